Background: an optimization exercise with open tools, aiming at small area and a short achievable clock period. Do not read the settings as production practice. Only simulation tests tie the RTL to the original design; equivalence was not proved. The runs stand in the order in which they began. Some may have run side by side, so a run need not build on the results above it, and the first need not be the original design. Not every run is shown, and edits may drop behaviour that the tests do not exercise. No activity file was given, so power comes from the tool's default toggle rates.

==> flow/design.v <==
module Adder #(parameter WIDTH=32)
    (
	  input	[WIDTH-1:0] DATA_A,
	  input	[WIDTH-1:0] DATA_B,
	  output [WIDTH-1:0] OUT
    );
assign OUT = DATA_A + DATA_B;
endmodule	 
module ALU #(parameter WIDTH=8)
    (
	  input [3:0] control,
	  input CI,
	  input [WIDTH-1:0] DATA_A,
	  input [WIDTH-1:0] DATA_B,
      output reg [WIDTH-1:0] OUT,
	  output reg CO,
	  output reg OVF,
	  output N, Z
    );
localparam AND=4'b0000,
		  EXOR=4'b0001,
		  SubtractionAB=4'b0010,
		  SubtractionBA=4'b0011,
		  Addition=4'b0100,
		  Addition_Carry=4'b0101,
		  SubtractionAB_Carry=4'b0110,
		  SubtractionBA_Carry=4'b0111,
		  ORR=4'b1100,
		  Move=4'b1101,
		  Bit_Clear=4'b1110,
		  Move_Not=4'b1111;
assign N = OUT[WIDTH-1];
assign Z = ~(|OUT);
always@(*) begin
	case(control)
		AND:begin
			OUT = DATA_A & DATA_B;
			CO = 1'b0;
			OVF = 1'b0;
		end
		EXOR:begin
			OUT = DATA_A ^ DATA_B;
			CO = 1'b0;
			OVF = 1'b0;
		end
		SubtractionAB:begin
			{CO,OUT} =  DATA_A +  $unsigned(~DATA_B) +  1'b1;
			OVF = (DATA_A[WIDTH-1] & ~DATA_B[WIDTH-1] & ~OUT[WIDTH-1]) | (~DATA_A[WIDTH-1] & DATA_B[WIDTH-1] & OUT[WIDTH-1]);
		end
		SubtractionBA:begin
			{CO,OUT} =  DATA_B +  $unsigned(~DATA_A) +  1'b1;
			OVF = (DATA_B[WIDTH-1] & ~DATA_A[WIDTH-1] & ~OUT[WIDTH-1]) | (~DATA_B[WIDTH-1] & DATA_A[WIDTH-1] & OUT[WIDTH-1]);
		end
		Addition:begin
			{CO,OUT} = DATA_A + DATA_B;
			OVF = (DATA_A[WIDTH-1] & DATA_B[WIDTH-1] & ~OUT[WIDTH-1]) | (~DATA_A[WIDTH-1] & ~DATA_B[WIDTH-1] & OUT[WIDTH-1]);
		end
		Addition_Carry:begin
			{CO,OUT} = DATA_A + DATA_B + CI;
			OVF = (DATA_A[WIDTH-1] & DATA_B[WIDTH-1] & ~OUT[WIDTH-1]) | (~DATA_A[WIDTH-1] & ~DATA_B[WIDTH-1] & OUT[WIDTH-1]);
		end
		SubtractionAB_Carry:begin
			{CO,OUT} =  DATA_A +  $unsigned(~DATA_B) + CI;
			OVF = (DATA_A[WIDTH-1] & ~DATA_B[WIDTH-1] & ~OUT[WIDTH-1]) | (~DATA_A[WIDTH-1] & DATA_B[WIDTH-1] & OUT[WIDTH-1]);
		end
		SubtractionBA_Carry:begin
			{CO,OUT} =  DATA_B +  $unsigned(~DATA_A) + CI;
			OVF = (DATA_B[WIDTH-1] & ~DATA_A[WIDTH-1] & ~OUT[WIDTH-1]) | (~DATA_B[WIDTH-1] & DATA_A[WIDTH-1] & OUT[WIDTH-1]);
		end
		ORR:begin
			OUT = DATA_A | DATA_B;
			CO = 1'b0;
			OVF = 1'b0;
		end
		Move:begin
			OUT = DATA_B;
			CO = 1'b0;
			OVF = 1'b0;
		end
		Bit_Clear:begin
			OUT = DATA_A ^ ~DATA_B;
			CO = 1'b0;
			OVF = 1'b0;
		end
		Move_Not:begin
			OUT = ~DATA_B;
			CO = 1'b0;
			OVF = 1'b0;
		end
		default:begin
		OUT = {WIDTH{1'b0}};
		CO = 1'b0;
		OVF = 1'b0;
		end
	endcase
end
endmodule	 
module Condition_Check(
	input clk, reset,
	input [3:0] CondE, FlagsE,
	input [1:0] FlagWriteE,
	output CarryIn,
	output CondEx
);
wire C,V,N,Z;
assign CarryIn = C;
Register_rsten #(2) CO_OVF_reg (.clk(clk),.reset(reset),.we(FlagWriteE[1]),.DATA(FlagsE[3:2]),.OUT({C,V}));
Register_rsten #(2) N_Z_reg (.clk(clk),.reset(reset),.we(FlagWriteE[0]),.DATA(FlagsE[1:0]),.OUT({N,Z}));
Mux_16to1 #(1) CondEx_mux(.select(CondE),.output_value(CondEx),
	.input_0(Z),.input_1(~Z),.input_2(C),.input_3(~C),
	.input_4(N),.input_5(~N),.input_6(V),.input_7(~V),
	.input_8(C & ~Z),.input_9(~C | Z),.input_10(N ~^ V),.input_11(N ^ V),
	.input_12(~Z & (N ~^ V)),.input_13(Z | (N ^ V)),.input_14(1'b1),.input_15(1'b0)
);
endmodule
module Controller(
	input clk,
	input [1:0] Op,
	input [5:0] Funct,	
	input Z_FLAG, 
	input [3:0] Rd,
	output reg PCSrcD,
	output reg BranchD,
	output reg RegWriteD,
	output reg MemWriteD,
	output reg MemtoRegD,
	output reg [3:0] ALUControlD,
	output reg ALUSrcD,
	output reg [1:0] FlagWriteD,
	output reg [1:0] ImmSrcD,
	output reg [1:0] RegSrcD
); 
always @(*) begin
	BranchD = 0;
	RegWriteD = 0;
	MemWriteD = 0;
	MemtoRegD = 0;
	ALUControlD = 0;
	ALUSrcD = 0;
	FlagWriteD = 0; 
	ImmSrcD = 0;
	RegSrcD = 0;
	case(Op)
		2'b00:begin
			MemtoRegD = 0; 
			MemWriteD = 0;
			ALUSrcD = 0;
			ImmSrcD = 0;
			RegSrcD = 0;
			case(Funct[4:1])				
				4'b0100: begin 
					ALUControlD = 4'b0100;
					RegWriteD = 1;
					FlagWriteD = 1;
				end			
				4'b0010: begin 
					ALUControlD = 4'b0010;
					RegWriteD = 1;
					FlagWriteD = 1;
				end				
				4'b0000: begin 
					ALUControlD = 4'b0000;
					RegWriteD = 1;
					FlagWriteD = 1;
				end			
				4'b1100: begin 
					ALUControlD = 4'b1100;
					RegWriteD = 1;
					FlagWriteD = 1;
				end	 
				4'b1101: begin 
					ALUControlD = 4'b1101;
					RegWriteD = 1;
					FlagWriteD = 0;
				end		
				4'b1010: begin 
					ALUControlD = 4'b0010;
					RegWriteD = 0;
					FlagWriteD = 1;
					end
				4'b1001: begin 
					ALUControlD = 4'b1101; 
					BranchD = 1;
					RegWriteD = 0;
					FlagWriteD = 0;
				end
				default: begin
					ALUControlD = 4'b0000; 
					RegWriteD = 0;
					FlagWriteD = 0;
				end
			endcase
		end	
		2'b01:begin
			case(Funct[0])
				1'b1: begin
					MemtoRegD = 1; 
					MemWriteD = 0;
					ALUControlD = 4'b0100;
					ALUSrcD = 1;
					ImmSrcD = 1;
					RegWriteD = 1;
					RegSrcD = 0;
				end			
				1'b0: begin
					RegSrcD = 2;
					MemtoRegD = 0;
					MemWriteD = 1;
					ALUControlD = 4'b0100;
					ALUSrcD = 1;
					ImmSrcD = 1;
					RegWriteD = 0;
				end	
				default:begin
					RegSrcD = 0;
					MemtoRegD = 0;
					MemWriteD = 0;
					ALUControlD = 0;
					ALUSrcD = 0;
					ImmSrcD = 0;
					RegWriteD = 0;
					end
			endcase		
		end	
		2'b10:begin
			MemtoRegD = 0;
			MemWriteD = 0;
			ImmSrcD = 2'b10;
			ALUSrcD = 1'b1;
			ALUControlD = 4'b0100;
			BranchD=1;
			case(Funct[5:4])
				2'b11: begin 
					RegSrcD = 2'b11;
					RegWriteD = 1;	
				end			
				2'b10: begin 
					RegSrcD = 2'b01;
					RegWriteD = 0;
				end
				default:begin
					RegSrcD = 0;
					RegWriteD = 0;
				end
			endcase
		end
		default:begin
			RegSrcD = 0;
			MemtoRegD = 0;
			MemWriteD = 0;
			ALUControlD = 0;
			ALUSrcD = 0;
			ImmSrcD = 0;
			RegWriteD = 0;
		end
	endcase
	PCSrcD = (Rd == 15) & (Funct != 4'b1001) & RegWriteD;
end
endmodule
module Controller_unit(
	input clk,reset,
	input [1:0] Op,
	input [5:0] Funct,
	input [3:0] Cond,
	input Z_FLAG,
	input [3:0] Rd,
	output [1:0] RegSrcD,
	output [1:0] ImmSrcD,
	output ALUSrcE,
	output [3:0] ALUControlE,
	output MemWriteM,
	output MemtoRegW,
	output Write_Z_ENABLE,
	output BranchTakenE,
	output MemtoRegE,
	output RegWriteW,
	output RegWriteM,
	output PCSrcD,
	output PCSrcE,
	output PCSrcM,
	output PCSrcW
);
assign BranchTakenE = BranchE & CondEx;
assign Write_Z_ENABLE = FlagWriteE[0];
wire [3:0] CondE;
wire CondEx;
wire BranchD;
wire RegWriteD;
wire MemWriteD;
wire MemtoRegD;
wire [3:0] ALUControlD;
wire ALUSrcD;
wire [1:0] FlagWriteD;
wire BranchE;
wire RegWriteE;
wire MemWriteE;
wire [1:0] FlagWriteE;
wire MemtoRegM;
wire BControl; 
wire FuncControl ; 
assign BControl = (Op == 2'b10); 
assign FuncControl = (Funct == 4'b0010); 
Controller my_controller(
	.clk(clk),
	.Op(Op),
	.Funct(Funct),	
	.Z_FLAG(Z_FLAG),
	.Rd(Rd),
	.PCSrcD(PCSrcD),
	.BranchD(BranchD),
	.RegWriteD(RegWriteD),
	.MemWriteD(MemWriteD),
	.MemtoRegD(MemtoRegD),
	.ALUControlD(ALUControlD),
	.ALUSrcD(ALUSrcD),
	.FlagWriteD(FlagWriteD),
	.ImmSrcD(ImmSrcD),
	.RegSrcD(RegSrcD)
);
Register_reset #(1) PCSrcD_Reg(
	.clk(clk),
	.reset(reset),
	.DATA(PCSrcD),
	.OUT(PCSrcE)
);
Register_reset #(1) BranchD_Reg(
	.clk(clk),
	.reset(reset),
	.DATA(BranchD),
	.OUT(BranchE)
);
Register_reset #(1) RegWriteE_Reg(
	.clk(clk),
	.reset(reset),
	.DATA(RegWriteD & (~(BControl | FuncControl))),
	.OUT(RegWriteE)
);
Register_reset #(1) MemWriteE_Reg(
	.clk(clk),
	.reset(reset),
	.DATA(MemWriteD),
	.OUT(MemWriteE)
);
Register_reset #(1) MemtoRegE_Reg(
	.clk(clk),
	.reset(reset),
	.DATA(MemtoRegD),
	.OUT(MemtoRegE)
);
Register_reset #(4) ALUControlE_Reg(
	.clk(clk),
	.reset(reset),
	.DATA(ALUControlD),
	.OUT(ALUControlE)
);
Register_reset #(1) ALUSrcE_Reg(
	.clk(clk),
	.reset(reset),
	.DATA(ALUSrcD),
	.OUT(ALUSrcE)
);
Register_reset #(2) FlagWriteE_Reg(
	.clk(clk),
	.reset(reset),
	.DATA(FlagWriteD),
	.OUT(FlagWriteE)
);
Register_reset #(4) Cond_Reg(
	.clk(clk),
	.reset(reset),
	.DATA(Cond),
	.OUT(CondE)
);
Condition_Check Condition_Check_unit (
	.clk(clk), 
	.reset(reset),
	.CondE(CondE), 
	.FlagsE({3'b000,Z_FLAG}),
	.FlagWriteE(FlagWriteE),
	.CondEx(CondEx)
);
Register_reset #(1) PCSrcM_Reg(
	.clk(clk),
	.reset(reset),
	.DATA((PCSrcE & CondEx)),
	.OUT(PCSrcM)
);
Register_reset #(1) RegWriteM_Reg(
	.clk(clk),
	.reset(reset),
	.DATA((RegWriteE & CondEx)),
	.OUT(RegWriteM)
);
Register_reset #(1) MemWriteM_Reg(
	.clk(clk),
	.reset(reset),
	.DATA((MemWriteE & CondEx)),
	.OUT(MemWriteM)
);
Register_reset #(1) MemtoRegM_Reg(
	.clk(clk),
	.reset(reset),
	.DATA(MemtoRegE),
	.OUT(MemtoRegM)
);
Register_reset #(1) PCSrcW_Reg(
	.clk(clk),
	.reset(reset),
	.DATA(PCSrcM),
	.OUT(PCSrcW)
);
Register_reset #(1) RegWriteW_Reg(
	.clk(clk),
	.reset(reset),
	.DATA(RegWriteM),
	.OUT(RegWriteW)
);
Register_reset #(1) MemtoRegW_Reg(
	.clk(clk),
	.reset(reset),
	.DATA(MemtoRegM),
	.OUT(MemtoRegW)
);
endmodule
module Decoder_4to16
    (
	  input [3:0] IN,
      output reg [15:0] OUT
    );
always @(*) begin
	case(IN)
		4'h0:OUT=16'h0001;
		4'h1:OUT=16'h0002;
		4'h2:OUT=16'h0004;
		4'h3:OUT=16'h0008;
		4'h4:OUT=16'h0010;
		4'h5:OUT=16'h0020;
		4'h6:OUT=16'h0040;
		4'h7:OUT=16'h0080;
		4'h8:OUT=16'h0100;
		4'h9:OUT=16'h0200;
		4'ha:OUT=16'h0400;
		4'hb:OUT=16'h0800;
		4'hc:OUT=16'h1000;
		4'hd:OUT=16'h2000;
		4'he:OUT=16'h4000;
		4'hf:OUT=16'h8000;
	endcase
end
endmodule
module Extender (
    output reg [31:0]Extended_data,
    input [23:0]DATA,
    input [1:0]select
);
always @(*) begin
    case (select)
        2'b00: Extended_data = {24'd0, DATA[7:0]};
        2'b01: Extended_data = {20'd0, DATA[11:0]};
        2'b10: Extended_data = {{6{DATA[23]}}, DATA[23:0], 2'b0};
        default: Extended_data = 32'd0;
    endcase
end
endmodule
module Hazard_unit(
	input MemtoRegE,
	input RegWriteW,
	input RegWriteM,
	input PCSrcD,
	input PCSrcE,
	input PCSrcM,
	input PCSrcW,
	input [3:0] RA1D,RA2D,RA1E,RA2E,WA3E,WA3M,WA3W,
	input BranchTakenE,
	output reg [1:0] ForwardBE,
	output reg [1:0] ForwardAE,
	output reg FlushE,
	output reg FlushD,
	output reg StallD,
	output reg StallF
);
wire Match_1E_M;
assign Match_1E_M = (RA1E == WA3M);
wire Match_1E_W;
assign Match_1E_W = (RA1E == WA3W);
wire Match_2E_M;
assign Match_2E_M = (RA2E == WA3M);
wire Match_2E_W;
assign Match_2E_W = (RA2E == WA3W);
wire Match_12D_E;
assign Match_12D_E = (RA1D == WA3E) | (RA2D == WA3E);
wire PCWrPendingF ;
assign PCWrPendingF= PCSrcD | PCSrcE | PCSrcM;
wire LDRstall ;
assign LDRstall= Match_12D_E & MemtoRegE;
always @(*) begin
	if(Match_1E_M & RegWriteM)begin
		ForwardAE = 2'b10;
	end
	else if(Match_1E_W & RegWriteW)begin
		ForwardAE = 2'b01;
	end
	else begin
		ForwardAE = 2'b00;
	end
	if(Match_2E_M & RegWriteM)begin
		ForwardBE = 2'b10;
	end
	else if(Match_2E_W & RegWriteW)begin
		ForwardBE = 2'b01;
	end
	else begin
		ForwardBE = 2'b00;
	end	
	StallF = LDRstall + PCWrPendingF;
	StallD = LDRstall;
	FlushD = PCWrPendingF + PCSrcW + BranchTakenE;
	FlushE = LDRstall + BranchTakenE;
end
endmodule
module Mux_16to1 #(parameter WIDTH=4)
    (
	  input [3:0] select,
	  input [WIDTH-1:0] input_0, input_1, input_2, input_3, input_4, input_5, input_6, input_7, input_8, input_9, input_10, input_11, input_12, input_13, input_14, input_15,
      output reg [WIDTH-1:0] output_value
    );
always@(*) begin
	case(select)
		4'b0000:output_value = input_0;
		4'b0001:output_value = input_1;
		4'b0010:output_value = input_2;
		4'b0011:output_value = input_3;
		4'b0100:output_value = input_4;
		4'b0101:output_value = input_5;
		4'b0110:output_value = input_6;
		4'b0111:output_value = input_7;
		4'b1000:output_value = input_8;
		4'b1001:output_value = input_9;
		4'b1010:output_value = input_10;
		4'b1011:output_value = input_11;
		4'b1100:output_value = input_12;
		4'b1101:output_value = input_13;
		4'b1110:output_value = input_14;
		4'b1111:output_value = input_15;
		default: output_value = {WIDTH{1'b0}};
	endcase
end
endmodule
module Mux_2to1 #(parameter WIDTH=4)
    (
	  input select,
	  input [WIDTH-1:0] input_0, input_1,
      output [WIDTH-1:0] output_value
    );
assign output_value = select ? input_1 : input_0;
endmodule
module Mux_4to1 #(parameter WIDTH=4)
    (
	  input [1:0] select,
	  input [WIDTH-1:0] input_0, input_1, input_2, input_3,
      output reg [WIDTH-1:0] output_value
    );
always@(*) begin
	case(select)
		2'b00:output_value = input_0;
		2'b01:output_value = input_1;
		2'b10:output_value = input_2;
		2'b11:output_value = input_3;
		default: output_value = {WIDTH{1'b0}};
	endcase
end
endmodule
module Register_en #(
     parameter WIDTH=8)
    (
	  input  clk, reset, en,
	  input	[WIDTH-1:0] DATA,
	  output reg [WIDTH-1:0] OUT
    );
always@(posedge clk) begin
	if (reset == 1'b1)
		OUT<={WIDTH{1'b0}};
	else if(en == 1'b1)
		OUT<=DATA;
end
endmodule	 
module Register_file #(parameter WIDTH=32)
    (
	  input clk, write_enable, reset,
	  input [3:0] Source_select_0, Source_select_1, Debug_Source_select, Destination_select,
	  input	[WIDTH-1:0] DATA, Reg_15,
	  output [WIDTH-1:0] out_0, out_1, Debug_out
    );
wire [WIDTH-1:0] Reg_Out [14:0];
wire [15:0] Reg_enable;
genvar i;
generate
    for (i = 0 ; i < 15 ; i = i + 1) begin : registers
        Register_rsten #(WIDTH) Reg (.clk(clk),.reset(reset),.we(Reg_enable[i]& write_enable),.DATA(DATA),.OUT(Reg_Out[i]));
    end
endgenerate
Decoder_4to16 dec (.IN(Destination_select),.OUT(Reg_enable));
Mux_16to1 #(WIDTH) mux_0 (.select(Source_select_0),
	.input_0 (Reg_Out[0]),
	.input_1 (Reg_Out[1]),
	.input_2 (Reg_Out[2]),
	.input_3 (Reg_Out[3]),
	.input_4 (Reg_Out[4]),
	.input_5 (Reg_Out[5]),
	.input_6 (Reg_Out[6]),
	.input_7 (Reg_Out[7]),
	.input_8 (Reg_Out[8]),
	.input_9 (Reg_Out[9]),
	.input_10(Reg_Out[10]),
	.input_11(Reg_Out[11]),
	.input_12(Reg_Out[12]),
	.input_13(Reg_Out[13]),
	.input_14(Reg_Out[14]),
	.input_15(Reg_15),
	.output_value(out_0)
    );
Mux_16to1 #(WIDTH) mux_1 (.select(Source_select_1),
	.input_0 (Reg_Out[0]),
	.input_1 (Reg_Out[1]),
	.input_2 (Reg_Out[2]),
	.input_3 (Reg_Out[3]),
	.input_4 (Reg_Out[4]),
	.input_5 (Reg_Out[5]),
	.input_6 (Reg_Out[6]),
	.input_7 (Reg_Out[7]),
	.input_8 (Reg_Out[8]),
	.input_9 (Reg_Out[9]),
	.input_10(Reg_Out[10]),
	.input_11(Reg_Out[11]),
	.input_12(Reg_Out[12]),
	.input_13(Reg_Out[13]),
	.input_14(Reg_Out[14]),
	.input_15(Reg_15),
	.output_value(out_1)
    );
Mux_16to1 #(WIDTH) mux_2 (.select(Debug_Source_select),
	.input_0 (Reg_Out[0]),
	.input_1 (Reg_Out[1]),
	.input_2 (Reg_Out[2]),
	.input_3 (Reg_Out[3]),
	.input_4 (Reg_Out[4]),
	.input_5 (Reg_Out[5]),
	.input_6 (Reg_Out[6]),
	.input_7 (Reg_Out[7]),
	.input_8 (Reg_Out[8]),
	.input_9 (Reg_Out[9]),
	.input_10(Reg_Out[10]),
	.input_11(Reg_Out[11]),
	.input_12(Reg_Out[12]),
	.input_13(Reg_Out[13]),
	.input_14(Reg_Out[14]),
	.input_15(Reg_15),
	.output_value(Debug_out)
    );	 
endmodule
module Register_reset#(
     parameter WIDTH=8)
    (
	  input  clk, reset,
	  input	[WIDTH-1:0] DATA,
	  output reg [WIDTH-1:0] OUT
    );
always@(posedge clk) begin
	if (reset == 1'b1)
		OUT<={WIDTH{1'b0}};		
	else	
		OUT<=DATA;
end
endmodule	 
module Register_rsten#(
     parameter WIDTH=8)
    (
	  input  clk, reset,we,
	  input	[WIDTH-1:0] DATA,
	  output reg [WIDTH-1:0] OUT
    );
always@(posedge clk) begin
	if (reset == 1'b1)
		OUT<={WIDTH{1'b0}};
	else if(we==1'b1)	
		OUT<=DATA;
end
endmodule	 
module shifter #(
     parameter WIDTH=8)
    (
	  input [1:0]  control,
	  input [4:0]  shamt,
	  input signed [WIDTH-1:0] DATA,
	  output reg signed [WIDTH-1:0] OUT
    );
localparam LSL=2'b00,
		  LSR=2'b01,
		  ASR=2'b10,
		  RR=2'b11;
always@(*) begin
	case(control)
	LSL: OUT = DATA << shamt;
	LSR: OUT = DATA >> shamt;
	ASR: OUT = DATA >>> shamt;
	RR: OUT = {DATA, DATA} >> shamt;
	endcase
end
endmodule	 
module datapath #(parameter WIDTH=32)
(
  input clk, reset,
  input PCSrcW,ALUSrcE,RegWriteW,MemtoRegW,MemWriteM,
  input [1:0] ImmSrcD,
  input [1:0] RegSrcD,
  input [3:0] ALUControlE,
  input [3:0] Debug_Source_select,
  input Write_Z_ENABLE,StallF,StallD,FlushD,FlushE,BranchTakenE,
  input [1:0] ForwardAE,ForwardBE,
  output [3:0] Cond,
  output [1:0] Op,
  output [5:0] Funct,
  output [WIDTH-1:0] PCFetch,
  output Z_FLAG,
  output [WIDTH-1:0] Debug_out,
  output [3:0] Rd,
  output [3:0] RA1D,RA2D,RA1E,RA2E,WA3E,WA3M,WA3W,
  input [WIDTH-1:0] InstrF,
  input [WIDTH-1:0] ReadDataM,
  output [WIDTH-1:0] DataAdrM,
  output [WIDTH-1:0] WriteDataOutM
);
wire [WIDTH-1:0] ALUResultE,PC_NEXT,PC_NEXT_NEXT,InstructionF,InstructionD,InstructionE,PCPlus4F,PCPlus8D,PCPlus4D, RD1, RD2,REG_FILE_DATA,SrcBEData;
wire [WIDTH-1:0] RD1E,RD2E,ExtImmD,ExtImmE,ALUOutM,ALUOutW,SrcAE,SrcB,SrcBE,WriteDataM,ReadDataW,ResultW; 
wire [WIDTH-1:0] SHIFT_DATA,SHIFTED_DATA;
wire Z_OUT;
wire [1:0] SHIFT_CONTROL;
wire [4:0] SHIFT_SHAMT;
wire [7:0] ROT_VALUE ;
wire I;
wire L;
wire BX;
wire [3:0] Rn,Rm,DestSelect;
wire [23:0] Inst;
assign ROT_VALUE = {InstructionE[11:8],InstructionE[11:8]}<< 1;
assign L = InstructionD[24] & InstructionD[27] &  (~InstructionD[26]) ;
assign BX = (InstructionE[24:21] == 4'b1001);
assign PCPlus8D = PCPlus4F;
assign Cond = InstructionD[31:28];
assign Op = InstructionD[27:26];
assign Funct = InstructionD[25:20];
assign Rd = InstructionD[15:12];
assign Rn = InstructionD[19:16];
assign Rm = InstructionD[3:0];
assign Inst = InstructionD[23:0];
Mux_2to1 #(32) PC_MUX_1 (
    .input_0(PCPlus4F),
    .input_1(ResultW),
    .select(PCSrcW),
    .output_value(PC_NEXT)
);
Mux_2to1 #(32) PC_MUX_2 (
    .input_0(PC_NEXT),
    .input_1(ALUResultE),
    .select(BranchTakenE),
    .output_value(PC_NEXT_NEXT)
);
Register_rsten #(32) Fetch_Register(
	.clk(clk),
	.reset(reset),
	.we(~StallF),
	.DATA(PC_NEXT_NEXT),
	.OUT(PCFetch)
);
Adder PC_PLUS_4(
	.DATA_A(PCFetch),
	.DATA_B(4),
	.OUT(PCPlus4F)
);
assign InstructionF = InstrF;
Register_rsten #(32) Decode_Register(
	.clk(clk),
	.reset(FlushD | reset),
	.we(~StallD),
	.DATA(InstructionF),
	.OUT(InstructionD)
);
Register_rsten #(32) Decode_PCPlus4D(
	.clk(clk),
	.reset(FlushD | reset),
	.we(~StallD),
	.DATA(PCPlus4F),
	.OUT(PCPlus4D)
);
Mux_2to1 RA1_MUX (
    .input_0(Rn),
    .input_1(4'b1111),
    .select(RegSrcD[0]),
    .output_value(RA1D)
);
Mux_2to1 RA2_MUX (
    .input_0(Rm),
    .input_1(Rd),
    .select(RegSrcD[1]),
    .output_value(RA2D)
);
Register_file #(WIDTH) reg_file_dp(
	.clk(clk),
	.write_enable(RegWriteW | L), 
	.reset(reset),
	.Source_select_0(RA1D), 
	.Source_select_1(RA2D), 
	.Destination_select(DestSelect), 
	.out_0(RD1),
	.out_1(RD2),
	.Debug_out(Debug_out), 
	.DATA(REG_FILE_DATA), 
	.Reg_15(PCPlus8D),
	.Debug_Source_select(Debug_Source_select) 
);
Mux_2to1 #(WIDTH) WD3_MUX (
    .input_0(ResultW ), 
    .input_1(PCPlus4D), 
    .select(L), 
    .output_value(REG_FILE_DATA)
);
Mux_2to1 #(4) WA3W_MUX (
    .input_0(WA3W ), 
    .input_1(4'b1110), 
    .select(L), 
    .output_value(DestSelect)
);
Extender EXTEND(
	.select(ImmSrcD),
	.Extended_data(ExtImmD),
	.DATA(Inst)
);
Register_reset #(32) Execute_Register_RD1(
	.clk(clk),
	.reset(FlushE | reset),
	.DATA(RD1),
	.OUT(RD1E)
);
Register_reset #(32) Execute_Instruction(
	.clk(clk),
	.reset(FlushE | reset),
	.DATA(InstructionD),
	.OUT(InstructionE)
);
Mux_2to1 #(2) SHIFT_MUX_CONTROL (
    .input_0(InstructionE[6:5]), 
    .input_1(2'b11), 
    .select(InstructionE[25]), 
    .output_value(SHIFT_CONTROL)
);
Mux_2to1 #(WIDTH) SHIFT_MUX_DATA (
    .input_0(SrcB ), 
    .input_1({24'b0,InstructionE[7:0]}), 
    .select(InstructionE[25]), 
    .output_value(SHIFT_DATA)
);
Mux_2to1 #(5) SHIFT_MUX_SHAMT(
    .input_0(InstructionE[11:7]), 
    .input_1(ROT_VALUE[4:0] ), 
    .select(InstructionE[25]), 
    .output_value(SHIFT_SHAMT)
);
shifter #(32) SHIFT(
	.control(SHIFT_CONTROL),
	.shamt(SHIFT_SHAMT),
	.DATA(SHIFT_DATA),
	.OUT(SHIFTED_DATA)
);
Mux_2to1 #(WIDTH) SRCBE_PRE_MUX (
    .input_0(SHIFTED_DATA ), 
    .input_1(RD2E), 
    .select(BX), 
    .output_value(SrcBEData)
);
Register_reset #(32) Execute_Register_RD2(
	.clk(clk),
	.reset(FlushE | reset),
	.DATA(RD2),
	.OUT(RD2E)
);
Register_reset #(4) Execute_Register_RA1E(
	.clk(clk),
	.reset(FlushE | reset),
	.DATA(RA1D),
	.OUT(RA1E)
);
Register_reset #(4) Execute_Register_RA2E(
	.clk(clk),
	.reset(FlushE | reset),
	.DATA(RA2D),
	.OUT(RA2E)
);
Register_reset #(4) Execute_Register_WA3D(
	.clk(clk),
	.reset(FlushE | reset),
	.DATA(Rd),
	.OUT(WA3E)
);
Register_reset #(32) Execute_Register_Extend(
	.clk(clk),
	.reset(reset | reset),
	.DATA(ExtImmD),
	.OUT(ExtImmE)
);
Mux_4to1 #(32) SRCAE_MUX(
    .input_0( RD1E),
    .input_1( ResultW),
	 .input_2( ALUOutM),
	 .input_3( 0),
    .select(ForwardAE),
    .output_value(SrcAE)
);
Mux_4to1 #(32) SRCBE_MUX(
    .input_0( RD2E ),
    .input_1( ResultW),
	 .input_2( ALUOutM),
	 .input_3( 0),
    .select(ForwardBE),
    .output_value(SrcB)
);
Mux_2to1 #(32) SRCBE_MUX_2(
    .input_0( SrcBEData),
    .input_1( ExtImmE),
    .select(ALUSrcE),
    .output_value(SrcBE)
);
ALU #(WIDTH) ALU(
	.control(ALUControlE),
	.DATA_A(SrcAE),
	.CI(1'b0),
	.DATA_B(SrcBE),
	.OUT(ALUResultE), 
	.Z(Z_OUT)
);
Register_en #(1) reg_z(
	.clk(clk),
	.reset(reset),
	.DATA(Z_OUT),
	.OUT(Z_FLAG),
   .en(Write_Z_ENABLE)
);
Register_reset #(32) Execute_Register_ALUResultE(
	.clk(clk),
	.reset(reset),
	.DATA(ALUResultE),
	.OUT(ALUOutM)
);
Register_reset #(32) Execute_Register_RD2E(
	.clk(clk),
	.reset(reset | reset),
	.DATA(RD2E), 
	.OUT(WriteDataM)
);
Register_reset #(4) Execute_Register_WA3E(
	.clk(clk),
	.reset(reset ),
	.DATA(WA3E),
	.OUT(WA3M)
);
assign DataAdrM = ALUOutM;
assign WriteDataOutM = WriteDataM;
Register_reset #(32) Execute_Register_ReadDataM(
	.clk(clk),
	.reset(reset ),
	.DATA(ReadDataM),
	.OUT(ReadDataW)
);
Register_reset #(32) Execute_Register_ALUOutM(
	.clk(clk),
	.reset(reset | reset),
	.DATA(ALUOutM), 
	.OUT(ALUOutW)
);
Register_reset #(4) Execute_Register_WA3M(
	.clk(clk),
	.reset(reset),
	.DATA(WA3M),
	.OUT(WA3W)
);
Mux_2to1 #(32) ResultMuxW(
    .input_0( ALUOutW),
    .input_1( ReadDataW),
    .select(MemtoRegW),
    .output_value(ResultW)
);
endmodule
module Pipeline_Computer#(parameter WIDTH=32)(
	input clk,
	input reset,
	input [3:0] debug_reg_select, 
	output [31:0] debug_reg_out,
	output [31:0] PCFetch,
	input [31:0] Instr,
	output [31:0] DataAdr,
	output [31:0] WriteData,
	output MemWrite,
	input [31:0] ReadData
);
assign MemWrite = MemWriteM;
wire [1:0] RegSrcD;
wire [1:0] ImmSrcD;
wire ALUSrcE;
wire [3:0] ALUControlE;
wire MemWriteM;
wire BranchTakenE;
wire MemtoRegW;
wire [3:0] RA1D,RA2D,RA1E,RA2E,WA3E,WA3M,WA3W;
wire [3:0] Cond;
wire [3:0] Rd;
wire [1:0] Op;
wire [5:0] Funct;
wire [1:0] ALUSrcB;
wire [3:0] RA1, RA2;
wire [3:0] State_reg;
wire [WIDTH-1:0] Rd1,Rd2,ALU_RESULT,Instruction,Result,SRC_A,SRC_B,Instr_read,Instr_write;
wire  Z_FLAG,Write_Z_ENABLE;
wire MemtoRegE;
wire RegWriteW;
wire RegWriteM;
wire PCSrcD;
wire PCSrcE;
wire PCSrcM;
wire PCSrcW;
wire StallF,StallD,FlushD,FlushE;
wire [1:0]ForwardAE,ForwardBE;
Controller_unit my_controller(
	.clk(clk),
	.reset(reset),
	.Op(Op),
	.Funct(Funct),
	.Cond(Cond),
	.Z_FLAG(Z_FLAG),
	.Rd(Rd),
	.RegSrcD(RegSrcD),
	.ImmSrcD(ImmSrcD),
	.ALUSrcE(ALUSrcE),
	.ALUControlE(ALUControlE),
	.MemWriteM(MemWriteM),
	.MemtoRegW(MemtoRegW),
	.Write_Z_ENABLE(Write_Z_ENABLE),
	.BranchTakenE(BranchTakenE),
	.MemtoRegE(MemtoRegE),
	.RegWriteW(RegWriteW),
	.RegWriteM(RegWriteM),
	.PCSrcD(PCSrcD),
	.PCSrcE(PCSrcE),
	.PCSrcM(PCSrcM),
	.PCSrcW(PCSrcW)
);
datapath #(32) my_datapath
(
  .clk(clk), .reset(reset),
  .PCSrcW(PCSrcW),.ALUSrcE(ALUSrcE),.RegWriteW(RegWriteW),.MemtoRegW(MemtoRegW),.MemWriteM(MemWriteM),
  .ImmSrcD(ImmSrcD),
  .RegSrcD(RegSrcD),
  .ALUControlE(ALUControlE),
  .Debug_Source_select(debug_reg_select),.BranchTakenE(BranchTakenE),
  .Write_Z_ENABLE(Write_Z_ENABLE),.StallF(StallF),.StallD(StallD),.FlushD(FlushD),.FlushE(FlushE),.ForwardAE(ForwardAE),.ForwardBE(ForwardBE),
  .Cond(Cond),.Rd(Rd),
  .Op(Op),
  .Funct(Funct),
  .PCFetch(PCFetch),
  .Z_FLAG(Z_FLAG),
  .Debug_out(debug_reg_out),
  .RA1D(RA1D),.RA2D(RA2D),.RA1E(RA1E),.RA2E(RA2E),.WA3E(WA3E),.WA3M(WA3M),.WA3W(WA3W),
  .InstrF(Instr),.ReadDataM(ReadData),.DataAdrM(DataAdr),.WriteDataOutM(WriteData)
);
Hazard_unit my_hazard_unit(
	.MemtoRegE(MemtoRegE),
	.RegWriteW(RegWriteW),
	.RegWriteM(RegWriteM),
	.PCSrcD(PCSrcD),
	.PCSrcE(PCSrcE),
	.PCSrcM(PCSrcM),
	.PCSrcW(PCSrcW),
	.RA1D(RA1D),.RA2D(RA2D),.RA1E(RA1E),.RA2E(RA2E),.WA3E(WA3E),.WA3M(WA3M),.WA3W(WA3W),
	.BranchTakenE(BranchTakenE),
	.ForwardBE(ForwardBE),
	.ForwardAE(ForwardAE),
	.FlushE(FlushE),
	.FlushD(FlushD),
	.StallD(StallD),
	.StallF(StallF)
);
endmodule
==> flow/run.sh <==
#!/bin/bash
# synth_recipe.tcl (not shown) runs the flow's synth.tcl, then flattens the netlist and writes it again
# the make line also repeats each setting of config.mk as NAME=value (left out here)
make -C /OpenROAD-flow-scripts/flow DESIGN_CONFIG=/design/flow/config.mk WORK_HOME=/design/flow/orfs CLKGATE_MAP_FILE= SYNTH_SCRIPT=/design/flow/synth_recipe.tcl finish
==> flow/config.mk <==
export PLATFORM = sky130hd
export DESIGN_NAME = Pipeline_Computer
export DESIGN_NICKNAME = Pipeline_Computer
export VERILOG_FILES = /design/flow/design.v
export SDC_FILE = /design/flow/constraint.sdc
export NUM_CORES = 4
export LEC_CHECK = 0
export CAP_MARGIN = 20
export CORE_MARGIN = 2
export CORE_UTILIZATION = 40
export PLACE_DENSITY = 0.6
export SLEW_MARGIN = 20
==> flow/constraint.sdc <==
create_clock -name core_clock -period 10.0 [get_ports {clk}]
set_input_delay 2.0000 -clock core_clock [delete_from_list [all_inputs] [get_ports {clk}]]
set_output_delay 2.0000 -clock core_clock [all_outputs]
set_load 0.01 [all_outputs]
==> summary.md, run 1 <==
| Metric | Value |
|---|---|
| I/O pin cnt | `199` |
| Combinational share of power | `31.4%` |
| Slowest library cell on the worst path | `a22oi_1` |
| Die width | `377.9 µm` |
| Fin crit share | `98.05%` |
| Syn_area_per_cell | `7.315 µm²` |
| First-pass GRT wire length | `508.4 mm` |
| Post-Synth Adder-Cell Area | `3.083%` |
| Max FO, Critical Path | `16` |
| Dpl hpwl | `263.5 mm` |
| Clk Latency, worst-skew pair | `0.75 ns` |
| Fillers | `13865` |
| Post-synth design cell area | `0.05593 mm²` |
| RSZ-0062 raised after global routing | `false` |
| Register area | `0.01713 mm²` |
| Worst endpoint required time | `10.63 ns` |
| FMAX | `102.0 MHz` |
| Mapped Cells | `7646` |
| Slew margin rel. | `11.14%` |
| Pwr dens | `163.4 mW/mm²` |
| DR vias | `69742` |
| Most used cell, CP | `buf_4` |
| XOR/XNOR Fraction of Synth Area | `2.490%` |
| Setup Skew | `0.07793 ns` |
| GPL Wtd Cong | `1.113` |
| Maximum root-to-sink buffer count | `3` |
| Crit-path max cell delay | `0.93 ns` |
| Initial antenna violation count | `42` |
| Total CTS buffers | `95` |
| Vias in the first global route | `62910` |
| Crit start category | `register` |
| Status | `no timing/DRC/antenna violations` |
| Mux cell area share after synthesis | `3.995%` |
| Initial Util | `40.18%` |
| Ys async rst share | `0%` |
| CTS Hold Buffers Added | `0` |
| EDFF count, synth | `0` |
| Sequential share of power | `33.5%` |
| DRT antenna net count | `0` |
| IO buf count | `198` |
| Post-CTS Resized | `0` |
| Placed cell area | `0.06323 mm²` |
| Yosys Warn Count | `17` |
| CTS Sinks | `855` |
| Maximum VDD drop | `140.1 µV` |
| Largest net degree at the start of global routing | `189` |
| Synth Area in Compound Gates | `31.32%` |
| Drt first-iter violations | `12494` |
| Max cap viols | `0` |
| CTS tree | `built` |
| Yosys cell types | `108` |
| Dominant cell type by area after synthesis | `dfxtp_1` |
| Fin nets | `8123` |
| LEAKAGE | `24.89 nW` |
| Pint | `6.882 mW` |
| Switching power total | `4.028 mW` |
| Largest family of logic cells by synthesized area | `compound AO/OA/AOI/OAI gates` |
| Worst Max-Slew Pin Slew | `1.330 ns` |
| Row count | `137` |
| Hold crit path type | `register to register` |
| CP Capture Type | `register` |
| Multi-input logic area | `0.03655 mm²` |
| Final Cell Area | `0.06676 mm²` |
| Final WL | `374.4 mm` |
| Core area | `0.1392 mm²` |
| GRT Residual Overflow | `0` |
| Most used flip-flop cell after synthesis | `dfxtp_1` |
| Worst EP arrival | `10.43 ns` |
| Layout cells sized above 1 | `12.46%` |
| Syn_nets | `7852` |
| Tmin final | `9.805 ns` |
| Die area | `0.1428 mm²` |
| Kind of critical path | `register to register` |
| H-tree depth | `3` |
| Share of the synthesized area in the top cell type | `30.60%` |
| Seq cells post-synth | `855` |
| Overall Global Routing Usage | `50.21%` |
| Buffer count from post-CTS setup fixing | `0` |
| Post-Route Setup TNS | `0 ns` |
| Root buffer cell | `clkbuf_16` |
| Largest cells by area after synthesis | `dfxtp_1 31%, nor2_1 11%, a21oi_1 7.3%, a22oi_1 6.2%, clkbuf_1 3.8%` |
| Register area share after synthesis | `30.60%` |
| DRT Pass-1 Iters | `14` |
| Clock power frac | `35.1%` |
| Sw Share | `36.92%` |
| Final Hold Fails | `0` |
| Clk pin slew, worst setup/hold paths | `0.06 ns` |
| Die height | `377.9 µm` |
| Final count of negative-setup-slack endpoints | `0` |
| Layout area overhead | `19.36%` |
| Slew Limit Fails | `0` |
| Synth Area in Simple Gates | `23.23%` |
| # DRC | `0` |
| Drt via density | `7.050` |
| Wire per inst | `37.84 µm` |
## path summary, 6_finish.rpt
check / startpoint / to / slack [ns] / cells after the start
worst max-delay path: my_controller.MemtoRegW_Reg.OUT / my_datapath.reg_z.OUT / 0.19 / 33
worst min-delay path: my_controller.MemWriteE_Reg.OUT / my_controller.MemWriteM_Reg.OUT / 0.43 / 1
worst min register to register: my_controller.MemWriteE_Reg.OUT / my_controller.MemWriteM_Reg.OUT / 0.43 / 1
worst max register to register: my_controller.MemtoRegW_Reg.OUT / my_datapath.reg_z.OUT / 0.19 / 33
## worst max-delay path: cells and delay by family, from the launching register on
kind	cells	cell delay (ns)
AO/OA/AOI/OAI	12	3.70
adder cells (fa/ha/maj)	1	0.40
buffers and inverters	8	1.62
flip-flops	1	0.56
multiplexers	3	1.20
AND/OR/NAND/NOR	9	2.15
## cells in the mapped netlist, types with 112 or more instances
| library cell | count |
|---|---|
| a21oi_1 | 821 |
| a22oi_1 | 464 |
| clkbuf_1 | 572 |
| dfxtp_1 | 855 |
| ha_1 | 133 |
| mux2i_1 | 176 |
| nand2_1 | 435 |
| nand3_1 | 213 |
| nand4_1 | 119 |
| nor2_1 | 1603 |
| nor2b_1 | 152 |
| nor3_1 | 112 |
| o21ai_0 | 250 |
| xnor2_1 | 118 |
## cells by family (layout without fill, tap and decap cells)
logic type,count (synthesis),in the layout
AND/OR/NAND/NOR,2923,2923
AO/OA/AOI/OAI,2603,2603
flip-flops,855,855
buffers and inverters,764,1117
multiplexers,206,206
XOR/XNOR,159,159
adder cells (fa/ha/maj),136,136
other,0,17
## flip-flops by register name (all words and copies together) (netlist names), 21 cells and up
name / cells
my_datapath.reg_file_dp.registers.Reg.OUT: 480
my_datapath.Decode_PCPlus4D.OUT: 32
my_datapath.Decode_Register.OUT: 32
my_datapath.Execute_Register_ALUOutM.OUT: 32
my_datapath.Execute_Register_ALUResultE.OUT: 32
my_datapath.Execute_Register_RD1.OUT: 32
my_datapath.Execute_Register_RD2.OUT: 32
my_datapath.Execute_Register_RD2E.OUT: 32
my_datapath.Execute_Register_ReadDataM.OUT: 32
my_datapath.Fetch_Register.OUT: 32
my_datapath.Execute_Register_Extend.OUT: 26
my_datapath.Execute_Instruction.OUT: 21
## routing by layer
metal	GRT usage, %	vias up	share of wire, %
li1	-	28622	-
met1	61.97	33249	37
met2	70.19	5995	39
met3	19.25	1852	14
met4	37.59	24	9.7
met5	0.3431	-	0.058
## cells in the final DEF, fill, tap and decap left out, drive strengths merged, types with 119 or more instances in the layout
| cell | netlist | routed |
|---|---|---|
| a21oi | 821 | 821 |
| a22oi | 465 | 465 |
| buf | 71 | 622 |
| clkbuf | 574 | 130 |
| clkdlybuf4s50 | 0 | 197 |
| dfxtp | 855 | 855 |
| ha | 133 | 133 |
| mux2i | 176 | 176 |
| nand2 | 435 | 435 |
| nand3 | 214 | 214 |
| nand4 | 119 | 119 |
| nor2 | 1603 | 1603 |
| nor2b | 153 | 153 |
| o21ai | 302 | 302 |
## power by group through the flow
stage	clock, mW	sequential (mW)	combinational, mW
floorplan	0	3.61	1.57
CTS	3.83	3.63	3.24
finish	3.83	3.65	3.43
detailed placement	0	3.71	3.22
global route	3.96	3.64	3.50
global placement	0	3.71	3.24
## cell type report
type	count	area share [%]
antenna	17	0.06372
clock buffer	130	4.044
clock inverter	49	1.038
inverter	119	0.6691
multi-input combinational	6027	54.75
sequential	855	25.66
tap	1876	3.516
timing repair buffer	819	10.26
## stage by stage
step	hold slack [ns]	power [mW]	setup WS, ns	cells	utilization [%]
floorplan	0.4057	5.183	2.101	7646	-
global placement	0.4139	6.946	0.05237	9694	45.40
detailed placement	0.4147	6.930	0.1452	9696	45.43
CTS	0.4288	10.70	0.03226	9875	47.87
global route	0.4519	11.10	0.02386	9879	47.94
finish	0.4267	10.91	0.1949	9892	47.96
==> run 2: changes to the inputs <==
==> flow/design.v (replaced) <==
module Pipeline_Computer#(parameter WIDTH=32)(
	input clk,
	input reset,
	input [3:0] debug_reg_select,
	output [31:0] debug_reg_out,
	output [31:0] PCFetch,
	input [31:0] Instr,
	output [31:0] DataAdr,
	output [31:0] WriteData,
	output MemWrite,
	input [31:0] ReadData
);
reg  [31:0] PC;
reg  [31:0] InstrD;
reg  [31:0] PCPlus4D;
reg  [31:0] RD1E;           
reg  [31:0] RD2E;           
reg  [31:0] ImmE;           
reg  [3:0]  WA3E;
reg  [1:0]  shtE;
reg  [4:0]  shamtE;
reg         useImmE, useRD2E;
reg         fA_M, fA_W, fA_R, fB_M, fB_W, fB_R;
reg         BranchE, RegWriteE, MemWriteE, MemtoRegE, PCSrcE, FlagWriteE;
reg  [3:0]  CondE;
reg         addE, subE, orrE, movE;
reg  [31:0] ALUOutM, WriteDataM;
reg  [3:0]  WA3M;
reg         PCSrcM, RegWriteM, MemWriteM, MemtoRegM;
reg  [31:0] ResultW;
reg  [3:0]  WA3W;
reg         PCSrcW, RegWriteW;
reg         Zf, Zc;
wire [31:0] PCPlus4F = PC + 32'd4;
assign PCFetch = PC;
wire [1:0] OpD    = InstrD[27:26];
wire [5:0] FunctD = InstrD[25:20];
wire [3:0] cmdD   = InstrD[24:21];
wire [3:0] RnD    = InstrD[19:16];
wire [3:0] RdD    = InstrD[15:12];
wire [3:0] RmD    = InstrD[3:0];
wire op00 = (OpD == 2'b00);
wire op01 = (OpD == 2'b01);
wire op10 = (OpD == 2'b10);
wire cADD = (cmdD == 4'b0100);
wire cSUB = (cmdD == 4'b0010);
wire cAND = (cmdD == 4'b0000);
wire cORR = (cmdD == 4'b1100);
wire cMOV = (cmdD == 4'b1101);
wire cCMP = (cmdD == 4'b1010);
wire cBX  = (cmdD == 4'b1001);
wire RegWriteD  = (op00 & (cADD | cSUB | cAND | cORR | cMOV)) | (op01 & FunctD[0]) | (op10 & FunctD[5] & FunctD[4]);
wire FlagWriteD = op00 & (cADD | cSUB | cAND | cORR | cCMP);
wire BranchD    = (op00 & cBX) | op10;
wire MemWriteD  = op01 & ~FunctD[0];
wire MemtoRegD  = op01 & FunctD[0];
wire ALUSrcD    = op01 | op10;
wire addD = op01 | op10 | (op00 & cADD);
wire subD = op00 & (cSUB | cCMP);
wire orrD = op00 & cORR;
wire movD = op00 & (cMOV | cBX);
wire RegSrc0 = op10 & FunctD[5];
wire RegSrc1 = (op01 & ~FunctD[0]) | (op10 & FunctD[5] & FunctD[4]);
wire PCSrcD = (RdD == 4'd15) & (FunctD != 6'b001001) & RegWriteD;
wire L = InstrD[24] & InstrD[27] & ~InstrD[26];
wire [3:0] RA1D = RegSrc0 ? 4'd15 : RnD;
wire [3:0] RA2D = RegSrc1 ? RdD : RmD;
wire [7:0]  imm8 = InstrD[7:0];
wire [4:0]  rot  = {InstrD[11:8], 1'b0};
wire [63:0] rotx = {24'd0, imm8, 24'd0, imm8} >> rot;
wire [31:0] rotimm = rotx[31:0];
wire [31:0] ImmD = op01 ? {20'd0, InstrD[11:0]} :
                   op10 ? {{6{InstrD[23]}}, InstrD[23:0], 2'b00} : rotimm;
wire        wen  = RegWriteW | L;
wire [3:0]  wdst = L ? 4'd14 : WA3W;
wire [31:0] wdat = (L ? PCPlus4D : ResultW) & {32{~reset}};
wire [31:0] rf [0:15];
genvar gi;
generate
	for (gi = 0; gi < 15; gi = gi + 1) begin : regs
		reg [31:0] q;
		always @(posedge clk)
			if (reset | (wen & (wdst == gi)))
				q <= wdat;
		assign rf[gi] = q;
	end
endgenerate
assign rf[15] = PCPlus4F;
wire [31:0] RD1 = rf[RA1D];
wire [31:0] RD2 = rf[RA2D];
assign debug_reg_out = rf[debug_reg_select];
wire CondEx;
wire BranchTakenE = BranchE & CondEx;
wire LDRstall   = MemtoRegE & ((RA1D == WA3E) | (RA2D == WA3E));
wire PCWrPending = PCSrcD | PCSrcE | PCSrcM;
wire StallF = LDRstall ^ PCWrPending;
wire StallD = LDRstall;
wire FlushD = PCWrPending ^ PCSrcW ^ BranchTakenE;
wire FlushE = LDRstall ^ BranchTakenE;
wire flE = reset | FlushE;
wire [3:0] nRA1E = flE ? 4'd0 : RA1D;
wire [3:0] nRA2E = flE ? 4'd0 : RA2D;
wire [3:0] nWA3M = reset ? 4'd0 : WA3E;
wire [3:0] nWA3W = reset ? 4'd0 : WA3M;
wire nRWM = ~reset & RegWriteE & CondEx;
wire nRWW = ~reset & RegWriteM;
wire nAM = nRWM & (nRA1E == nWA3M);
wire nAW = ~nAM & nRWW & (nRA1E == nWA3W);
wire nBM = nRWM & (nRA2E == nWA3M);
wire nBW = ~nBM & nRWW & (nRA2E == nWA3W);
assign CondEx = (CondE == 4'd0)  ? Zc  :
                (CondE == 4'd1)  ? ~Zc :
                (CondE == 4'd12) ? ~Zc :
                (CondE == 4'd13) ? Zc  :
                (CondE == 4'd3) | (CondE == 4'd5) | (CondE == 4'd7) | (CondE == 4'd9) |
                (CondE == 4'd10) | (CondE == 4'd14);
wire [31:0] SrcA = ({32{fA_M}} & ALUOutM) | ({32{fA_W}} & ResultW) | ({32{fA_R}} & RD1E);
wire [31:0] SrcB = ({32{fB_M}} & ALUOutM) | ({32{fB_W}} & ResultW) | ({32{fB_R}} & RD2E);
wire [63:0] shr = {(shtE[1] ? (shtE[0] ? SrcB : {32{SrcB[31]}}) : 32'd0), SrcB} >> shamtE;
wire [31:0] shifted = (shtE == 2'b00) ? SrcB << shamtE : shr[31:0];
wire [31:0] opB = useImmE ? ImmE : useRD2E ? RD2E : shifted;
wire [31:0] sum = SrcA + (opB ^ {32{subE}}) + {31'd0, subE};
wire [31:0] ALUResultE = (addE | subE) ? sum :
                         orrE ? (SrcA | opB) :
                         movE ? opB : (SrcA & opB);
wire Z_OUT = ~|ALUResultE;
wire [31:0] PCnext = BranchTakenE ? ALUResultE : (PCSrcW ? ResultW : PCPlus4F);
always @(posedge clk) begin
	if (reset) PC <= 32'd0;
	else if (~StallF) PC <= PCnext;
	if (reset | FlushD) InstrD <= 32'd0;
	else if (~StallD) InstrD <= Instr;
	if (~StallD) PCPlus4D <= PCPlus4F;
	RD1E <= RD1;
	ImmE <= ImmD;
	RD2E   <= flE ? 32'd0 : RD2;
	WA3E   <= flE ? 4'd0 : RdD;
	shtE   <= flE ? 2'd0 : InstrD[6:5];
	shamtE <= flE ? 5'd0 : InstrD[11:7];
	useImmE <= ~reset & (ALUSrcD | (~FlushE & InstrD[25] & ~cBX));
	useRD2E <= ~reset & ~ALUSrcD & ~FlushE & cBX;
	fA_M <= nAM;
	fA_W <= nAW;
	fA_R <= ~flE & ~nAM & ~nAW;
	fB_M <= nBM;
	fB_W <= nBW;
	fB_R <= ~nBM & ~nBW;
	BranchE    <= ~reset & BranchD;
	RegWriteE  <= ~reset & RegWriteD & ~op10 & (FunctD != 6'b000010);
	MemWriteE  <= ~reset & MemWriteD;
	MemtoRegE  <= ~reset & MemtoRegD;
	PCSrcE     <= ~reset & PCSrcD;
	FlagWriteE <= ~reset & FlagWriteD;
	CondE      <= reset ? 4'd0 : InstrD[31:28];
	addE <= ~reset & addD;
	subE <= ~reset & subD;
	orrE <= ~reset & orrD;
	movE <= ~reset & movD;
	if (reset) begin
		Zf <= 1'b0;
		Zc <= 1'b0;
	end else if (FlagWriteE) begin
		Zf <= Z_OUT;
		Zc <= Zf;
	end
	ALUOutM    <= reset ? 32'd0 : ALUResultE;
	WriteDataM <= reset ? 32'd0 : RD2E;
	WA3M       <= nWA3M;
	PCSrcM     <= ~reset & PCSrcE & CondEx;
	RegWriteM  <= nRWM;
	MemWriteM  <= ~reset & MemWriteE & CondEx;
	MemtoRegM  <= ~reset & MemtoRegE;
	ResultW   <= MemtoRegM ? ReadData : ALUOutM;
	WA3W      <= nWA3W;
	PCSrcW    <= ~reset & PCSrcM;
	RegWriteW <= nRWW;
end
assign DataAdr   = ALUOutM;
assign WriteData = WriteDataM;
assign MemWrite  = MemWriteM;
endmodule
==> run 2 against run 1 <==
Compared with the run above:
- clock power down 5.2%
- highest routed layer unchanged
- global-route usage down 8.6 points
- synthesized cell count down 38%
- hold slack better by 0.038 ns
- first-iteration DRC count down 19%
==> summary.md, run 2 <==
| Metric | Value |
|---|---|
| Clk pin slew, worst setup/hold paths | `0.06 ns` |
| WL met1 | `89.06 mm` |
| Most used flip-flop cell after synthesis | `edfxtp_1` |
| Yosys cell types | `106` |
| Core area | `0.1162 mm²` |
| Largest Register | `regs.q` |
| Met2 wire length | `107.9 mm` |
| Post-Route Setup TNS | `0 ns` |
| Worst endpoint required time | `8.00 ns` |
| Initial Util | `40.30%` |
| Maximum root-to-sink buffer count | `3` |
| Final WL | `258.3 mm` |
| Post-synth design cell area | `0.04683 mm²` |
| H-tree depth | `3` |
| Share of the synthesized area in the top cell type | `32.83%` |
| Setup Skew | `0.02141 ns` |
| GPL Wtd Cong | `1.088` |
| Drt via density | `7.406` |
| Largest cells by area after synthesis | `edfxtp_1 33%, dfxtp_1 13%, a22oi_1 7.6%, nor2_1 3.5%, a21oi_1 3.0%` |
| DR vias | `47581` |
| Yosys Warn Count | `1` |
| Vias in the first global route | `44776` |
| DRT Pass-1 Iters | `10` |
| Tmin final | `8.033 ns` |
| Max cap viols | `0` |
| Met3 WL | `36.91 mm` |
| Slew margin rel. | `13.30%` |
| CTS tree | `built` |
| Most frequent cells in the layout | `512 x edfxtp_1, 472 x a22oi_1, 398 x nor2_1` |
| FMAX | `124.5 MHz` |
| Fin crit share | `80.33%` |
| Finished Layout Cells | `6425` |
| # DRC | `0` |
| Row count | `125` |
| Worst R2R Setup Slack | `2.57 ns` |
| Reg2reg end | `Zf` |
| Top routing layer in use | `met5` |
| Clk Latency, worst-skew pair | `0.71 ns` |
| EDFF count, synth | `512` |
| Slew Limit Fails | `0` |
| Kind of critical path | `primary input to output port` |
| Multi-input logic area | `0.02401 mm²` |
| Drt first-iter violations | `10161` |
| Wire per inst | `40.20 µm` |
| Final Hold Fails | `0` |
| Ys async rst share | `0%` |
| Dominant cell type by area after synthesis | `edfxtp_1` |
| Hold path start | `InstrD[31]` |
| Syn_area_per_cell | `9.932 µm²` |
| Post-CTS Resized | `0` |
| Final count of negative-setup-slack endpoints | `0` |
| Power, Total | `10.00 mW` |
| Syn_nets | `4820` |
| Most common library cell in the layout ignoring fill and taps | `edfxtp_1` |
| Crit start category | `primary input` |
| Status | `no timing/DRC/antenna violations` |
| Worst Max-Slew Pin Slew | `1.291 ns` |
| Overall Global Routing Usage | `41.59%` |
| CTS Hold Buffers Added | `0` |
| Root buffer cell | `clkbuf_16` |
| LEAKAGE | `19.55 nW` |
| Largest net degree at the start of global routing | `77` |
| Max reg flops | `480` |
| Hold crit path type | `register to register` |
| Max FO, Critical Path | `20` |
| Maximum VDD drop | `129.6 µV` |
| First-pass GRT wire length | `355.4 mm` |
| IO buf count | `198` |
| Dpl hpwl | `168.9 mm` |
| Buffer count from post-CTS setup fixing | `0` |
| R2r startpoint | `shamtE[0]` |
| Most common library cells after synthesis | `512 x edfxtp_1, 473 x a22oi_1, 435 x nor2_1` |
| Mapped Cells | `4715` |
| GRT Residual Overflow | `0` |
| Die width | `346.2 µm` |
| Layout area overhead | `16.45%` |
| CTS Sinks | `817` |
| Register area | `0.02150 mm²` |
| CP Capture Type | `output port` |
| Initial antenna violation count | `18` |
| Worst Reg-to-Reg Cells | `21` |
| RSZ-0062 raised after global routing | `false` |
| Register area share after synthesis | `45.87%` |
| Hold Path Sink | `CondE[3]` |
| Dpl cells | `6245` |
| Total CTS buffers | `93` |
| Fin util | `46.93%` |
| Hold depth | `1` |
| Cell with the most instances after synthesis | `edfxtp_1` |
| DRT antenna net count | `0` |
| Layout cells sized above 1 | `13.09%` |
| Worst EP arrival | `6.03 ns` |
| Die area | `0.1198 mm²` |
| Pwr dens | `183.4 mW/mm²` |
| I/O pin cnt | `199` |
| Seq cells post-synth | `817` |
| Die height | `346.2 µm` |
| Fin nets | `4923` |
| Fillers | `10811` |
[run 2: cell types whose count changed after synthesis, sizes merged, moves of 66 or more]
| cell | delta |
|---|---|
| nor2 | -1168 |
| dfxtp | -550 |
| a21oi | -538 |
| edfxtp | +512 |
| clkbuf | -250 |
| o21ai | -131 |
| ha | -99 |
| nor2b | -94 |
| nand2 | -85 |
| nor3 | -66 |
[run 2: layout make-up]
type,count,share of cell area [%]
Inverter,57,0.3923
Multi-Input combinational cell,3428,44.03
Clock inverter,49,1.106
Tap cell,1524,3.496
Sequential cell,817,39.42
Clock buffer,126,4.795
Timing Repair Buffer,421,6.752
Antenna cell,3,0.01377
[run 2: report_power, final]
group          total (mW)  switching (mW)  internal (mW)
clock network        3.63            1.50           2.13
registers            4.19           0.341           3.85
logic                2.18            1.45          0.729
total                10.0            3.29           6.71
[run 2: worst max-delay path by stage]
stage                              from           endpoint  slack [ns]
global route        debug_reg_select[3]  debug_reg_out[13]        2.09
global placement    debug_reg_select[2]  debug_reg_out[20]        2.39
detailed placement  debug_reg_select[2]  debug_reg_out[26]        2.30
floorplan                     shamtE[0]                 Zf        4.15
finish              debug_reg_select[2]  debug_reg_out[20]        1.97
CTS                 debug_reg_select[2]  debug_reg_out[20]        2.28
[run 2: worst max-delay path, cell delays in order]
cell and delay [ns]:
clkdlybuf4s50_1 0.63, nand2b_1 0.41, nor3_2 0.98, buf_4 0.59, a222oi_1 0.20, nand3_1 0.15, a211oi_1 0.06, nor2_1 0.36
clkdlybuf4s50_1 0.62
[run 2: cells by family after synthesis]
family / count (synthesis) / share of synthesized area [%]
AOI/OAI and AO/OA: 1685 / 26.27
and+or+nand+nor: 1351 / 13.48
DFF: 817 / 45.87
buffers and inverters: 470 / 4.024
muxes: 270 / 7.777
xor gates and xnor gates: 87 / 1.627
adders and majority gates: 35 / 0.9511
[run 2: through the flow]
step / instance area, µm² / hold slack (ns) / setup WS [ns]
3_3_place_gp: 51230 / 0.4522 / 2.392
4_1_cts: 54460 / 0.4668 / 2.283
2_1_floorplan: 46830 / 0.4250 / 4.148
6_report: 54540 / 0.4649 / 1.967
5_1_grt: 54530 / 0.4762 / 2.091
3_5_place_dp: 51250 / 0.4579 / 2.304
[run 2: metal layers]
layer	global-route usage [%]	vias to the layer above
met5	0	-
met3	15.01	1379
met2	61.46	4601
li1	-	18880
met1	49.95	22711
met4	30.18	10
==> run 3: changes to the inputs <==
--- a/flow/design.v
+++ b/flow/design.v
@@ -20,5 +20,5 @@
 reg  [1:0]  shtE;
 reg  [4:0]  shamtE;
-reg         useImmE, useRD2E;
+reg         useImmE, useRD2E, ALUSrcE;
 reg         fA_M, fA_W, fA_R, fB_M, fB_W, fB_R;
 reg         BranchE, RegWriteE, MemWriteE, MemtoRegE, PCSrcE, FlagWriteE;
@@ -124,6 +124,14 @@
                          orrE ? (SrcA | opB) :
                          movE ? opB : (SrcA & opB);
-wire Z_OUT = ~|ALUResultE;
-wire [31:0] PCnext = BranchTakenE ? ALUResultE : (PCSrcW ? ResultW : PCPlus4F);
+wire [31:0] zX = SrcA;
+wire [31:0] zY = opB ^ {32{subE}};
+wire [31:0] zP = zX ^ zY;
+wire [31:0] zK = zX | zY;
+wire zArith = &(zP ~^ {zK[30:0], subE});
+wire zLogic = ~|(orrE ? (SrcA | opB) : movE ? opB : (SrcA & opB));
+wire Z_OUT = (addE | subE) ? zArith : zLogic;
+wire [31:0] BranchSum = SrcA + ImmE;
+wire [31:0] BranchTarget = ALUSrcE ? BranchSum : (useRD2E ? RD2E : SrcB);
+wire [31:0] PCnext = BranchTakenE ? BranchTarget : (PCSrcW ? ResultW : PCPlus4F);
 always @(posedge clk) begin
 	if (reset) PC <= 32'd0;
@@ -140,4 +148,5 @@
 	useImmE <= ~reset & (ALUSrcD | (~FlushE & InstrD[25] & ~cBX));
 	useRD2E <= ~reset & ~ALUSrcD & ~FlushE & cBX;
+	ALUSrcE <= ~reset & ALUSrcD;
 	fA_M <= nAM;
 	fA_W <= nAW;
==> flow/flow/run.sh (new file) <==
#!/bin/bash
# Own layout flow: the standard flow (standard.sh) with two changes:
#  - synthesis maps with flow/abc_speed.script instead of ORFS's abc_speed.script
#    (everything else in synthesis is the standard script, so registers keep
#    their standard names and cells);
#  - the port buffers that global placement inserts are buf_2 cells.
set -euo pipefail
W=$PWD
PORTBUF="BUFFER_PORTS_ARGS=-buffer_cell sky130_fd_sc_hd__buf_2"

# ORFS scripts with only the ABC mapping script replaced, used for synthesis only
rm -rf "$W/synth_scripts"
cp -r "$FLOW_HOME/scripts" "$W/synth_scripts"
cp "$W/flow/abc_speed.script" "$W/synth_scripts/abc_speed.script"

bash standard.sh "SCRIPTS_DIR=$W/synth_scripts" "$PORTBUF" synth > "$W/synth.log" 2>&1
bash standard.sh "$PORTBUF" > "$W/layout.log" 2>&1
test -f "$W/out/final.def"
==> flow/flow/abc_speed.script (new file) <==
&get -n
&st
&dch
&nf
&put
buffer -c
topo
stime -c
upsize -c
dnsize -c
==> flow/standard.sh (new file) <==
#!/bin/bash
# synth_recipe.tcl (not shown) runs the flow's synth.tcl, then flattens the netlist and writes it again
# the make line also repeats each setting of config.mk as NAME=value (left out here)
make -C /OpenROAD-flow-scripts/flow DESIGN_CONFIG=/design/flow/config.mk WORK_HOME=/design/flow/orfs CLKGATE_MAP_FILE= SYNTH_SCRIPT=/design/flow/synth_recipe.tcl "${@:-finish}"
--- a/flow/config.mk
+++ b/flow/config.mk
@@ -8,5 +8,6 @@
 export CAP_MARGIN = 20
 export CORE_MARGIN = 2
-export CORE_UTILIZATION = 40
-export PLACE_DENSITY = 0.6
+export CORE_UTILIZATION = 60
+export PLACE_DENSITY = 0.7
+export SETUP_SLACK_MARGIN = 4.5
 export SLEW_MARGIN = 20
removed: flow/run.sh
==> run 3 against run 2 <==
Compared with the run above:
- combinational power up 14%
- core utilization is 24 points higher
- still clean
- wire length decreased by 12%
- critical endpoint is now debug_reg_out[2]
- via count grew 1.1%
- sequential cell count grew 1
- register-to-register slack better by 1.6 ns
- setup slack improved by 2.1 ns
- cell count is 7.4% lower
- highest routed layer unchanged
- die area shrank 33%
- sequential power up 2%
- area after synthesis grew 0.26%
- count of clock-buffer cells in the layout shrank 14
==> summary.md, run 3 <==
| Metric | Value |
|---|---|
| Maximum VDD drop | `217.6 µV` |
| Final WL | `227.2 mm` |
| Clk Latency, worst-skew pair | `0.71 ns` |
| CP Capture Type | `output port` |
| LEAKAGE | `20.94 nW` |
| Tmin final | `5.899 ns` |
| H-tree depth | `3` |
| Layout cells sized above 1 | `22.34%` |
| Fin crit share | `58.99%` |
| DR vias | `48108` |
| Largest Register | `regs.q` |
| Hold slack | `0.4618 ns` |
| CTS tree | `built` |
| Initial antenna violation count | `15` |
| Final count of negative-setup-slack endpoints | `0` |
| Hold crit path type | `register to register` |
| Combinational share of power | `24.5%` |
| Initial Util | `60.61%` |
| Post-Route Setup TNS | `0 ns` |
| IO buf count | `198` |
| Kind of critical path | `primary input to output port` |
| Multi-input logic area | `0.02494 mm²` |
| Root buffer cell | `clkbuf_16` |
| Most common library cells after synthesis | `512 x edfxtp_1, 452 x nor2_1, 428 x nand2_1` |
| Switching power total | `3.477 mW` |
| Die height | `283.7 µm` |
| Met2 wire length | `89.49 mm` |
| Pint | `6.665 mW` |
| Die width | `283.7 µm` |
| Post-synth design cell area | `0.04695 mm²` |
| # DRC | `0` |
| Vias in the first global route | `44842` |
| Finished Layout Cells | `5949` |
| Maximum root-to-sink buffer count | `3` |
| Yosys cell types | `80` |
| Core area | `0.07747 mm²` |
| Register area share after synthesis | `45.79%` |
| Worst endpoint required time | `8.00 ns` |
| Dpl cells | `5670` |
| Max reg flops | `480` |
| Row count | `102` |
| DRT Pass-1 Iters | `22` |
| Wire per inst | `38.20 µm` |
| RSZ-0062 raised after global routing | `true` |
| Drt via density | `8.087` |
| Worst R2R Setup Slack | `4.18 ns` |
| Ys async rst share | `0%` |
| Max cap viols | `0` |
| Overall Global Routing Usage | `53.89%` |
| Total CTS buffers | `87` |
| Syn_nets | `4801` |
| Most frequent cells in the layout | `512 x edfxtp_1, 421 x nand2_1, 407 x nor2_1` |
| Pwr dens | `183.9 mW/mm²` |
| Sequential share of power | `42.2%` |
| Worst Max-Slew Pin Slew | `1.303 ns` |
| CTS Hold Buffers Added | `0` |
| Fin nets | `4996` |
| Top routing layer in use | `met5` |
| GRT Residual Overflow | `0` |
| WL met1 | `70.29 mm` |
| Status | `no timing/DRC/antenna violations` |
| Final Hold Fails | `0` |
| EDFF count, synth | `512` |
| Yosys Warn Count | `1` |
| Sw Share | `34.28%` |
| Fillers | `5488` |
| GPL Wtd Cong | `1.105` |
| Die area | `0.08051 mm²` |
| Met3 WL | `40.90 mm` |
| Register area | `0.02155 mm²` |
| Worst EP arrival | `3.90 ns` |
| Crit start category | `primary input` |
| Setup Skew | `0.05711 ns` |
| Cell with the most instances after synthesis | `edfxtp_1` |
| Slew margin rel. | `12.22%` |
| Max FO, Critical Path | `6` |
| Slew Limit Fails | `0` |
| Most common library cell in the layout ignoring fill and taps | `edfxtp_1` |
| Most used flip-flop cell after synthesis | `edfxtp_1` |
| Layout area overhead | `17.45%` |
| DRT antenna net count | `0` |
| Clk pin slew, worst setup/hold paths | `0.06 ns` |
| First-pass GRT wire length | `314.2 mm` |
| CTS Sinks | `818` |
| I/O pin cnt | `199` |
| Dpl hpwl | `142.6 mm` |
| Seq cells post-synth | `818` |
| Clock power frac | `33.3%` |
| FMAX | `169.5 MHz` |
| Share of the synthesized area in the top cell type | `32.75%` |
| Largest cells by area after synthesis | `edfxtp_1 33%, dfxtp_1 13%, a222oi_1 6.7%, mux4_2 5.8%, a21oi_1 3.8%` |
| Largest net degree at the start of global routing | `93` |
| Drt first-iter violations | `13688` |
| Mapped Cells | `4633` |
| Syn_area_per_cell | `10.13 µm²` |
| Dominant cell type by area after synthesis | `edfxtp_1` |
==> run 3: cell types whose count changed after synthesis, sizes merged, moves of 38 or more <==
cell    change
ha         +62
xor2       +45
nand2      +78
a222oi    +202
mux4       +58
a211oi     -38
inv        +46
a22oi     -268
nand3      -80
nor3       +60
a21oi      +77
==> run 3: metrics by stage <==
step           setup slack (ns)  utilization (%)  area (µm²)  power (mW)
2_1_floorplan             4.473                -       46980       5.448
3_3_place_gp              2.808            64.04       49610       6.420
3_5_place_dp              2.831            64.04       49610       6.421
4_1_cts                   4.307            69.90       54150       9.810
5_1_grt                   4.074            71.16       55130       10.29
6_report                  4.101            71.18       55140       10.14
==> run 3: cell type report <==
cell class                      count  share of cell area [%]
Multi-Input combinational cell   3313                   45.22
Sequential cell                   818                   39.09
Timing Repair Buffer              503                   7.159
Clock buffer                      112                   4.248
Tap cell                         1040                   2.360
Clock inverter                     50                   1.098
Inverter                          105                  0.7896
Antenna cell                        8                 0.03630
==> run 3: kinds of logic after synthesis <==
| logic type | after synthesis | synth area share, % |
|---|---|---|
| AOI/OAI and AO/OA | 1449 | 22.60 |
| and+or+nand+nor | 1344 | 12.88 |
| DFF | 818 | 45.79 |
| buffers and inverters | 504 | 4.136 |
| muxes | 270 | 9.151 |
| xor gates and xnor gates | 150 | 2.798 |
| adders and majority gates | 98 | 2.644 |
==> run 3: critical path, stage by stage <==
cell and delay, ns:
buf_12 0.10, nand2b_4 0.16, buf_4 0.12, buf_6 0.10, nor2_4 0.05, buf_12 0.15
clkbuf_16 0.18, a22o_1 0.19, a221oi_2 0.19, nand3_1 0.10, a211o_1 0.38, buf_6 0.17
==> run 3: power groups by stage <==
| stage | Sequential [mW] | Clock [mW] | Combinational [mW] |
|---|---|---|---|
| floorplan | 4.12 | 0 | 1.32 |
| global placement | 4.29 | 0 | 2.13 |
| detailed placement | 4.29 | 0 | 2.13 |
| CTS | 4.23 | 3.34 | 2.25 |
| global route | 4.27 | 3.47 | 2.54 |
| finish | 4.28 | 3.38 | 2.48 |
==> run 3: final timing paths <==
path | depth (start not counted) | from | end
max reg2reg | 18 | fB_M | Zf
max | 12 | debug_reg_select[1] | debug_reg_out[2]
min | 1 | InstrD[31] | CondE[3]
min reg2reg | 1 | InstrD[31] | CondE[3]
==> run 3: metal layers <==
metal	global-route usage [%]	vias up
met2	74.98	5451
met4	43.64	10
met1	63.41	22156
met3	25.28	1795
li1	-	18696
met5	0.6548	-
==> run 3: timing repair <==
action / CTS / global route
resized for setup: 252 / 129
pin swaps: 117 / 69
gates cloned: 7 / 6
endpoints found under the setup margin: 61 / 49
buffers inserted: 53 / 43
hold endpoints to repair: 0 / 0
==> run 4: changes to the inputs <==
==> flow/flow/abc_speed.script (replaced) <==
&get -n
&st
&dch
&nf -R 1000
&put
buffer -c
topo
stime -c
upsize -c
dnsize -c
--- a/flow/config.mk
+++ b/flow/config.mk
@@ -8,6 +8,6 @@
 export CAP_MARGIN = 20
 export CORE_MARGIN = 2
-export CORE_UTILIZATION = 60
-export PLACE_DENSITY = 0.7
+export CORE_UTILIZATION = 45
+export PLACE_DENSITY = 0.55
 export SETUP_SLACK_MARGIN = 4.5
 export SLEW_MARGIN = 20
==> run 4 against run 3 <==
Compared with the run above:
- combinational power increased by 7%
- wire length increased by 5.3%
- core utilization decreased by 15 points
- global-route usage decreased by 10 points
- largest cell class unchanged
==> summary.md, run 4 <==
| Metric | Value |
|---|---|
| Slew Limit Fails | `0` |
| CTS Sinks | `818` |
| Fin util | `55.79%` |
| Most used cell, CP | `nor3_4` |
| Multi-input logic area | `0.02482 mm²` |
| Dominant cell type by area after synthesis | `edfxtp_1` |
| Final Cell Area | `0.05668 mm²` |
| Ys async rst share | `0%` |
| Layout cells sized above 1 | `23.13%` |
| Largest net degree at the start of global routing | `88` |
| FMAX | `167.4 MHz` |
| Seq cells post-synth | `818` |
| # DRC | `0` |
| Largest cells by area after synthesis | `edfxtp_1 33%, dfxtp_1 13%, a222oi_1 6.7%, a21oi_1 5.1%, nor2_1 4.4%` |
| Crit start category | `primary input` |
| Most common library cells after synthesis | `544 x nor2_1, 512 x edfxtp_1, 487 x nand2_1` |
| Pwr dens | `188.2 mW/mm²` |
| RSZ-0062 raised after global routing | `true` |
| Placed cell area | `0.04907 mm²` |
| Hold crit path type | `register to register` |
| Dpl cells | `6244` |
| Post-synth design cell area | `0.04602 mm²` |
| Initial antenna violation count | `17` |
| EDFF count, synth | `512` |
| Maximum root-to-sink buffer count | `3` |
| CTS Hold Buffers Added | `0` |
| Finished Layout Cells | `6629` |
| Die width | `323.8 µm` |
| Share of the synthesized area in the top cell type | `33.41%` |
| Die height | `323.8 µm` |
| First-pass GRT wire length | `327.1 mm` |
| Worst EP arrival | `3.97 ns` |
| DRT antenna net count | `0` |
| CTS tree | `built` |
| Mapped Cells | `4899` |
| LEAKAGE | `21.51 nW` |
| Max FO, Critical Path | `8` |
| I/O pin cnt | `199` |
| Largest Register | `regs.q` |
| Status | `no timing/DRC/antenna violations` |
| DRT Pass-1 Iters | `14` |
| Setup Skew | `0.03041 ns` |
| Register area share after synthesis | `46.72%` |
| CP Capture Type | `output port` |
| Worst endpoint required time | `8.00 ns` |
| Cell with the most instances after synthesis | `nor2_1` |
| Syn_nets | `5067` |
| Worst Max-Slew Pin Slew | `1.106 ns` |
| Row count | `117` |
| Overall Global Routing Usage | `43.90%` |
| Final WL | `239.3 mm` |
| Post-Route Setup TNS | `0 ns` |
| Die area | `0.1048 mm²` |
| Vias in the first global route | `44159` |
| Hold slack | `0.4619 ns` |
| Fillers | `9189` |
| Max cap viols | `0` |
| Initial Util | `45.30%` |
| Kind of critical path | `primary input to output port` |
| Fin crit share | `59.73%` |
| Wire per inst | `36.10 µm` |
| Maximum VDD drop | `139.4 µV` |
| Dpl hpwl | `147.4 mm` |
| Syn_area_per_cell | `9.394 µm²` |
| Most frequent cells in the layout | `512 x edfxtp_1, 482 x nor2_1, 468 x nand2_1` |
| Worst path cell trace | `buf_8, nand2b_4, nor3_4, clkbuf_16, buf_4, a222oi_1, nand4_1, nor3_4, a21oi_4, buf_6` |
| IO buf count | `198` |
| Final Hold Fails | `0` |
| H-tree depth | `3` |
| Core area | `0.1016 mm²` |
| Clk Latency, worst-skew pair | `0.71 ns` |
| Most used flip-flop cell after synthesis | `edfxtp_1` |
| Yosys Warn Count | `1` |
| Max reg flops | `480` |
| Slew margin rel. | `25.61%` |
| DR vias | `47486` |
| Drt via density | `7.163` |
| Total CTS buffers | `94` |
| Drt first-iter violations | `10381` |
| Layout area overhead | `23.16%` |
| Tmin final | `5.973 ns` |
| Yosys cell types | `82` |
| Fin nets | `5344` |
| Register area | `0.02157 mm²` |
| Most common library cell in the layout ignoring fill and taps | `edfxtp_1` |
| Root buffer cell | `clkbuf_16` |
| Slowest library cell on the worst path | `a21oi_4` |
| Final count of negative-setup-slack endpoints | `0` |
| GPL Wtd Cong | `1.027` |
| Clk pin slew, worst setup/hold paths | `0.06 ns` |
| Crit-path max cell delay | `0.34 ns` |
| GRT Residual Overflow | `0` |
-- run 4: changes by cell type after synthesis, moves of 11 or more --
cell,delta
clkbuf_1,-23
a21oi_1,+111
buf_1,+11
nand2_1,+59
a221oi_1,-11
mux4_2,-121
nor2b_1,+13
a211oi_1,+13
a22oi_1,+12
o21ai_0,+123
nor2_1,+92
a21o_1,+11
-- run 4: final cells by class --
class                      count  share of cell area (%)
clock buffer                 111                   4.446
multi-input combinational   3589                   43.79
antenna                        4                 0.01766
timing repair buffer         574                   8.593
sequential                   818                   38.05
inverter                      99                  0.6600
clock inverter                66                   1.428
tap                         1368                   3.020
-- run 4: cells by family after synthesis --
family          after synthesis  share of synthesized area [%]
simple gates               1506                          14.55
mux                         161                          3.692
flops                       818                          46.72
xor+xnor                    145                          2.759
fa+ha+maj                    98                          2.697
compound gates             1676                          25.42
buf+inv                     495                          4.170
-- run 4: what timing repair did --
action                                  in CTS  in global routing
resized for setup                          365                232
pin swaps                                  181                124
cloned                                      15                  6
endpoints found under the setup margin      56                 56
buffers inserted                           137                 46
-- run 4: worst paths after layout --
check,end,cells after the start,from,slack (ns)
min,CondE[3],1,InstrD[31],0.46
max reg2reg,ALUOutM[30],35,fB_R,4.21
min reg2reg,CondE[3],1,InstrD[31],0.46
max,debug_reg_out[15],10,debug_reg_select[0],4.03
-- run 4: stage by stage --
stage               worst slack (ns)  total power [mW]
CTS                            4.223             10.35
floorplan                      4.483             5.420
detailed placement             3.173             6.446
finish                         4.027             10.67
global route                   4.027             10.92
global placement               3.211             6.460
-- run 4: worst max-delay path, delay by kind of cell --
kind | cells | cell delay, ns
and+or+nand+nor | 4 | 0.77
AOI/OAI and AO/OA | 2 | 0.46
buffers and inverters | 4 | 0.72
-- run 4: report_power, final --
group | internal (mW) | switching (mW)
registers | 3.90 | 0.387
logic | 0.936 | 1.71
clock network | 2.20 | 1.53
-- run 4: per-layer routing --
| layer | track usage [%] | share of wire (%) | wire length (µm) |
|---|---|---|---|
| met5 | 0 | 0.020 | 48 |
| met4 | 31.85 | 8.6 | 20690 |
| met3 | 13.11 | 14 | 32400 |
| met2 | 63.85 | 42 | 99710 |
| met1 | 55.36 | 36 | 86420 |
==> run 5: changes to the inputs <==
--- a/flow/config.mk
+++ b/flow/config.mk
@@ -8,6 +8,7 @@
 export CAP_MARGIN = 20
 export CORE_MARGIN = 2
-export CORE_UTILIZATION = 45
-export PLACE_DENSITY = 0.55
+export CORE_UTILIZATION = 52
+export PLACE_DENSITY = 0.65
 export SETUP_SLACK_MARGIN = 4.5
 export SLEW_MARGIN = 20
+export TNS_END_PERCENT = 5
==> run 5 against run 4 <==
Compared with the run above:
- still clean
- maximum frequency shrank 0.45%
- via count down 0.56%
- core utilization grew 5.7 points
- global-route usage is 4.5 points higher
- count of clock-buffer cells in the layout up 9
- clock power fell by 7.5%
- synthesized cell count unchanged
- total power down 4.5%
- setup slack got worse by 0.027 ns
- area after synthesis did not move
- critical endpoint is now debug_reg_out[29]
==> summary.md, run 5 <==
| Metric | Value |
|---|---|
| I/O pin cnt | `199` |
| Initial Util | `52.24%` |
| Drt via density | `7.446` |
| Switching power total | `3.475 mW` |
| Largest cells by area after synthesis | `edfxtp_1 33%, dfxtp_1 13%, a222oi_1 6.7%, a21oi_1 5.1%, nor2_1 4.4%` |
| GRT Residual Overflow | `0` |
| Hold depth | `1` |
| Synth Area in Compound Gates | `25.42%` |
| CP Capture Type | `output port` |
| Max cap viols | `0` |
| Status | `no timing/DRC/antenna violations` |
| Vias in the first global route | `43911` |
| Yosys cell types | `82` |
| Final Cell Area | `0.05416 mm²` |
| Placed cell area | `0.04870 mm²` |
| Layout cells sized above 1 | `18.55%` |
| Mux cell area share after synthesis | `3.692%` |
| Register area share after synthesis | `46.72%` |
| Post-synth design cell area | `0.04602 mm²` |
| First-pass GRT wire length | `314.7 mm` |
| DR vias | `47221` |
| # DRC | `0` |
| Row count | `109` |
| Maximum VDD drop | `162.7 µV` |
| Tmin final | `6.000 ns` |
| Maximum root-to-sink buffer count | `3` |
| Hold crit path type | `register to register` |
| Final WS setup | `4.000 ns` |
| Worst Max-Slew Pin Slew | `1.372 ns` |
| Fillers | `7491` |
| H-tree depth | `3` |
| Share of the synthesized area in the top cell type | `33.41%` |
| Worst endpoint required time | `8.00 ns` |
| Hold Path Sink | `MemWriteM` |
| DRT antenna net count | `0` |
| Ys async rst share | `0%` |
| Most common library cells after synthesis | `544 x nor2_1, 512 x edfxtp_1, 487 x nand2_1` |
| Die width | `301.5 µm` |
| Max reg flops | `480` |
| Pwr dens | `188.2 mW/mm²` |
| Final WL | `228.6 mm` |
| Final count of negative-setup-slack endpoints | `0` |
| Most used flip-flop cell after synthesis | `edfxtp_1` |
| Die area | `0.09090 mm²` |
| LEAKAGE | `20.83 nW` |
| Root buffer cell | `clkbuf_16` |
| Sw Share | `34.09%` |
| Yosys Warn Count | `1` |
| Clk Latency, worst-skew pair | `0.72 ns` |
| Clock power frac | `33.9%` |
| Slew margin rel. | `8.451%` |
| Dominant cell type by area after synthesis | `edfxtp_1` |
| Worst R2R Setup Slack | `4.13 ns` |
| XOR/XNOR Fraction of Synth Area | `2.759%` |
| Post-Route Setup TNS | `0 ns` |
| Layout area overhead | `17.69%` |
| Syn_nets | `5067` |
| Initial antenna violation count | `8` |
| DRT Pass-1 Iters | `19` |
| Register area | `0.02154 mm²` |
| Core area | `0.08810 mm²` |
| Combinational share of power | `24.3%` |
| Cell with the most instances after synthesis | `nor2_1` |
| Crit start category | `primary input` |
| EDFF count, synth | `512` |
| Max FO, Critical Path | `43` |
| CTS Sinks | `818` |
| Fin util | `61.48%` |
| Dpl hpwl | `144.0 mm` |
| Most frequent cells in the layout | `512 x edfxtp_1, 494 x nor2_1, 481 x nand2_1` |
| Setup Skew | `0.05664 ns` |
| Setup WS pre-CTS | `2.957 ns` |
| Sequential share of power | `41.8%` |
| Drt first-iter violations | `11064` |
| Slew Limit Fails | `0` |
| Pint | `6.717 mW` |
| Largest family of logic cells by synthesized area | `compound AO/OA/AOI/OAI gates` |
| Clk pin slew, worst setup/hold paths | `0.06 ns` |
| CTS tree | `built` |
| Most common library cell in the layout ignoring fill and taps | `edfxtp_1` |
| Syn_area_per_cell | `9.394 µm²` |
| Final Hold Fails | `0` |
| Seq cells post-synth | `818` |
| Total CTS buffers | `88` |
| Kind of critical path | `primary input to output port` |
| Worst Reg-to-Reg Cells | `39` |
| CTS Hold Buffers Added | `0` |
| Die height | `301.5 µm` |
| Worst EP arrival | `4.00 ns` |
| Crit path from | `debug_reg_select[3]` |
| Hold path start | `MemWriteE` |
| RSZ-0062 raised after global routing | `true` |
| IO buf count | `198` |
| Largest Register | `regs.q` |
| GPL Wtd Cong | `1.087` |
| Largest net degree at the start of global routing | `81` |
| FMAX | `166.7 MHz` |
| Fin nets | `5276` |
| R2r startpoint | `fB_M` |
| Reg2reg end | `Zf` |
| Fin crit share | `60.00%` |
| Overall Global Routing Usage | `48.38%` |
| Mapped Cells | `4899` |
| Wire per inst | `36.05 µm` |
| Post-Synth Adder-Cell Area | `2.697%` |
| Synth Area in Simple Gates | `14.55%` |
| Multi-input logic area | `0.02376 mm²` |
| Hold slack | `0.4494 ns` |
-- run 5: changes by cell type in the layout (fill, tap and decap cells not counted), sizes merged --
cell / before / now
buf: 568 / 507
clkinv: 42 / 31
bufinv: 15 / 7
clkinvlp: 9 / 1
clkbuf: 116 / 122
bufbuf: 1 / 4
diode: 4 / 2
inv: 99 / 97
nor2: 548 / 547
-- run 5: worst max-delay path, stage by stage --
cell	delay, ns
buf_12	0.11
buf_4	0.14
or4_2	0.70
buf_12	0.25
nand3_1	0.23
a21oi_1	0.06
nor2_1	0.27
buf_2	0.20
-- run 5: final cells by class --
type / instances / share of cell area, %
multi-input combinational: 3588 / 43.87
sequential: 818 / 39.77
timing repair buffer: 513 / 7.408
clock buffer: 120 / 4.745
tap: 1165 / 2.691
clock inverter: 37 / 0.8247
inverter: 99 / 0.6861
antenna: 2 / 0.009240
-- run 5: logic make-up (layout without fill, tap and decap cells) --
| kind of cell | after synthesis | after routing |
|---|---|---|
| flip-flops | 818 | 818 |
| adder cells (fa/ha/maj) | 98 | 98 |
| buffers and inverters | 495 | 769 |
| multiplexers | 161 | 161 |
| AND/OR/NAND/NOR | 1506 | 1508 |
| AO/OA/AOI/OAI | 1676 | 1676 |
| XOR/XNOR | 145 | 145 |
| other | 0 | 2 |
-- run 5: power by group through the flow --
| stage | clock, mW | combinational [mW] | sequential, mW |
|---|---|---|---|
| after floorplan | 0 | 1.29 | 4.13 |
| after global placement | 0 | 2.14 | 4.29 |
| after detailed placement | 0 | 2.13 | 4.30 |
| after CTS | 3.44 | 2.28 | 4.23 |
| after global routing | 3.57 | 2.56 | 4.27 |
| final | 3.45 | 2.48 | 4.26 |
-- run 5: repair_timing --
action | in CTS | in global routing
gates cloned | 10 | 3
endpoints found under the setup margin | 57 | 65
pin swaps | 77 | 40
setup buffers | 105 | 22
resized for setup | 206 | 73
-- run 5: routing by layer --
layer  GRT usage [%]  wire (µm)  vias to the layer above
met5               0         33                        -
met4           35.90      22130                        4
met3           15.24      34030                     1273
met2           70.33      93540                     4472
met1           60.30      78910                    22151
li1                -          -                    19321
-- run 5: how the worst max path moves through the flow --
| stage | to | slack, ns | cells after the start |
|---|---|---|---|
| 2_1_floorplan | debug_reg_out[16] | 4.48 | 9 |
| 3_3_place_gp | ALUOutM[30] | 2.96 | 28 |
| 3_5_place_dp | ALUOutM[30] | 2.96 | 29 |
| 4_1_cts | debug_reg_out[21] | 4.25 | 11 |
| 5_1_grt | ALUOutM[30] | 3.91 | 32 |
| 6_report | debug_reg_out[29] | 4.00 | 8 |
-- run 5: per-stage QoR --
stage / cells / total power, mW
6_report: 6342 / 10.19
5_1_grt: 6340 / 10.39
4_1_cts: 6315 / 9.954
3_5_place_dp: 6043 / 6.428
3_3_place_gp: 6042 / 6.437
2_1_floorplan: 4899 / 5.419
==> run 6: changes to the inputs <==
--- a/flow/design.v
+++ b/flow/design.v
@@ -131,6 +131,5 @@
 wire zLogic = ~|(orrE ? (SrcA | opB) : movE ? opB : (SrcA & opB));
 wire Z_OUT = (addE | subE) ? zArith : zLogic;
-wire [31:0] BranchSum = SrcA + ImmE;
-wire [31:0] BranchTarget = ALUSrcE ? BranchSum : (useRD2E ? RD2E : SrcB);
+wire [31:0] BranchTarget = ALUSrcE ? sum : opB;
 wire [31:0] PCnext = BranchTakenE ? BranchTarget : (PCSrcW ? ResultW : PCPlus4F);
 always @(posedge clk) begin
==> run 6 against run 5 <==
Compared with the run above:
- hold slack improved by 0.011 ns
- wire length decreased by 4.5%
- sequential cell count stayed put
- critical path depth rose by 14
- clock power rose by 1%
- maximum frequency fell by 1.9%
- count of clock-buffer cells in the layout rose by 3
- core utilization barely moved
- critical path type is now register to register
==> summary.md, run 6 <==
| Metric | Value |
|---|---|
| Switching power total | `3.383 mW` |
| Most frequent cells in the layout | `512 x edfxtp_1, 467 x nand2_1, 454 x nor2_1` |
| Syn_area_per_cell | `9.475 µm²` |
| Synth Area in Simple Gates | `14.24%` |
| I/O pin cnt | `199` |
| Final count of negative-setup-slack endpoints | `0` |
| Fin nets | `4988` |
| FMAX | `163.5 MHz` |
| DRT Pass-1 Iters | `15` |
| XOR/XNOR Fraction of Synth Area | `2.529%` |
| Worst R2R Setup Slack | `3.89 ns` |
| Largest family of logic cells by synthesized area | `compound AO/OA/AOI/OAI gates` |
| Final Hold Fails | `0` |
| Max FO, Critical Path | `8` |
| Most common library cell in the layout ignoring fill and taps | `edfxtp_1` |
| Ys async rst share | `0%` |
| H-tree depth | `3` |
| Slowest library cell on the worst path | `a2bb2oi_2` |
| Die height | `296.0 µm` |
| Clk pin slew, worst setup/hold paths | `0.06 ns` |
| Largest Register | `regs.q` |
| Max cap viols | `0` |
| Mux cell area share after synthesis | `3.308%` |
| EDFF count, synth | `512` |
| Worst Max-Slew Pin Slew | `1.155 ns` |
| CP Capture Type | `register` |
| Worst endpoint required time | `10.57 ns` |
| Die width | `296.0 µm` |
| Initial Util | `52.23%` |
| Clock power frac | `34.6%` |
| Crit path from | `fB_M` |
| Max reg flops | `480` |
| DR vias | `44778` |
| Hold slack | `0.4606 ns` |
| DRT antenna net count | `0` |
| Register area share after synthesis | `48.50%` |
| Worst Reg-to-Reg Cells | `22` |
| Largest cells by area after synthesis | `edfxtp_1 35%, dfxtp_1 14%, a222oi_1 7.0%, a21oi_1 5.3%, nor2_1 4.3%` |
| Root buffer cell | `clkbuf_16` |
| RSZ-0062 raised after global routing | `true` |
| Crit start category | `register` |
| Sequential share of power | `42.0%` |
| Setup crit end | `Zf` |
| Drt via density | `7.370` |
| Worst path cell trace | `buf_6, nand2_1, nand2_4, o21ai_4, buf_4, a31oi_2, mux2i_2, buf_4, mux2i_1, nor2_1, a21oi_1, a21oi_1, o22ai_1, o21ai_0, a2bb2oi_2, xnor2_1, ha_1, a221oi_1, nand4_1, nor4_1, o211ai_1, a311oi_1` |
| Yosys cell types | `71` |
| GRT Residual Overflow | `0` |
| Hold crit path type | `register to register` |
| Syn_nets | `4815` |
| LEAKAGE | `19.74 nW` |
| First-pass GRT wire length | `299.1 mm` |
| CTS Sinks | `818` |
| R2r startpoint | `fB_M` |
| Core area | `0.08488 mm²` |
| Layout area overhead | `17.71%` |
| Fin crit share | `61.15%` |
| Most used flip-flop cell after synthesis | `edfxtp_1` |
| Initial antenna violation count | `12` |
| Post-Route Setup TNS | `0 ns` |
| Most common library cells after synthesis | `512 x edfxtp_1, 506 x nor2_1, 480 x nand2_1` |
| Largest net degree at the start of global routing | `95` |
| # DRC | `0` |
| Slew Limit Fails | `0` |
| Tmin final | `6.115 ns` |
| Cell with the most instances after synthesis | `edfxtp_1` |
| Post-Synth Adder-Cell Area | `1.880%` |
| GPL Wtd Cong | `1.073` |
| Fillers | `7306` |
| CTS tree | `built` |
| Mapped Cells | `4679` |
| Final WL | `218.3 mm` |
| Pwr dens | `193.4 mW/mm²` |
| Kind of critical path | `register to register` |
| Die area | `0.08760 mm²` |
| Yosys Warn Count | `1` |
| Clk Latency, worst-skew pair | `0.67 ns` |
| Share of the synthesized area in the top cell type | `34.68%` |
| Post-synth design cell area | `0.04433 mm²` |
| Pint | `6.706 mW` |
| Dpl hpwl | `142.1 mm` |
| Layout cells sized above 1 | `19.35%` |
| Drt first-iter violations | `10705` |
| Sw Share | `33.53%` |
| Combinational share of power | `23.4%` |
| Slew margin rel. | `22.56%` |
| Total CTS buffers | `89` |
| Wire per inst | `35.93 µm` |
| Synth Area in Compound Gates | `25.26%` |
| Worst EP arrival | `6.68 ns` |
| Maximum VDD drop | `169.7 µV` |
| Setup Skew | `0.02546 ns` |
| Dominant cell type by area after synthesis | `edfxtp_1` |
| Seq cells post-synth | `818` |
| Power, Total | `10.09 mW` |
| Reg2reg end | `Zf` |
| Status | `no timing/DRC/antenna violations` |
| Overall Global Routing Usage | `48.03%` |
| Crit-path max cell delay | `0.57 ns` |
| IO buf count | `198` |
| Vias in the first global route | `40889` |
| Row count | `107` |
| Maximum root-to-sink buffer count | `3` |
-- run 6: cell type report --
cell class,count,area [µm²],area share (%)
multi-input combinational,3360,22360,42.85
timing repair buffer,472,3346,6.412
antenna,6,15.01,0.02877
clock inverter,42,553.0,1.060
inverter,111,427.9,0.8200
sequential,818,21560,41.31
tap,1144,1431,2.743
clock buffer,123,2490,4.772
-- run 6: cells by family (layout without fill, tap and decap cells) --
logic type | Yosys count | after routing
compound gates | 1609 | 1609
xor+xnor | 128 | 128
fa+ha+maj | 66 | 66
buf+inv | 501 | 748
flops | 818 | 818
mux | 140 | 140
other cells | 0 | 6
simple gates | 1417 | 1417
-- run 6: per-layer routing --
layer / track usage, % / part of all wire (%) / wire [µm]
met1: 60.09 / 34 / 74320
met2: 69.16 / 41 / 90280
met3: 16.14 / 15 / 33720
met4: 35.06 / 9.1 / 19920
met5: 0.3326 / 0.038 / 84
-- run 6: timing repair --
item,4_1_cts,5_1_grt
hold endpoints to repair,0,0
gates cloned,4,1
buffers inserted,87,16
pin swaps,94,40
resized for setup,219,85
hold buffers,0,0
endpoints found under the setup margin,83,75
-- run 6: critical path, delay by kind of cell (launching register included) --
family / cells / cell delay [ns]
AOI/OAI and AO/OA: 10 / 2.84
and+or+nand+nor: 5 / 1.19
muxes: 2 / 0.33
xor gates and xnor gates: 1 / 0.19
adders and majority gates: 1 / 0.57
DFF: 1 / 0.42
buffers and inverters: 3 / 0.47
-- run 6: worst min path at each step --
stage,startpoint,end,cells after the start
after detailed placement,PCSrcE,PCSrcM,1
after floorplan,MemWriteE,MemWriteM,1
after CTS,PCSrcE,PCSrcM,1
after global placement,PCSrcE,PCSrcM,1
after global routing,PCSrcE,PCSrcM,1
final,PCSrcE,PCSrcM,1
-- run 6: stage by stage --
step           setup slack [ns]  instances  utilization, %  area (µm²)
2_1_floorplan             4.450       4679               -       44380
3_3_place_gp              2.542       5795           55.44       47060
3_5_place_dp              2.535       5797           55.47       47080
4_1_cts                   4.103       6053           60.93       51710
5_1_grt                   3.824       6073           61.47       52170
6_report                  3.885       6076           61.48       52180
-- run 6: power by group through the flow --
| stage | registers [mW] | clock network (mW) | logic, mW |
|---|---|---|---|
| after floorplan | 4.11 | 0 | 1.21 |
| after global placement | 4.27 | 0 | 2.04 |
| after detailed placement | 4.27 | 0 | 2.03 |
| after CTS | 4.21 | 3.48 | 2.18 |
| after global routing | 4.24 | 3.61 | 2.43 |
| final | 4.24 | 3.49 | 2.36 |
==> run 7: changes to the inputs <==
==> flow/flow/abc_speed.script (replaced) <==
&get -n
&st
&dch
&nf
&put
buffer -c
topo
stime -c
upsize -c
dnsize -c
==> run 7 against run 6 <==
Compared with the run above:
- still clean on timing, DRC and antenna
- global-route usage down 3.2 points
- die area up 2.3%
- hold slack worse by 0.0024 ns
- register-to-register slack better by 0.12 ns
- wire length down 3.8%
- combinational power about the same
- maximum frequency up 1.7%
- non-clock buffer count up 23
- synthesized cell count down 4.8%
- cell count down 2.9%
- final area up 2.7%
- setup slack better by 0.10 ns
- largest power group unchanged
- highest routed layer unchanged
==> summary.md, run 7 <==
| Metric | Value |
|---|---|
| Cell with the most instances after synthesis | `edfxtp_1` |
| Largest cells by area after synthesis | `edfxtp_1 34%, dfxtp_1 14%, a222oi_1 7.0%, mux4_2 4.7%, nand2_1 3.6%` |
| DRT antenna net count | `0` |
| Die height | `299.4 µm` |
| Kind of critical path | `primary input to output port` |
| Root buffer cell | `clkbuf_16` |
| CTS tree | `built` |
| Largest Register | `regs.q` |
| Initial antenna violation count | `11` |
| LEAKAGE | `19.88 nW` |
| Fin crit share | `60.11%` |
| IO buf count | `198` |
| Most common library cells after synthesis | `512 x edfxtp_1, 431 x nand2_1, 421 x nor2_1` |
| Yosys Warn Count | `1` |
| Clk Latency, worst-skew pair | `0.68 ns` |
| XOR/XNOR Fraction of Synth Area | `2.567%` |
| Post-Synth Adder-Cell Area | `1.837%` |
| I/O pin cnt | `199` |
| Syn_nets | `4589` |
| Core area | `0.08662 mm²` |
| First-pass GRT wire length | `291.2 mm` |
| Dominant cell type by area after synthesis | `edfxtp_1` |
| CTS Sinks | `818` |
| # DRC | `0` |
| Maximum VDD drop | `163.0 µV` |
| Final WL | `210.1 mm` |
| Worst endpoint required time | `8.00 ns` |
| Hold path start | `MemWriteE` |
| Layout area overhead | `18.15%` |
| Most common library cell in the layout ignoring fill and taps | `edfxtp_1` |
| Fin nets | `4797` |
| Initial Util | `52.38%` |
| Dpl hpwl | `130.2 mm` |
| Wire per inst | `35.63 µm` |
| Row count | `108` |
| Post-Route Setup TNS | `0 ns` |
| R2r startpoint | `fB_M` |
| Register area | `0.02154 mm²` |
| Status | `no timing/DRC/antenna violations` |
| CP Capture Type | `output port` |
| Share of the synthesized area in the top cell type | `33.88%` |
| Drt first-iter violations | `11064` |
| Pwr dens | `183.9 mW/mm²` |
| Hold slack | `0.4582 ns` |
| Syn_area_per_cell | `10.19 µm²` |
| Worst EP arrival | `4.01 ns` |
| Final Hold Fails | `0` |
| Setup Skew | `0.04470 ns` |
| Die area | `0.08963 mm²` |
| Hold crit path type | `register to register` |
| Tmin final | `6.011 ns` |
| Yosys cell types | `78` |
| GPL Wtd Cong | `1.068` |
| Slew margin rel. | `17.51%` |
| Clk pin slew, worst setup/hold paths | `0.06 ns` |
| H-tree depth | `3` |
| Total CTS buffers | `88` |
| Most used flip-flop cell after synthesis | `edfxtp_1` |
| Mapped Cells | `4453` |
| Largest net degree at the start of global routing | `101` |
| Mux cell area share after synthesis | `8.948%` |
| Seq cells post-synth | `818` |
| Drt via density | `7.569` |
| Multi-input logic area | `0.02352 mm²` |
| Worst Max-Slew Pin Slew | `1.231 ns` |
| DR vias | `44636` |
| Maximum root-to-sink buffer count | `3` |
| Layout cells sized above 1 | `21.91%` |
| FMAX | `166.4 MHz` |
| Ys async rst share | `0%` |
| Max FO, Critical Path | `32` |
| EDFF count, synth | `512` |
| Slew Limit Fails | `0` |
| Most frequent cells in the layout | `512 x edfxtp_1, 416 x nand2_1, 380 x nor2_1` |
| Max cap viols | `0` |
| Crit path from | `debug_reg_select[2]` |
| Post-synth design cell area | `0.04537 mm²` |
| Die width | `299.4 µm` |
| Largest family of logic cells by synthesized area | `compound AO/OA/AOI/OAI gates` |
| Final count of negative-setup-slack endpoints | `0` |
| Max reg flops | `480` |
| RSZ-0062 raised after global routing | `true` |
| Fillers | `7099` |
| GRT Residual Overflow | `0` |
| CTS Hold Buffers Added | `0` |
| Overall Global Routing Usage | `44.84%` |
| DRT Pass-1 Iters | `15` |
| Vias in the first global route | `40614` |
| Synth Area in Simple Gates | `12.98%` |
| Synth Area in Compound Gates | `22.16%` |
| Register area share after synthesis | `47.39%` |
| Crit start category | `primary input` |
## run 7: changes by cell type after synthesis, moves of 13 or more
cell,before,now
nor3_1,86,107
a21oi_1,469,318
nand2_1,480,431
xnor2_1,96,81
xor2_1,32,52
mux4_2,0,95
buf_2,2,15
nor2_1,506,421
clkbuf_1,327,312
mux2i_1,88,123
o21ai_0,262,178
## run 7: area by class of cell
type	count	share of cell area, %
clock inverter	61	1.102
antenna	9	0.04201
clock buffer	101	4.236
sequential	818	40.18
tap	1155	2.696
timing repair buffer	495	7.119
multi-input combinational	3152	43.87
inverter	106	0.7562
## run 7: worst max-delay path: stages
cell      delay, ns
buf_4          0.16
nand2b_4       0.20
nor3_2         0.23
buf_12         0.31
a222oi_1       0.15
and4_1         0.22
nand3_1        0.10
a21oi_2        0.07
nor2_1         0.31
buf_2          0.20
## run 7: final timing paths
check	slack, ns	endpoint	cells past startpoint
max	3.99	debug_reg_out[27]	10
min	0.46	MemWriteM	1
max reg2reg	4.01	PC[22]	29
min reg2reg	0.46	MemWriteM	1
## run 7: what timing repair did
action / 4_1_cts / 5_1_grt
gates cloned: 7 / 8
resized for setup: 184 / 102
endpoints found under the setup margin: 84 / 75
pin swaps: 37 / 42
setup buffers: 44 / 45
## run 7: through the flow
step | util (%) | worst slack, ns | area, µm² | power, mW | instances
after floorplan | - | 4.432 | 45420 | 5.329 | 4453
after detailed placement | 55.80 | 3.251 | 48330 | 6.257 | 5621
after global placement | 55.80 | 3.303 | 48330 | 6.255 | 5621
final | 61.89 | 3.989 | 53610 | 9.857 | 5897
after global routing | 61.87 | 3.885 | 53590 | 10.05 | 5890
after CTS | 60.67 | 4.162 | 52560 | 9.565 | 5834
## run 7: kinds of logic (layout without fill, tap and decap cells)
kind of cell | Yosys count | in the layout
adder cells (fa/ha/maj) | 66 | 66
AND/OR/NAND/NOR | 1305 | 1307
other | 0 | 9
XOR/XNOR | 133 | 133
flip-flops | 818 | 818
AO/OA/AOI/OAI | 1370 | 1371
multiplexers | 275 | 275
buffers and inverters | 486 | 763
## run 7: metal layers
metal	up-vias	share of wire (%)	global-route usage [%]
li1	17931	-	-
met2	4603	42	65.23
met1	20871	33	55.49
met4	12	9.2	32.48
met5	-	0.040	0
met3	1219	16	15.55
## run 7: report_power, final
group / internal [mW] / total [mW] / switching, mW
Sequential: 3.89 / 4.22 / 0.329
Clock: 1.83 / 3.29 / 1.46
Combinational: 0.824 / 2.35 / 1.52
==> run 8: changes to the inputs <==
==> flow/flow/abc_speed.script (replaced) <==
&get -n
&st
&dch
&nf -R 1000
&put
buffer -c
topo
stime -c
upsize -c
dnsize -c
--- a/flow/config.mk
+++ b/flow/config.mk
@@ -8,6 +8,6 @@
 export CAP_MARGIN = 20
 export CORE_MARGIN = 2
-export CORE_UTILIZATION = 52
-export PLACE_DENSITY = 0.65
+export CORE_UTILIZATION = 56
+export PLACE_DENSITY = 0.68
 export SETUP_SLACK_MARGIN = 4.5
 export SLEW_MARGIN = 20
==> run 8 against run 7 <==
Compared with the run above:
- still clean on timing, DRC and antenna
- total power increased by 0.66%
- die area shrank 9.2%
- sequential share of layout area rose by 1.4 points
- count of clock-buffer cells in the layout rose by 24
- sequential cell count unchanged
- wire length up 1.4%
- synthesized cell count grew 5.1%
- combinational power is 2% lower
- critical path type is now register to register
- critical endpoint is now Zf
- largest cell class unchanged
==> summary.md, run 8 <==
| Metric | Value |
|---|---|
| Clk Latency, worst-skew pair | `0.70 ns` |
| Layout cells sized above 1 | `18.48%` |
| Maximum root-to-sink buffer count | `3` |
| Post-synth design cell area | `0.04433 mm²` |
| Worst endpoint required time | `10.56 ns` |
| Crit path max-delay family | `compound AO/OA/AOI/OAI gates` |
| Die area | `0.08143 mm²` |
| Final WS setup | `3.733 ns` |
| Post-Route Setup TNS | `0 ns` |
| I/O pin cnt | `199` |
| GPL Wtd Cong | `1.086` |
| Cell with the most instances after synthesis | `edfxtp_1` |
| Pwr dens | `191.6 mW/mm²` |
| Die width | `285.4 µm` |
| Max reg flops | `480` |
| Slowest library cell on the worst path | `o211ai_1` |
| Fin crit share | `62.67%` |
| Maximum VDD drop | `151.6 µV` |
| Most frequent cells in the layout | `512 x edfxtp_1, 468 x nand2_1, 457 x nor2_1` |
| Most used flip-flop cell after synthesis | `edfxtp_1` |
| RSZ-0062 raised after global routing | `true` |
| Max cap viols | `0` |
| # DRC | `0` |
| Yosys Warn Count | `1` |
| Core area | `0.07874 mm²` |
| CTS tree | `built` |
| Crit-path max cell delay | `0.50 ns` |
| Largest net degree at the start of global routing | `103` |
| Drt first-iter violations | `11183` |
| Final Hold Fails | `0` |
| Syn_area_per_cell | `9.475 µm²` |
| Seq cells post-synth | `818` |
| CTS Sinks | `818` |
| GRT Residual Overflow | `0` |
| Vias in the first global route | `41629` |
| Row count | `103` |
| Worst Path Buf+Inv | `3` |
| Root buffer cell | `clkbuf_16` |
| R2r startpoint | `fB_M` |
| Hold crit path type | `register to register` |
| Max FO, Critical Path | `13` |
| Initial antenna violation count | `17` |
| CP Capture Type | `register` |
| DRT antenna net count | `0` |
| FMAX | `159.6 MHz` |
| Final WL | `213.1 mm` |
| Most used cell, CP | `a21oi_1` |
| Register area share after synthesis | `48.50%` |
| Wire per inst | `35.59 µm` |
| Final count of negative-setup-slack endpoints | `0` |
| Status | `no timing/DRC/antenna violations` |
| DR vias | `45114` |
| Overall Global Routing Usage | `50.31%` |
| Largest cells by area after synthesis | `edfxtp_1 35%, dfxtp_1 14%, a222oi_1 7.0%, a21oi_1 5.3%, nor2_1 4.3%` |
| EDFF count, synth | `512` |
| Layout area overhead | `16.84%` |
| Clk pin slew, worst setup/hold paths | `0.07 ns` |
| Most common library cells after synthesis | `512 x edfxtp_1, 506 x nor2_1, 480 x nand2_1` |
| Setup WS pre-CTS | `2.498 ns` |
| Slew margin rel. | `11.63%` |
| Mapped Cells | `4679` |
| Tmin final | `6.267 ns` |
| Setup Skew | `0.05658 ns` |
| CTS Hold Buffers Added | `0` |
| Worst path cell trace | `buf_12, clkbuf_16, nand2_1, nand2_4, o21ai_4, buf_4, a21oi_1, mux2_2, mux2i_1, nor2_1, a21oi_1, nand2_1, o21ai_0, a21oi_1, o21ai_1, a2bb2oi_2, xnor2_1, ha_1, xnor2_1, nor4_1, nand4_1, nor4_1, o211ai_1, a311oi_1` |
| Worst EP arrival | `6.83 ns` |
| Share of the synthesized area in the top cell type | `34.68%` |
| Drt via density | `7.534` |
| Initial Util | `56.30%` |
| Syn_nets | `4815` |
| LEAKAGE | `19.68 nW` |
| Die height | `285.4 µm` |
| DRT Pass-1 Iters | `15` |
| Hold slack | `0.4616 ns` |
| Largest Register | `regs.q` |
| First-pass GRT wire length | `295.7 mm` |
| Dpl hpwl | `134.8 mm` |
| Total CTS buffers | `87` |
| IO buf count | `198` |
| Crit start category | `register` |
| Most common library cell in the layout ignoring fill and taps | `edfxtp_1` |
| Hold path start | `PCSrcE` |
| H-tree depth | `3` |
| Yosys cell types | `71` |
| Crit path from | `fB_M` |
| Slew Limit Fails | `0` |
| Kind of critical path | `register to register` |
| Worst Max-Slew Pin Slew | `1.320 ns` |
| Dominant cell type by area after synthesis | `edfxtp_1` |
| Fin nets | `4991` |
| Ys async rst share | `0%` |
run 8: cell types whose count changed in the layout (fill, tap and decap cells not counted), sizes merged, moves of 20 or more:
cell and delta:
a21oi +150, mux4 -98, o21ai +89, nor2 +83, nand2 +52, mux2i -36, nor3 -20, xor2 -20
run 8: routing by layer:
layer  part of all wire, %  global-route usage [%]  vias up
li1                      -                       -    18415
met1                    33                   62.26    20957
met2                    41                   71.54     4459
met3                    16                   18.52     1275
met4                    10                   38.10        8
met5                 0.024                       0        -
run 8: repair_timing:
item | CTS | global route
setup buffers | 73 | 31
resized for setup | 146 | 105
pin swaps | 60 | 54
cloned | 4 | 1
endpoints found under the hold margin | 0 | 0
endpoints found under the setup margin | 81 | 79
run 8: cells by family after synthesis:
kind of cell,Yosys count,synth area share [%]
compound gates,1609,25.26
flops,818,48.50
simple gates,1417,14.24
mux,140,3.308
xor+xnor,128,2.529
buf+inv,501,4.282
fa+ha+maj,66,1.880
run 8: final timing paths:
| check | slack, ns | cells after the start | endpoint |
|---|---|---|---|
| worst min-delay path | 0.46 | 1 | PCSrcM |
| worst max-delay path | 3.73 | 24 | Zf |
| worst min register to register | 0.46 | 1 | PCSrcM |
| worst max register to register | 3.73 | 24 | Zf |
run 8: final cells by class:
cell class | instances | area, µm²
antenna | 9 | 22.52
clock buffer | 125 | 2451
clock inverter | 38 | 515.5
fill | 6427 | 26940
inverter | 111 | 429.2
multi-input combinational | 3360 | 22140
sequential | 818 | 21540
tap | 1050 | 1314
timing repair buffer | 476 | 3376
timing repair inverter | 1 | 5.005
run 8: metrics by stage:
step | area (µm²) | util, % | total power [mW] | cells
floorplan | 44380 | - | 5.323 | 4679
global placement | 46870 | 59.53 | 6.240 | 5705
detailed placement | 46900 | 59.56 | 6.247 | 5706
CTS | 51060 | 64.85 | 9.659 | 5946
global route | 51780 | 65.76 | 10.12 | 5981
finish | 51800 | 65.78 | 9.922 | 5988
run 8: report_power, final:
part	internal [mW]	switching [mW]
logic	0.768	1.55
registers	3.89	0.337
clock network	1.93	1.45
total	6.59	3.33

## re-timing with driven ports
The results above use ideal ports. As a check the final layouts listed here were re-extracted and re-timed, cells and wires unchanged.
Step 1 assumes that a clkbuf_16 drives the clock port and a buf_2 every other input.
Step 2, shift: input delay + t, output delay - t, t = (earliest + latest rising clock arrival at the registers) / 2. This alone moves slack from input paths to output paths.
a / b / c = ideal / step 1 / step 2; a / b = the first two.
run	shift t [ns]	slack for setup (ns)	worst setup path after step 2	worst data-port slew with drivers (ns)
run 1	0.789	0.195 / 0.195 / 0.195	register to register	0.09
run 2	0.782	1.967 / 1.907 / 1.907	input to output	0.13
run 3	0.758	4.101 / 3.975 / 3.975	input to output	0.12
run 4	0.768	4.027 / 3.989 / 3.989	input to output	0.10
run 5	0.764	4.000 / 3.951 / 3.951	input to output	0.08
run 6	0.733	3.885 / 3.832 / 3.883	input to output	0.08
run 7	0.727	3.989 / 3.966 / 3.966	input to output	0.08
run 8	0.741	3.733 / 3.733 / 3.733	register to register	0.06
After both steps setup and hold are still met in every run listed. For run 3, which loses most, drivers alone change the setup slack by -0.126 ns; drivers and shift together by -0.126 ns.
